Background: an optimization exercise with open tools, aiming at small area, a short achievable clock period and few clock cycles. Do not read the settings as production practice. At most, simulation tests tie the RTL to the original design; equivalence was not proved. The runs stand in the order in which they began. Some may have run side by side, so a run need not build on the results above it, and the first need not be the original design. The series may have gaps, and a smaller design here may also do less where the tests do not look. Function not checked in runs 6 and 7: the RTL went through the layout flow alone.

===== flow/config.mk =====
export PLATFORM = sky130hd
export DESIGN_NAME = ascon_CORE
export DESIGN_NICKNAME = ascon_CORE
export VERILOG_FILES = /design/flow/design.v
export SDC_FILE = /design/flow/constraint.sdc
export NUM_CORES = 4
export LEC_CHECK = 0
export CAP_MARGIN = 30
export CORE_MARGIN = 2
export CORE_UTILIZATION = 25
export PLACE_DENSITY = 0.35
export SLEW_MARGIN = 30

===== flow/run.sh =====
#!/bin/bash
# synth_recipe.tcl (not shown) runs the flow's synth.tcl, then flattens the netlist and writes it again
# the make line also repeats each setting of config.mk as NAME=value (left out here)
make -C /OpenROAD-flow-scripts/flow DESIGN_CONFIG=/design/flow/config.mk WORK_HOME=/design/flow/orfs CLKGATE_MAP_FILE= SYNTH_SCRIPT=/design/flow/synth_recipe.tcl finish

===== flow/design.v =====
`timescale 1ns/1ps
module ASCON_ROUND_COMB (
    input  wire [319:0] state_in,
    input  wire [3:0]   ridx,
    output wire [319:0] state_out
);
    wire [63:0] x0 = state_in[319:256];
    wire [63:0] x1 = state_in[255:192];
    wire [63:0] x2 = state_in[191:128] ^ {56'h0, ~ridx, ridx};
    wire [63:0] x3 = state_in[127: 64];
    wire [63:0] x4 = state_in[ 63:  0];
    wire [63:0] v0 = x0 ^ x4;
    wire [63:0] v2 = x2 ^ x1;
    wire [63:0] v4 = x4 ^ x3;
    wire [63:0] u0 = v0 ^ (~x1 & v2);
    wire [63:0] u1 = x1 ^ (~v2 & x3);
    wire [63:0] u2 = v2 ^ (~x3 & v4);
    wire [63:0] u3 = x3 ^ (~v4 & v0);
    wire [63:0] u4 = v4 ^ (~v0 & x1);
    wire [63:0] s0 = u0 ^ u4;
    wire [63:0] s1 = u1 ^ u0;
    wire [63:0] s2 = ~u2;
    wire [63:0] s3 = u3 ^ u2;
    wire [63:0] s4 = u4;
    assign state_out = {
        s0 ^ {s0[18:0], s0[63:19]} ^ {s0[27:0], s0[63:28]},
        s1 ^ {s1[60:0], s1[63:61]} ^ {s1[38:0], s1[63:39]},
        s2 ^ {s2[ 0:0], s2[63: 1]} ^ {s2[ 5:0], s2[63: 6]},
        s3 ^ {s3[ 9:0], s3[63:10]} ^ {s3[16:0], s3[63:17]},
        s4 ^ {s4[ 6:0], s4[63: 7]} ^ {s4[40:0], s4[63:41]}
    };
endmodule
`timescale 1ns/1ps
module ascon_CORE (
    input  wire         clk,
    input  wire         rst_n,
    input  wire         start,
    input  wire [1:0]   mode,
    input  wire         enc_dec,
    input  wire [127:0] key_in,
    input  wire [127:0] nonce_in,
    input  wire [127:0] ad_in,
    input  wire         ad_valid,
    input  wire         ad_last,
    input  wire [127:0] data_in,
    input  wire         data_valid,
    input  wire         data_last,
    input  wire [6:0]   data_len,
    input  wire [127:0] tag_received,
    output wire [127:0] data_out,
    output wire         data_out_valid,
    output wire         data_ready,
    output wire         ad_ready,
    output wire [127:0] tag_out,
    output wire         tag_valid,
    output wire         tag_match,
    output wire         done,
    output wire         busy
);
    localparam integer NR = 3;    
    localparam [1:0] S_IDLE = 2'd0, S_RUN = 2'd1, S_DONE = 2'd2;
    localparam [1:0] P_INIT = 2'd0, P_B = 2'd1, P_FIN = 2'd2;
    function [63:0] bswap64;
        input [63:0] x;
        begin
            bswap64 = { x[ 7: 0], x[15: 8], x[23:16], x[31:24],
                        x[39:32], x[47:40], x[55:48], x[63:56] };
        end
    endfunction
    reg  [1:0]   fsm;
    reg  [1:0]   run;        
    reg  [3:0]   rnd;        
    reg          a128;       
    reg          dec;        
    reg          exp_ad;     
    reg          exp_dt;     
    reg          first_dt;   
    reg          bval;       
    reg          bad;        
    reg          blast;      
    reg  [4:0]   blen;       
    reg          dov;        
    reg  [127:0] blk;
    reg  [63:0]  x0, x1, x2, x3, x4;
    reg          tmatch;
    wire [319:0] chain [0:NR];
    assign chain[0] = {x0, x1, x2, x3, x4};
    genvar g;
    generate
        for (g = 0; g < NR; g = g + 1) begin : rounds
            ASCON_ROUND_COMB u_round (
                .state_in (chain[g]),
                .ridx     (rnd + g[3:0]),
                .state_out(chain[g+1])
            );
        end
    endgenerate
    wire last_chunk = ({1'b0, rnd} + NR) >= 5'd12;
    wire short      = ({1'b0, rnd} + NR) >  5'd12;
    wire [319:0] pout = short ? chain[2] : chain[NR];
    wire [63:0] r0 = pout[319:256];
    wire [63:0] r1 = pout[255:192];
    wire [63:0] r2 = pout[191:128];
    wire [63:0] r3 = pout[127: 64];
    wire [63:0] r4 = pout[ 63:  0];
    wire running  = (fsm == S_RUN);
    wire idle     = (fsm == S_IDLE);
    wire fin_end  = running && last_chunk && (run == P_FIN);
    wire absorb   = running && last_chunk && (run != P_FIN) && bval;
    wire stall    = running && last_chunk && (run != P_FIN) && !bval;
    wire ab_dt    = absorb && !bad;
    wire post_ini = absorb && (run == P_INIT);
    wire pre_fin  = ab_dt && blast;
    wire dom_sep  = ab_dt && first_dt;
    wire take_ad  = running && exp_ad && !bval && ad_valid;
    wire take_dt  = running && exp_dt && !bval && data_valid;
    wire [63:0] khi = bswap64(key_in[127:64]);
    wire [63:0] klo = bswap64(key_in[ 63: 0]);
    wire [127:0] rrate = {r0, r1};
    reg  [127:0] nrate;      
    reg  [127:0] tout;       
    integer i;
    reg [7:0] xb, bb, ub;
    reg       act, lt, eq;
    always @(*) begin
        nrate = rrate;
        tout  = 128'h0;
        for (i = 0; i < 16; i = i + 1) begin
            xb  = rrate[64 - 64*(i/8) + 8*(i%8) +: 8];
            bb  = blk[127 - 8*i -: 8];
            act = (i < 8) || a128;
            lt  = (i < blen);
            eq  = (i == blen);
            ub  = xb ^ (lt || (dec && !bad) ? bb : 8'h00);
            if (absorb && act) begin
                if (bad || !dec) begin
                    nrate[64 - 64*(i/8) + 8*(i%8) +: 8] = ub ^ {7'h0, eq};
                    tout[127 - 8*i -: 8] = ub ^ {7'h0, eq};
                end else begin
                    nrate[64 - 64*(i/8) + 8*(i%8) +: 8] = lt ? bb : (ub ^ {7'h0, eq});
                    tout[127 - 8*i -: 8] = ub;
                end
            end
        end
    end
    reg [63:0] n0, n1, n2, n3, n4;
    always @(*) begin
        if (idle) begin
            n0 = {18'h0, mode[0], ~mode[0], 44'h000_808c0001};
            n1 = khi;
            n2 = klo;
            n3 = bswap64(nonce_in[127:64]);
            n4 = bswap64(nonce_in[ 63: 0]);
        end else begin
            n0 = nrate[127:64];
            n1 = nrate[ 63: 0];
            n2 = r2 ^ (pre_fin ? khi : 64'h0);
            n3 = r3 ^ (post_ini || fin_end ? khi : 64'h0) ^ (pre_fin ? klo : 64'h0);
            n4 = r4 ^ (post_ini || fin_end ? klo : 64'h0) ^ {dom_sep, 63'h0};
        end
    end
    wire st_en = idle || (running && !stall);
    always @(posedge clk) begin
        if (st_en) begin
            x0 <= n0; x1 <= n1; x2 <= n2; x3 <= n3; x4 <= n4;
        end
    end
    wire [127:0] tag_pre = {bswap64(r3), bswap64(r4)};
    always @(posedge clk) begin
        if (fin_end)
            tmatch <= (tag_pre == blk);
    end
    always @(posedge clk) begin
        if (ab_dt)
            blk <= tout;
        else if (!bval) begin
            if (exp_ad)      blk <= ad_in;
            else if (exp_dt) blk <= data_in;
            else             blk <= tag_received ^ key_in;
        end
        if (!bval) begin
            blen  <= data_len[4:0];
            blast <= exp_ad ? ad_last : data_last;
            bad   <= exp_ad;
        end
    end
    always @(posedge clk or negedge rst_n) begin
        if (!rst_n) begin
            fsm      <= S_IDLE;
            run      <= P_INIT;
            rnd      <= 4'd0;
            a128     <= 1'b0;
            dec      <= 1'b0;
            exp_ad   <= 1'b0;
            exp_dt   <= 1'b0;
            first_dt <= 1'b0;
            bval     <= 1'b0;
            dov      <= 1'b0;
        end else begin
            dov <= ab_dt;
            case (fsm)
                S_IDLE: begin
                    bval <= 1'b0;
                    if (start) begin
                        fsm      <= S_RUN;
                        run      <= P_INIT;
                        rnd      <= 4'd0;
                        a128     <= mode[0];
                        dec      <= enc_dec;
                        exp_ad   <= ad_valid;
                        exp_dt   <= !ad_valid;
                        first_dt <= 1'b1;
                    end
                end
                S_RUN: begin
                    if (take_ad) begin
                        bval <= 1'b1;
                        if (ad_last) begin
                            exp_ad <= 1'b0;
                            exp_dt <= 1'b1;
                        end
                    end else if (take_dt) begin
                        bval <= 1'b1;
                        if (data_last)
                            exp_dt <= 1'b0;
                    end else if (absorb)
                        bval <= 1'b0;
                    if (!last_chunk)
                        rnd <= rnd + NR;
                    else if (fin_end)
                        fsm <= S_DONE;
                    else if (absorb) begin
                        if (ab_dt)
                            first_dt <= 1'b0;
                        if (pre_fin) begin
                            run <= P_FIN;
                            rnd <= 4'd0;
                        end else begin
                            run <= P_B;
                            rnd <= a128 ? 4'd4 : 4'd6;
                        end
                    end
                end
                default: begin
                    fsm <= S_IDLE;
                end
            endcase
        end
    end
    assign data_out       = blk;
    assign data_out_valid = dov;
    assign data_ready     = idle || (running && exp_dt && !bval);
    assign ad_ready       = running && exp_ad && !bval;
    assign tag_out        = {bswap64(x3), bswap64(x4)};
    assign tag_valid      = (fsm == S_DONE);
    assign tag_match      = tmatch;
    assign done           = (fsm == S_DONE);
    assign busy           = running;
endmodule

===== flow/constraint.sdc =====
create_clock -name core_clock -period 40.0 [get_ports {clk}]
set_input_delay 8.0000 -clock core_clock [delete_from_list [all_inputs] [get_ports {clk}]]
set_output_delay 8.0000 -clock core_clock [all_outputs]
set_load 0.01 [all_outputs]

==> metrics.yaml, run 1 <==
outcome:
  status: "complete, no violations"
floorplan:
  fp.dieW_um: 584
  io-pin-count: 920
  start_util_pct: 25.1
  rows: 213
  core_area_sq_um: 336000
  die_h_um: 584
  dieArea_sq_um: 341000
synthesis:
  syn_nets: 10615
  synth_top_area_share_pct: 22.8
  synth_ff_type: "edfxtp_1"
  yosysMostFrequentCell: "xnor2_1"
  yosys.area.top_type: "xnor2_1"
  synth_common_cells: "2192 x xnor2_1, 1091 x nand2_1, 900 x nor2_1"
  yosysWarnings: 1
  ys_types: 80
  yosys-top-cells-area: "xnor2_1 23%, edfxtp_1 16%, xnor3_1 12%"
  netlist_instances: 9628
  syn_area_sq_um: 84200
  synth_area_per_cell_sq_um: 8.74
  ys_seq_elements: 471
  synthArstFlopShare_pct: 3.18
  ys_seq_area_share_pct: 16.7
  synth_edf_count: 456
setup_path:
  cpMaxStageDelayCell: "nor4_2"
  critical_path_class: "flip-flop to flip-flop"
  cp.required_ns: 40.69
  crit_chain: "xnor2_1, ha_1, xnor2_1, xnor2_1, xnor2_1, ha_1, xnor2_2, xnor2_1, xnor2_1, xnor2_1, ha_1, xnor2_1, xnor2_1, xnor2_1, xnor2_4, a22o_1, nor3_1, o221ai_1, nor4_1, o2111ai_1, nor4_2, buf_4"
  path_common_cell: "xnor2_1"
  slowest_delay_ns: 0.90
  start_kind: "flip-flop"
  cp.arrival_ns: 11.96
  cp-end-kind: "flip-flop"
  worstPathMaxFanout: 11
clock_tree:
  ctsResizeCount: 0
  cts_setup_buffers: 0
  clk_latency_ns: 0.85
  cts_sinks: 471
  hold_buffers: 0
  clockBufferDepth: 4
  clk_root_buffer_cell: "clkbuf_16"
  numCtsBuffers: 73
  h-tree-depth: 3
  cts_tree: "built"
  cts.clk_slew.worst_paths_ns: 0.06
placed_design:
  place_congestion: 1.09
  dp_hpwl_mm: 698
  pre_cts_slack_ns: 29.25
  io_buffers: 916
final_layout:
  layout-drive-gt1-share_pct: 12.9
  syn_to_final_growth_pct: 29.2
  num-nets-final: 11793
route:
  met2_wirelength_mm: 318
  wl_met1_mm: 321
  routed_wirelength_mm: 786
  dr_wl_met3_mm: 76.1
  vias: 86282
  dr.pass1.iters: 6
  drc: 0
  highest_layer: "met5"
  drt-vias-per-instance: 5.61
  detail-route-antenna-nets: 0
  drt_iter0_drc: 13960
  wire_per_inst_um: 51.1
sta:
  setup_slack_ns: 28.73
  fin_crit_sh_pct: 28.2
  min_period_ns: 11.27
  fmax_mhz: 88.7
  skew_ns: 0.0825
  hold_viol: 0
  totalNegativeSetupSlack_ns: 0
  relSlewSlack_pct: 9.94
  finalSetupViolCount: 0
  tightest_slew_ns: 1.34
  holdWs_ns: 0.521
  slew_viol_final: 0
  rsz0062_at_grt: "false"
flow_run:
  cap_violations: 0
grt:
  grt-ovfl-total: 0
  track_usage_pct: 44.7
  grt_pass1_vias: 76776
  antenna_found_initial: 149
  grt_pass1_wl_mm: 948
  grt_max_degree: 142
worst_hold_path:
  min_path_type: "flip-flop to flip-flop"
## area by class of cell
class	instances	area (sq um)
fill	34984	227000
multi-input combinational	8313	70700
inverter	355	1330
antenna	129	323
timing repair buffer	1592	14400
tap	4407	5510
clock inverter	41	474
sequential	471	14100
clock buffer	84	1900
## kinds of logic after synthesis
| logic type | Yosys count | share of synthesized area, % |
|---|---|---|
| multiplexers | 305 | 3.66 |
| XOR/XNOR | 3661 | 47.2 |
| AND/OR/NAND/NOR | 2317 | 11.2 |
| AO/OA/AOI/OAI | 1623 | 11.0 |
| flip-flops | 471 | 16.7 |
| buffers and inverters | 844 | 4.35 |
| adder cells (fa/ha/maj) | 407 | 5.83 |
## per-layer routing
| metal | up-vias | GRT usage, % |
|---|---|---|
| met2 | 6264 | 63.6 |
| li1 | 34791 | - |
| met4 | 46 | 32.9 |
| met3 | 1304 | 12.1 |
| met5 | - | 0 |
| met1 | 43877 | 57.5 |
## metrics by stage
step           area, sq um  std cells  utilization (%)
2_1_floorplan        84200       9628                -
3_3_place_gp        104000      15124             30.9
3_5_place_dp        106000      15133             31.4
4_1_cts             108000      15258             32.1
5_1_grt             108000      15265             32.3
6_report            109000      15392             32.4
## critical path, delay by kind of cell, from the launching register on
kind | cells | cell delay [ns]
buffers and inverters | 1 | 0.24
XOR/XNOR | 12 | 5.88
AO/OA/AOI/OAI | 3 | 0.80
flip-flops | 1 | 0.73
adder cells (fa/ha/maj) | 3 | 1.09
AND/OR/NAND/NOR | 3 | 2.32
## sequential cells by signal, summed over array words and instances, names as in the netlist, 4 cells and up
| register | count |
|---|---|
| blk | 128 |
| x2 | 64 |
| blen | 5 |
| x3 | 64 |
| rnd | 4 |
| x4 | 64 |
| x1 | 64 |
| x0 | 64 |
## worst paths after layout
check | from | cells after the start | slack (ns) | endpoint
max in group asynchronous | rst_n | 1 | 31.81 | exp_ad
min in group asynchronous | rst_n | 1 | 7.63 | rnd[2]
max reg2reg | rnd[3] | 22 | 28.73 | tmatch
min reg2reg | rnd[1] | 2 | 0.52 | rnd[1]
min | rnd[1] | 2 | 0.52 | rnd[1]
max | rnd[3] | 22 | 28.73 | tmatch
## cells in the final DEF (no fill, tap or decap), types with 129 or more instances in the layout
cell type and instances:
xnor2_1 1897, nand2_1 1090, clkdlybuf4s50_1 915, nor2_1 889, xor2_1 812, a21oi_1 699
buf_4 661, edfxtp_1 456, xnor3_1 450, inv_1 350, ha_1 330, o21ai_0 326
xnor2_2 317, mux2i_1 267, o22ai_1 137, diode_2 129
Testbench counts, summed over its fixed seeds: cycles 7,964.
Power of run 1 is left out: the tool's default activity adds up to more than one toggle a clock period on the data nets, which glitch-free logic cannot reach.
==> inputs of run 2 (changes only) <==
--- a/flow/design.v
+++ b/flow/design.v
@@ -60,3 +60,3 @@
     localparam integer NR = 3;    
-    localparam [1:0] S_IDLE = 2'd0, S_RUN = 2'd1, S_DONE = 2'd2;
+    localparam [1:0] S_IDLE = 2'd0, S_RUN = 2'd1, S_CMP = 2'd2, S_DONE = 2'd3;
     localparam [1:0] P_INIT = 2'd0, P_B = 2'd1, P_FIN = 2'd2;
@@ -72,2 +72,5 @@
     reg  [3:0]   rnd;        
+    reg  [3:0]   ridx [0:NR-1];  
+    reg          lchunk;     
+    reg          shrt;       
     reg          a128;       
@@ -82,2 +85,3 @@
     reg          dov;        
+    reg          busy_r, done_r, adr_r, dtr_r;
     reg  [127:0] blk;
@@ -92,3 +96,3 @@
                 .state_in (chain[g]),
-                .ridx     (rnd + g[3:0]),
+                .ridx     (ridx[g]),
                 .state_out(chain[g+1])
@@ -97,5 +101,3 @@
     endgenerate
-    wire last_chunk = ({1'b0, rnd} + NR) >= 5'd12;
-    wire short      = ({1'b0, rnd} + NR) >  5'd12;
-    wire [319:0] pout = short ? chain[2] : chain[NR];
+    wire [319:0] pout = shrt ? chain[2] : chain[NR];
     wire [63:0] r0 = pout[319:256];
@@ -107,5 +109,5 @@
     wire idle     = (fsm == S_IDLE);
-    wire fin_end  = running && last_chunk && (run == P_FIN);
-    wire absorb   = running && last_chunk && (run != P_FIN) && bval;
-    wire stall    = running && last_chunk && (run != P_FIN) && !bval;
+    wire fin_end  = running && lchunk && (run == P_FIN);
+    wire absorb   = running && lchunk && (run != P_FIN) && bval;
+    wire stall    = running && lchunk && (run != P_FIN) && !bval;
     wire ab_dt    = absorb && !bad;
@@ -167,6 +169,5 @@
     end
-    wire [127:0] tag_pre = {bswap64(r3), bswap64(r4)};
     always @(posedge clk) begin
-        if (fin_end)
-            tmatch <= (tag_pre == blk);
+        if (fsm == S_CMP)
+            tmatch <= ({bswap64(x3), bswap64(x4)} == blk);
     end
@@ -178,3 +179,3 @@
             else if (exp_dt) blk <= data_in;
-            else             blk <= tag_received ^ key_in;
+            else             blk <= tag_received;
         end
@@ -186,2 +187,63 @@
     end
+    reg [1:0] fsm_n, run_n;
+    reg [3:0] rnd_n;
+    reg       exp_ad_n, exp_dt_n, bval_n, first_dt_n, a128_n, dec_n;
+    always @(*) begin
+        fsm_n      = fsm;
+        run_n      = run;
+        rnd_n      = rnd;
+        exp_ad_n   = exp_ad;
+        exp_dt_n   = exp_dt;
+        bval_n     = bval;
+        first_dt_n = first_dt;
+        a128_n     = a128;
+        dec_n      = dec;
+        case (fsm)
+            S_IDLE: begin
+                bval_n = 1'b0;
+                if (start) begin
+                    fsm_n      = S_RUN;
+                    run_n      = P_INIT;
+                    rnd_n      = 4'd0;
+                    a128_n     = mode[0];
+                    dec_n      = enc_dec;
+                    exp_ad_n   = ad_valid;
+                    exp_dt_n   = !ad_valid;
+                    first_dt_n = 1'b1;
+                end
+            end
+            S_RUN: begin
+                if (take_ad) begin
+                    bval_n = 1'b1;
+                    if (ad_last) begin
+                        exp_ad_n = 1'b0;
+                        exp_dt_n = 1'b1;
+                    end
+                end else if (take_dt) begin
+                    bval_n = 1'b1;
+                    if (data_last)
+                        exp_dt_n = 1'b0;
+                end else if (absorb)
+                    bval_n = 1'b0;
+                if (!lchunk)
+                    rnd_n = rnd + NR;
+                else if (fin_end)
+                    fsm_n = dec ? S_CMP : S_DONE;
+                else if (absorb) begin
+                    if (ab_dt)
+                        first_dt_n = 1'b0;
+                    if (pre_fin) begin
+                        run_n = P_FIN;
+                        rnd_n = 4'd0;
+                    end else begin
+                        run_n = P_B;
+                        rnd_n = a128 ? 4'd4 : 4'd6;
+                    end
+                end
+            end
+            S_CMP:   fsm_n = S_DONE;
+            default: fsm_n = S_IDLE;
+        endcase
+    end
+    integer k;
     always @(posedge clk or negedge rst_n) begin
@@ -191,2 +253,6 @@
             rnd      <= 4'd0;
+            for (k = 0; k < NR; k = k + 1)
+                ridx[k] <= k;
+            lchunk   <= 1'b0;
+            shrt     <= 1'b0;
             a128     <= 1'b0;
@@ -198,51 +264,25 @@
             dov      <= 1'b0;
+            busy_r   <= 1'b0;
+            done_r   <= 1'b0;
+            adr_r    <= 1'b0;
+            dtr_r    <= 1'b1;
         end else begin
-            dov <= ab_dt;
-            case (fsm)
-                S_IDLE: begin
-                    bval <= 1'b0;
-                    if (start) begin
-                        fsm      <= S_RUN;
-                        run      <= P_INIT;
-                        rnd      <= 4'd0;
-                        a128     <= mode[0];
-                        dec      <= enc_dec;
-                        exp_ad   <= ad_valid;
-                        exp_dt   <= !ad_valid;
-                        first_dt <= 1'b1;
-                    end
-                end
-                S_RUN: begin
-                    if (take_ad) begin
-                        bval <= 1'b1;
-                        if (ad_last) begin
-                            exp_ad <= 1'b0;
-                            exp_dt <= 1'b1;
-                        end
-                    end else if (take_dt) begin
-                        bval <= 1'b1;
-                        if (data_last)
-                            exp_dt <= 1'b0;
-                    end else if (absorb)
-                        bval <= 1'b0;
-                    if (!last_chunk)
-                        rnd <= rnd + NR;
-                    else if (fin_end)
-                        fsm <= S_DONE;
-                    else if (absorb) begin
-                        if (ab_dt)
-                            first_dt <= 1'b0;
-                        if (pre_fin) begin
-                            run <= P_FIN;
-                            rnd <= 4'd0;
-                        end else begin
-                            run <= P_B;
-                            rnd <= a128 ? 4'd4 : 4'd6;
-                        end
-                    end
-                end
-                default: begin
-                    fsm <= S_IDLE;
-                end
-            endcase
+            fsm      <= fsm_n;
+            run      <= run_n;
+            rnd      <= rnd_n;
+            for (k = 0; k < NR; k = k + 1)
+                ridx[k] <= rnd_n + k;
+            lchunk   <= ({1'b0, rnd_n} + NR) >= 5'd12;
+            shrt     <= ({1'b0, rnd_n} + NR) >  5'd12;
+            a128     <= a128_n;
+            dec      <= dec_n;
+            exp_ad   <= exp_ad_n;
+            exp_dt   <= exp_dt_n;
+            first_dt <= first_dt_n;
+            bval     <= bval_n;
+            dov      <= ab_dt;
+            busy_r   <= (fsm_n == S_RUN) || (fsm_n == S_CMP);
+            done_r   <= (fsm_n == S_DONE);
+            adr_r    <= (fsm_n == S_RUN) && exp_ad_n && !bval_n;
+            dtr_r    <= (fsm_n == S_IDLE) || ((fsm_n == S_RUN) && exp_dt_n && !bval_n);
         end
@@ -251,9 +291,9 @@
     assign data_out_valid = dov;
-    assign data_ready     = idle || (running && exp_dt && !bval);
-    assign ad_ready       = running && exp_ad && !bval;
+    assign data_ready     = dtr_r;
+    assign ad_ready       = adr_r;
     assign tag_out        = {bswap64(x3), bswap64(x4)};
-    assign tag_valid      = (fsm == S_DONE);
+    assign tag_valid      = done_r;
     assign tag_match      = tmatch;
-    assign done           = (fsm == S_DONE);
-    assign busy           = running;
+    assign done           = done_r;
+    assign busy           = busy_r;
 endmodule
--- a/flow/config.mk
+++ b/flow/config.mk
@@ -7,6 +7,7 @@
 export LEC_CHECK = 0
-export CAP_MARGIN = 30
+export ABC_CLOCK_PERIOD_IN_PS = 8000
+export CAP_MARGIN = 10
 export CORE_MARGIN = 2
-export CORE_UTILIZATION = 25
-export PLACE_DENSITY = 0.35
-export SLEW_MARGIN = 30
+export CORE_UTILIZATION = 50
+export PLACE_DENSITY = 0.6
+export SLEW_MARGIN = 10
==> run 2 against run 1 <==
Effect of this change:
- the flow now stops in 5_1_grt
- area after synthesis shrank 0.68%
- synthesized cell count down 6.4%
==> metrics.yaml, run 2 <==
synthesis:
  ys_types: 91  # +14%
  synthMuxAreaShare_pct: 5.48  # +1.8 points
  synth-simple-area-share_pct: 10.1  # -1.1 points
  ys_seq_area_share_pct: 17.2  # +0.51 points
  synth_ff_type: "edfxtp_1"
  synth_common_cells: "1985 x xnor2_1, 1141 x nand2_1, 747 x xor2_1"
  synthArstFlopShare_pct: 5.79  # +2.6 points
  yosysMostFrequentCell: "xnor2_1"
  synth_edf_count: 456  # unchanged
  yosys.area.top_type: "xnor2_1"
  synth_area_per_cell_sq_um: 9.27  # +6.1%
  yosysWarnings: 3  # +2
  synth_top_family_by_area: "XOR/XNOR gates"
  synth-xor-area-share_pct: 47.1  # -0.16 points
  synthAdderAreaFrac_pct: 7.37  # +1.5 points
  syn_area_sq_um: 83600  # -0.68%
  ys_seq_elements: 484  # +2.8%
  netlist_instances: 9013  # -6.4%
  synth_top_area_share_pct: 20.8  # -2.0 points
  synth_compound_area_share_pct: 8.50  # -2.5 points
  syn_nets: 10062  # -5.2%
  yosys-top-cells-area: "xnor2_1 21%, edfxtp_1 16%, xnor3_1 13%"
grt:
  grt_pass1_wl_mm: 927
  grt_pass1_vias: 88601
  grt_max_degree: 195
  track_usage_pct: 79.6
  grt-ovfl-total: 1283
clock_tree:
  h-tree-depth: 2  # -1
  numCtsBuffers: 58  # -21%
  clk_root_buffer_cell: "clkbuf_16"
  ctsResizeCount: 0  # unchanged
  cts_sinks: 484  # +2.8%
  clockBufferDepth: 3  # -1
  cts_setup_buffers: 0  # unchanged
  hold_buffers: 0  # unchanged
floorplan:
  fp.dieW_um: 413  # -29%
  io-pin-count: 920  # unchanged
  start_util_pct: 50.2  # +25 points
  rows: 150  # -30%
  die_h_um: 413  # -29%
outcome:
  status: "did not finish"
  haltStage: "5_1_grt"
  firstError: "[ERROR GRT-0116] Global routing finished with congestion. Check the congestion regions in the DRC Viewer."
placed_design:
  io_buffers: 916  # unchanged
  dp_hpwl_mm: 532  # -24%
  place_congestion: 1.53  # +40%
  dp.cells: 12045  # -20%
[run 2: cell count changes after synthesis, moves of 50 or more]
cell      before   now
a21oi_1      741   442
clkbuf_1     318   259
ha_1         330   392
mux2i_1      280   364
nand2_1     1091  1141
nor2_1       900   599
o21ai_1       11    65
o22ai_1      137    87
xnor2_1     2192  1985
xnor2_2       69   138
xor2_1       880   747
[run 2: per-stage QoR]
step	instance area [sq um]	worst slack, ns
after floorplan	83600	21.34
after global placement	96400	28.73
after detailed placement	96400	28.52
after CTS	98400	29.25
[run 2: cells by family after synthesis]
family / count (synthesis)
AO/OA/AOI/OAI: 1244
XOR/XNOR: 3455
adder cells (fa/ha/maj): 516
buffers and inverters: 810
flip-flops: 484
multiplexers: 442
AND/OR/NAND/NOR: 2062
[run 2: layer usage]
layer / GRT overflow / global-route usage [%]
met1: 4 / 81.7
met2: 776 / 91.9
met3: 25 / 69.3
met4: 471 / 73.7
met5: 7 / 37.9
[run 2: worst max-delay path by stage]
| stage | depth (start not counted) | startpoint | to | slack, ns |
|---|---|---|---|---|
| after floorplan | 2 | fsm[0] | x0[0] | 21.34 |
| after global placement | 9 | start | lchunk | 28.73 |
| after detailed placement | 9 | start | lchunk | 28.52 |
| after CTS | 9 | start | lchunk | 29.25 |
Testbench counts for the RTL of run 2, summed over its fixed seeds: cycles 8,157.
==> inputs of run 3 (changes only) <==
--- a/flow/config.mk
+++ b/flow/config.mk
@@ -7,3 +7,2 @@
 export LEC_CHECK = 0
-export ABC_CLOCK_PERIOD_IN_PS = 8000
 export CAP_MARGIN = 10
==> run 3 against run 2 <==
Effect of this change:
- the run again fails in 5_1_grt
- synthesized cell count unchanged
- area after synthesis unchanged
==> metrics.yaml, run 3 <==
outcome:
  firstError: "[ERROR GRT-0116] Global routing finished with congestion. Check the congestion regions in the DRC Viewer."
  status: "did not finish"
  haltStage: "5_1_grt"
placed_design:
  dp.cells: 12045  # unchanged
  dp_hpwl_mm: 532  # unchanged
  io_buffers: 916  # unchanged
  place_congestion: 1.53  # unchanged
  pre_cts_slack_ns: 28.52  # unchanged
grt:
  grt_max_degree: 195
  grt_pass1_wl_mm: 927
  track_usage_pct: 79.6
  grt_pass1_vias: 88601
  grt-ovfl-total: 1283
synthesis:
  synth_top_family_by_area: "XOR/XNOR gates"
  syn_nets: 10062  # unchanged
  ys_seq_elements: 484  # unchanged
  synth_ff_type: "edfxtp_1"
  synth_compound_area_share_pct: 8.50  # unchanged
  netlist_instances: 9013  # unchanged
  ys_seq_area_share_pct: 17.2  # unchanged
  yosys.area.top_type: "xnor2_1"
  synthArstFlopShare_pct: 5.79  # unchanged
  ys_types: 91  # unchanged
  synthMuxAreaShare_pct: 5.48  # unchanged
  synth-simple-area-share_pct: 10.1  # unchanged
  synth_common_cells: "1985 x xnor2_1, 1141 x nand2_1, 747 x xor2_1"
  synth-xor-area-share_pct: 47.1  # unchanged
  synthAdderAreaFrac_pct: 7.37  # unchanged
  synth_top_area_share_pct: 20.8  # unchanged
  yosysMostFrequentCell: "xnor2_1"
  synth_edf_count: 456  # unchanged
  syn_area_sq_um: 83600  # unchanged
  synth_area_per_cell_sq_um: 9.27  # unchanged
  yosysWarnings: 3  # unchanged
  yosys-top-cells-area: "xnor2_1 21%, edfxtp_1 16%, xnor3_1 13%"
floorplan:
  io-pin-count: 920  # unchanged
  fp.dieW_um: 413  # unchanged
  start_util_pct: 50.2  # unchanged
  die_h_um: 413  # unchanged
  rows: 150  # unchanged
clock_tree:
  h-tree-depth: 2  # unchanged
  clockBufferDepth: 3  # unchanged
  cts_sinks: 484  # unchanged
  clk_root_buffer_cell: "clkbuf_16"
  cts_setup_buffers: 0  # unchanged
  ctsResizeCount: 0  # unchanged
  hold_buffers: 0  # unchanged
  numCtsBuffers: 58  # unchanged
[run 3: cell counts after synthesis]
No cell type changed its count.
[run 3: worst max path at each step]
stage	from	end	slack, ns
after floorplan	fsm[0]	x0[0]	21.34
after detailed placement	start	lchunk	28.52
after CTS	start	lchunk	29.25
after global placement	start	lchunk	28.73
[run 3: per-stage QoR]
step / hold slack [ns] / cell area, sq um
floorplan: 0.423 / 83600
global placement: 0.496 / 96400
detailed placement: 0.534 / 96400
CTS: 0.553 / 98400
[run 3: per-layer routing]
metal	GRT overflow	track usage, %
met5	7	37.9
met4	471	73.7
met3	25	69.3
met2	776	91.9
met1	4	81.7
[run 3: cells by family after synthesis]
family                     after synthesis
xor gates and xnor gates              3455
and+or+nand+nor                       2062
AOI/OAI and AO/OA                     1244
buffers and inverters                  810
adders and majority gates              516
DFF                                    484
muxes                                  442
==> inputs of run 4 (changes only) <==
==> flow/flow/run.sh (new file) <==
#!/bin/bash
# Standard layout (standard.sh), with two changes to how it is made:
#  - repair_timing works towards a setup slack margin of SETUP_MARGIN ns, so
#    that it sizes the logic for a short achieved period (the clock period and
#    all constraints stay the design's);
#  - every port still gets its own buffer, but a plain sky130 buffer instead
#    of the clkdlybuf4s50 delay cell buffer_ports picks by default.
# Each step's full output goes to a log file in this folder.
set -euo pipefail
SETUP_MARGIN=30
bash standard.sh synth > flow_synth.log 2>&1
bash standard.sh "SETUP_SLACK_MARGIN=${SETUP_MARGIN}" \
    "BUFFER_PORTS_ARGS=-buffer_cell sky130_fd_sc_hd__buf_2" finish > flow_layout.log 2>&1
cp -r orfs/logs flow_orfs_logs 2>/dev/null || true
==> flow/standard.sh (new file) <==
#!/bin/bash
# synth_recipe.tcl (not shown) runs the flow's synth.tcl, then flattens the netlist and writes it again
# the make line also repeats each setting of config.mk as NAME=value (left out here)
make -C /OpenROAD-flow-scripts/flow DESIGN_CONFIG=/design/flow/config.mk WORK_HOME=/design/flow/orfs CLKGATE_MAP_FILE= SYNTH_SCRIPT=/design/flow/synth_recipe.tcl "${@:-finish}"
--- a/flow/config.mk
+++ b/flow/config.mk
@@ -9,4 +9,4 @@
 export CORE_MARGIN = 2
-export CORE_UTILIZATION = 50
-export PLACE_DENSITY = 0.6
+export CORE_UTILIZATION = 33
+export PLACE_DENSITY = 0.45
 export SLEW_MARGIN = 10
removed: flow/run.sh
==> run 4 against run 3 <==
Effect of this change:
- the layout now fails its checks (max-capacitance violations, max-slew violations)
- synthesized cell count did not move
- area after synthesis stayed put
==> metrics.yaml, run 4 <==
sta:
  hold_viol: 0
  skew_ns: 0.0723
  fin_crit_sh_pct: 26.2
  rsz0062_at_grt: "false"
  slew_viol_final: 8
  fmax_mhz: 95.4
  relSlewSlack_pct: -5.04
  tightest_slew_ns: 1.57
  totalNegativeSetupSlack_ns: 0
  min_period_ns: 10.48
  holdWs_ns: 0.561
  finalSetupViolCount: 0
setup_path:
  path_common_cell: "xnor2_1"
  slowest_delay_ns: 1.10
  critical_path_class: "flip-flop to flip-flop"
  cpMaxStageDelayCell: "xor2_1"
  worstPathMaxFanout: 5
  start_kind: "flip-flop"
  cp.required_ns: 40.47
  cp.arrival_ns: 10.95
  crit_chain: "ha_1, xor2_1, xor2_1, xnor3_1, inv_1, ha_1, xnor2_1, xnor2_1, xnor2_1, inv_1, ha_1, xor2_1, xnor2_1, xor3_1, o21ai_1, a21oi_1, nand3b_1, a21oi_1"
  cp-end-kind: "flip-flop"
synthesis:
  syn_area_sq_um: 83600  # unchanged
  yosysMostFrequentCell: "xnor2_1"
  synth_ff_type: "edfxtp_1"
  ys_types: 91  # unchanged
  synth_common_cells: "1985 x xnor2_1, 1141 x nand2_1, 747 x xor2_1"
  ys_seq_elements: 484  # unchanged
  yosys.area.top_type: "xnor2_1"
  syn_nets: 10062  # unchanged
  yosysWarnings: 3  # unchanged
  synth_edf_count: 456  # unchanged
  synth_top_area_share_pct: 20.8  # unchanged
  yosys-top-cells-area: "xnor2_1 21%, edfxtp_1 16%, xnor3_1 13%"
  synthArstFlopShare_pct: 5.79  # unchanged
  netlist_instances: 9013  # unchanged
  ys_seq_area_share_pct: 17.2  # unchanged
  synth_area_per_cell_sq_um: 9.27  # unchanged
final_layout:
  largest_reg_flops: 128
  multiInputGateArea_sq_um: 67100
  layout-drive-gt1-share_pct: 20.2
  regMostFlops: "blk"
  finish.utilization_pct: 39.3
  syn_to_final_growth_pct: 18.2
  seq_area_sq_um: 14400
  nFillCells: 25341
  stdcell_area_sq_um: 98800
  final_common_cell: "xnor2_1"
  num-nets-final: 11149
  layout_common_cells: "1834 x xnor2_1, 1140 x nand2_1, 916 x buf_2"
clock_tree:
  hold_buffers: 0  # unchanged
  clk_root_buffer_cell: "clkbuf_16"
  clk_latency_ns: 0.80
  h-tree-depth: 3  # +1
  clockBufferDepth: 3  # unchanged
  cts_tree: "built"
  cts.clk_slew.worst_paths_ns: 0.06
  numCtsBuffers: 67  # +16%
  cts_sinks: 484  # unchanged
outcome:
  violatedChecks: "max-capacitance violations, max-slew violations"
  status: "finished with violations"
route:
  drt_iter0_drc: 17802
  drc: 0
  vias: 87311
  wire_per_inst_um: 55.1
  dr.pass1.iters: 8
  drt-vias-per-instance: 6.39
  routed_wirelength_mm: 753
  detail-route-antenna-nets: 0
placed_design:
  place_congestion: 1.21  # -20%
  place_area_sq_um: 95300  # -1.2%
  io_buffers: 916  # unchanged
  dp_hpwl_mm: 653  # +23%
worst_hold_path:
  min_path_type: "flip-flop to flip-flop"
flow_run:
  cap_violations: 5
grt:
  grt_pass1_vias: 75752
  track_usage_pct: 56.6
  grt_pass1_wl_mm: 912
  grt_max_degree: 141
  antenna_found_initial: 170
  grt-ovfl-total: 0
floorplan:
  rows: 184  # +23%
  dieArea_sq_um: 257000
  io-pin-count: 920  # unchanged
  die_h_um: 507  # +23%
  fp.dieW_um: 507  # +23%
  core_area_sq_um: 252000
  start_util_pct: 33.2  # -17 points
[run 4: through the flow]
| stage | setup slack, ns | cells |
|---|---|---|
| CTS | 30.00 | 13484 |
| global route | 30.03 | 13574 |
| floorplan | 30.27 | 9013 |
| detailed placement | 29.50 | 13328 |
| global placement | 29.74 | 13327 |
| finish | 29.52 | 13665 |
[run 4: worst paths after layout]
| path | start | to | slack, ns | cells after the start |
|---|---|---|---|---|
| max in group asynchronous | rst_n | shrt | 31.86 | 1 |
| min | a128 | a128 | 0.56 | 1 |
| min reg2reg | a128 | a128 | 0.56 | 1 |
| max reg2reg | x4[23] | x0[36] | 29.52 | 18 |
| max | x4[23] | x0[36] | 29.52 | 18 |
| min in group asynchronous | rst_n | dov | 7.35 | 1 |
[run 4: critical path: cells and delay by family, from the launching register on]
kind                     cells  cell delay [ns]
AO/OA/AOI/OAI                3             1.48
buffers and inverters        2             0.22
XOR/XNOR                     9             6.39
adder cells (fa/ha/maj)      3             0.78
flip-flops                   1             1.06
AND/OR/NAND/NOR              1             0.19
[run 4: cell families (layout without fill, tap and decap cells)]
kind of cell | Yosys count | count (layout) | synth area share, %
AOI/OAI and AO/OA | 1244 | 1244 | 8.50
adders and majority gates | 516 | 516 | 7.37
and+or+nand+nor | 2062 | 2062 | 10.1
muxes | 442 | 442 | 5.48
DFF | 484 | 484 | 17.2
xor gates and xnor gates | 3455 | 3455 | 47.1
buffers and inverters | 810 | 1951 | 4.23
other | 0 | 163 | 0
[run 4: timing repair]
action / 4_1_cts / 5_1_grt
buffers inserted: 33 / 8
resized for setup: 0 / 3
endpoints found under the setup margin: 15 / 9
[run 4: layer usage]
| metal | track usage [%] | vias to the layer above | part of all wire (%) |
|---|---|---|---|
| met2 | 73.9 | 9283 | 37 |
| li1 | - | 32653 | - |
| met5 | 3.28 | - | 0.14 |
| met1 | 60.7 | 42683 | 33 |
| met4 | 58.6 | 42 | 13 |
| met3 | 33.1 | 2650 | 16 |
[run 4: layout make-up]
type,count,share of cell area (%)
well taps,3348,4.24
clock inverters,46,0.579
inverters,382,1.46
clock buffers,77,1.80
diodes,163,0.413
multi-input cells,7719,67.9
flip-flops and latches,484,14.6
repair buffers,1446,8.97
Power of run 4 is left out for the same reason.
==> inputs of run 5 (changes only) <==
--- a/flow/design.v
+++ b/flow/design.v
@@ -60,3 +60,3 @@
     localparam integer NR = 3;    
-    localparam [1:0] S_IDLE = 2'd0, S_RUN = 2'd1, S_CMP = 2'd2, S_DONE = 2'd3;
+    localparam [1:0] S_IDLE = 2'd0, S_RUN = 2'd1, S_DONE = 2'd2;
     localparam [1:0] P_INIT = 2'd0, P_B = 2'd1, P_FIN = 2'd2;
@@ -159,4 +159,4 @@
             n2 = r2 ^ (pre_fin ? khi : 64'h0);
-            n3 = r3 ^ (post_ini || fin_end ? khi : 64'h0) ^ (pre_fin ? klo : 64'h0);
-            n4 = r4 ^ (post_ini || fin_end ? klo : 64'h0) ^ {dom_sep, 63'h0};
+            n3 = r3 ^ (post_ini ? khi : 64'h0) ^ (pre_fin ? klo : 64'h0);
+            n4 = r4 ^ (post_ini ? klo : 64'h0) ^ {dom_sep, 63'h0};
         end
@@ -169,5 +169,6 @@
     end
+    wire [127:0] tag_pre = {bswap64(r3), bswap64(r4)};
     always @(posedge clk) begin
-        if (fsm == S_CMP)
-            tmatch <= ({bswap64(x3), bswap64(x4)} == blk);
+        if (fin_end)
+            tmatch <= (tag_pre == blk);
     end
@@ -176,2 +177,4 @@
             blk <= tout;
+        else if (fin_end)
+            blk <= tag_pre ^ key_in;
         else if (!bval) begin
@@ -179,3 +182,3 @@
             else if (exp_dt) blk <= data_in;
-            else             blk <= tag_received;
+            else             blk <= tag_received ^ key_in;
         end
@@ -230,3 +233,3 @@
                 else if (fin_end)
-                    fsm_n = dec ? S_CMP : S_DONE;
+                    fsm_n = S_DONE;
                 else if (absorb) begin
@@ -243,3 +246,2 @@
             end
-            S_CMP:   fsm_n = S_DONE;
             default: fsm_n = S_IDLE;
@@ -283,3 +285,3 @@
             dov      <= ab_dt;
-            busy_r   <= (fsm_n == S_RUN) || (fsm_n == S_CMP);
+            busy_r   <= (fsm_n == S_RUN);
             done_r   <= (fsm_n == S_DONE);
@@ -293,3 +295,3 @@
     assign ad_ready       = adr_r;
-    assign tag_out        = {bswap64(x3), bswap64(x4)};
+    assign tag_out        = blk;
     assign tag_valid      = done_r;
--- a/flow/config.mk
+++ b/flow/config.mk
@@ -7,6 +7,6 @@
 export LEC_CHECK = 0
-export CAP_MARGIN = 10
+export CAP_MARGIN = 25
 export CORE_MARGIN = 2
-export CORE_UTILIZATION = 33
-export PLACE_DENSITY = 0.45
-export SLEW_MARGIN = 10
+export CORE_UTILIZATION = 28
+export PLACE_DENSITY = 0.4
+export SLEW_MARGIN = 25
==> run 5 against run 4 <==
Effect of this change:
- non-clock buffer count is 126 higher
- register-to-register slack worse by 0.09 ns
- highest routed layer unchanged
- critical path type unchanged
- cell area is 7.6% higher
- global-route usage is 8.8 points lower
- hold slack worse by 0.071 ns
- the layout still fails its checks (max-capacitance violations, max-slew violations)
- final cell count is 13% higher
- count of clock-buffer cells in the layout is 9 higher
- flip-flop and latch count stayed put
==> metrics.yaml, run 5 <==
outcome:
  status: "finished with violations"
  violatedChecks: "max-capacitance violations, max-slew violations"
clock_tree:
  cts_sinks: 484  # unchanged
  numCtsBuffers: 74  # +10%
  clk_root_buffer_cell: "clkbuf_16"
  cts.clk_slew.worst_paths_ns: 0.07  # about the same
  clockBufferDepth: 4  # +1
  clk_latency_ns: 0.82  # +0.02 ns
  h-tree-depth: 3  # unchanged
  cts_tree: "built"
final_layout:
  finish.utilization_pct: 34.0  # -5.2 points
  syn_to_final_growth_pct: 20.6
  final_common_cell: "xnor2_1"
  regMostFlops: "blk"
  layout_common_cells: "2003 x xnor2_1, 1229 x nand2_1, 916 x buf_2"
  largest_reg_flops: 128  # unchanged
  layout-drive-gt1-share_pct: 21.3  # +1.1 points
  num-nets-final: 12029  # +7.9%
grt:
  track_usage_pct: 47.7  # -8.8 points
  grt_max_degree: 146  # +3.5%
  grt-ovfl-total: 0  # unchanged
  antenna_found_initial: 153  # -10%
  grt_pass1_vias: 78986  # +4.3%
  grt_pass1_wl_mm: 948  # +4.0%
synthesis:
  synthArstFlopShare_pct: 5.79  # unchanged
  ys_seq_elements: 484  # unchanged
  yosysWarnings: 3  # unchanged
  yosys-top-cells-area: "xnor2_1 22%, edfxtp_1 16%, xnor3_1 11%"
  synth_ff_type: "edfxtp_1"
  netlist_instances: 9908  # +9.9%
  synth_area_per_cell_sq_um: 8.89  # -4.1%
  yosysMostFrequentCell: "xnor2_1"
  ys_seq_area_share_pct: 16.3  # -0.89 points
  synth_top_area_share_pct: 21.9  # +1.1 points
  syn_area_sq_um: 88100  # +5.4%
  syn_nets: 10895  # +8.3%
  ys_types: 95  # +4.4%
  synth_common_cells: "2206 x xnor2_1, 1231 x nand2_1, 861 x xor2_1"
  yosys.area.top_type: "xnor2_1"
  synth_edf_count: 456  # unchanged
sta:
  fmax_mhz: 94.6  # -0.88%
  finalSetupViolCount: 0  # unchanged
  fin_crit_sh_pct: 26.4  # +0.23 points
  relSlewSlack_pct: -5.89  # -0.85 points
  min_period_ns: 10.58  # +0.0927 ns
  holdWs_ns: 0.489  # -0.0714 ns
  rsz0062_at_grt: "true"
  tightest_slew_ns: 1.58  # +0.00984 ns
  totalNegativeSetupSlack_ns: 0  # unchanged
  skew_ns: 0.0733  # +0.00106 ns
  slew_viol_final: 12  # +4
  hold_viol: 0  # unchanged
floorplan:
  io-pin-count: 920  # unchanged
  core_area_sq_um: 312000  # +24%
  die_h_um: 565  # +11%
  fp.dieW_um: 565  # +11%
  start_util_pct: 28.2  # -5.0 points
  dieArea_sq_um: 319000  # +24%
  rows: 205  # +11%
setup_path:
  worstPathMaxFanout: 7  # +2
  start_kind: "flip-flop"
  cp.required_ns: 40.58  # +0.11 ns
  cp.arrival_ns: 11.16  # +0.21 ns
  regToRegSetupSlack_ns: 29.42  # -0.09 ns
  cp-end-kind: "flip-flop"
  critical_path_class: "flip-flop to flip-flop"
  ff2ff_path_depth: 21  # +3
  r2r_start: "ridx[0][2]"
  r2r_end: "tmatch"
route:
  wire_per_inst_um: 51.0  # -7.5%
  drt_iter0_drc: 14184  # -20%
  drc: 0  # unchanged
  dr.pass1.iters: 7  # -1
  routed_wirelength_mm: 786  # +4.5%
  drt-vias-per-instance: 5.80  # -9.2%
  vias: 89478  # +2.5%
  detail-route-antenna-nets: 0  # unchanged
worst_hold_path:
  min_path_cells: 2  # +1
  hold_path.startpoint: "first_dt"
  min_path_type: "flip-flop to flip-flop"
  worstHoldEndpoint: "first_dt"
flow_run:
  cap_violations: 1  # -4
placed_design:
  place_congestion: 1.08  # -11%
  dp_hpwl_mm: 693  # +6.1%
  io_buffers: 916  # unchanged
==> run 5: stage by stage <==
stage                     cells  setup slack (ns)  instance area, sq um
after global routing      15289             29.80                106000
after floorplan            9908             30.25                 88100
after global placement    15081             29.15                102000
after CTS                 15227             29.79                105000
final                     15428             29.42                106000
after detailed placement  15087             29.34                103000
==> run 5: kinds of logic (layout without fill, tap and decap cells) <==
logic type | count (synthesis) | count (layout) | synth area share [%]
buffers and inverters | 900 | 2088 | 4.39
AOI/OAI and AO/OA | 1649 | 1649 | 10.9
adders and majority gates | 405 | 405 | 5.55
other | 0 | 192 | 0
DFF | 484 | 484 | 16.3
muxes | 358 | 358 | 4.15
and+or+nand+nor | 2321 | 2321 | 10.9
xor gates and xnor gates | 3791 | 3791 | 47.8
==> run 5: worst max-delay path: stages, from the launching register on <==
cell and delay [ns]:
dfrtp_1 0.93, xor2_1 0.30, ha_1 0.31, xnor2_1 0.45
xor2_1 0.85, xnor3_1 0.69, inv_1 0.13, ha_1 0.25
xnor2_1 0.63, xor2_1 0.80, xor2_1 0.22, xnor2_2 0.18
buf_4 0.26, xnor2_4 0.56, xor2_1 0.18, xnor2_1 0.60
mux2i_1 0.52, xnor2_1 0.89, nand4_1 0.46, nor4_1 0.42
nand3_1 0.26, nor4_2 0.40
==> run 5: worst max path at each step <==
stage                from  cells past startpoint     end
5_1_grt            x4[30]                     22  tmatch
4_1_cts        ridx[0][1]                     21  tmatch
3_5_place_dp        start                     10  lchunk
6_report       ridx[0][2]                     21  tmatch
2_1_floorplan       start                      8  lchunk
3_3_place_gp        start                     10  lchunk
==> run 5: routing by layer <==
metal | GRT usage [%] | up-vias | routed length, um
met5 | 1.58 | - | 602
met1 | 58.2 | 45271 | 303000
met4 | 37.9 | 64 | 75700
li1 | - | 35793 | -
met3 | 17.6 | 1541 | 90700
met2 | 67.1 | 6809 | 317000
==> run 5: area by class of cell <==
cell class	count	area [sq um]
inverter	386	1460
multi-input combinational	8524	72800
fill	32590	206000
clock inverter	44	389
antenna	192	480
sequential	484	14400
tap	4140	5180
clock buffer	86	1910
timing repair buffer	1572	9630
==> run 5: what timing repair did <==
item                                    4_1_cts  5_1_grt
endpoints found under the setup margin       13        2
endpoints found under the hold margin         0        0
cloned                                        0        0
buffers inserted                             10        0
resized for setup                             5        3
hold buffers                                  0        0
Testbench counts for the RTL of run 5, summed over its fixed seeds: cycles 7,964.
Power of run 5 is left out for the same reason.
==> inputs of run 6 (changes only) <==
--- a/flow/design.v
+++ b/flow/design.v
@@ -59,3 +59,3 @@
 );
-    localparam integer NR = 3;    
+    localparam integer NR = 4;    
     localparam [1:0] S_IDLE = 2'd0, S_RUN = 2'd1, S_DONE = 2'd2;
--- a/flow/flow/run.sh
+++ b/flow/flow/run.sh
@@ -9,3 +9,3 @@
 set -euo pipefail
-SETUP_MARGIN=30
+SETUP_MARGIN=29
 bash standard.sh synth > flow_synth.log 2>&1
--- a/flow/config.mk
+++ b/flow/config.mk
@@ -7,3 +7,3 @@
 export LEC_CHECK = 0
-export CAP_MARGIN = 25
+export CAP_MARGIN = 35
 export CORE_MARGIN = 2
@@ -11,2 +11,2 @@
 export PLACE_DENSITY = 0.4
-export SLEW_MARGIN = 25
+export SLEW_MARGIN = 35
==> run 6 against run 5 <==
Effect of this change:
- now clean on timing, DRC and antenna
- clock skew increased by 0.038 ns
- register-to-register slack got worse by 1.5 ns
- flip-flop and latch count increased by 3
- critical path type unchanged
- critical endpoint unchanged
==> metrics.yaml, run 6 <==
outcome:
  status: "complete, no violations"
final_layout:
  num-nets-final: 14006  # +16%
  syn_to_final_growth_pct: 25.5
  nFillCells: 37518  # +15%
  regMostFlops: "blk"
  fin_cells: 18139  # +18%
  layout_common_cells: "2173 x xnor2_1, 1247 x nand2_1, 970 x xor2_1"
  final_common_cell: "xnor2_1"
  stdcell_area_sq_um: 131000  # +23%
  seq_area_sq_um: 14500  # +0.54%
  finish.utilization_pct: 35.3  # +1.3 points
  layout-drive-gt1-share_pct: 24.8  # +3.4 points
  largest_reg_flops: 128  # unchanged
  multiInputGateArea_sq_um: 93000  # +28%
clock_tree:
  cts_sinks: 487  # +0.62%
  hold_buffers: 0  # unchanged
  cts_tree: "built"
  h-tree-depth: 3  # unchanged
  clockBufferDepth: 4  # unchanged
  cts.clk_slew.worst_paths_ns: 0.06  # about the same
  numCtsBuffers: 76  # +2.7%
  clk_latency_ns: 0.88  # +0.06 ns
  clk_root_buffer_cell: "clkbuf_16"
grt:
  grt_max_degree: 153  # +4.8%
  grt_pass1_wl_mm: 1290  # +36%
  grt-ovfl-total: 0  # unchanged
  track_usage_pct: 55.7  # +8.0 points
  grt_pass1_vias: 100067  # +27%
  antenna_found_initial: 220  # +44%
sta:
  rsz0062_at_grt: "true"
  totalNegativeSetupSlack_ns: 0  # unchanged
  finalSetupViolCount: 0  # unchanged
  slew_viol_final: 0  # -12
  tightest_slew_ns: 1.21  # -0.369 ns
  min_period_ns: 12.05  # +1.48 ns
  skew_ns: 0.111  # +0.0377 ns
  fmax_mhz: 83.0  # -12%
  fin_crit_sh_pct: 30.1  # +3.7 points
  hold_viol: 0  # unchanged
  relSlewSlack_pct: 19.4  # +25 points
synthesis:
  synth_ff_type: "edfxtp_1"
  syn_nets: 12658  # +16%
  synth_common_cells: "2687 x xnor2_1, 1248 x nand2_1, 1094 x xor2_1"
  yosys.area.top_type: "xnor2_1"
  yosys-top-cells-area: "xnor2_1 23%, xnor3_1 14%, edfxtp_1 13%"
  netlist_instances: 11505  # +16%
  yosysMostFrequentCell: "xnor2_1"
  ys_seq_area_share_pct: 13.9  # -2.4 points
  yosysWarnings: 3  # unchanged
  syn_area_sq_um: 104000  # +18%
  synth_top_area_share_pct: 22.6  # +0.70 points
  synthArstFlopShare_pct: 6.37  # +0.58 points
  ys_seq_elements: 487  # +0.62%
  ys_types: 96  # +1.1%
  synth_edf_count: 456  # unchanged
  synth_area_per_cell_sq_um: 9.04  # +1.7%
setup_path:
  worstPathMaxFanout: 5  # -2
  ff2ff_path_depth: 32  # +52%
  r2r_end: "tmatch"
  cpMaxStageDelayCell: "xnor2_2"
  critPathTopFamily: "XOR/XNOR gates"
  critical_path_class: "flip-flop to flip-flop"
  slowest_delay_ns: 0.68  # -0.25 ns
  path_common_cell: "xnor2_1"
  cp.arrival_ns: 12.61  # +1.45 ns
  start_kind: "flip-flop"
  r2r_start: "ridx[2][0]"
  crit_cells: 32  # +52%
  regToRegSetupSlack_ns: 27.95  # -1.48 ns
  cp-end-kind: "flip-flop"
  cp.required_ns: 40.56  # -0.02 ns
  path_buf_inv: 7  # +5
route:
  wire_per_inst_um: 59.7  # +17%
  drc: 0  # unchanged
  drt_iter0_drc: 22069  # +56%
  dr.pass1.iters: 13  # +6
  routed_wirelength_mm: 1080  # +38%
  drt-vias-per-instance: 6.24  # +7.6%
  vias: 113187  # +26%
  detail-route-antenna-nets: 0  # unchanged
placed_design:
  dp.cells: 17699  # +17%
  place_area_sq_um: 125000  # +22%
  io_buffers: 916  # unchanged
  place_congestion: 1.22  # +12%
  dp_hpwl_mm: 947  # +37%
worst_hold_path:
  min_path_cells: 2  # unchanged
  min_path_type: "flip-flop to flip-flop"
  hold_path.startpoint: "first_dt"
  worstHoldEndpoint: "first_dt"
floorplan:
  fp.dieW_um: 613  # +8.6%
  die_h_um: 613  # +8.6%
  rows: 223  # +8.8%
  io-pin-count: 920  # unchanged
  core_area_sq_um: 369000  # +18%
  dieArea_sq_um: 376000  # +18%
  start_util_pct: 28.2  # -0.047 points
flow_run:
  cap_violations: 0  # -1
run 6: cell types whose count changed after synthesis, sizes merged, moves of 33 or more:
cell,before,now
maj3,75,179
inv,386,576
xor2,891,1127
mux2i,330,260
xnor2,2383,2951
nor2b,72,105
a21oi,531,617
nor2,706,811
o211ai,180,145
ha,330,496
xnor3,444,639
run 6: how the worst max path moves through the flow:
stage / start / end / slack (ns)
global route: rnd[2] / tmatch / 28.67
detailed placement: rnd[3] / tmatch / 27.43
finish: ridx[2][0] / tmatch / 27.95
floorplan: start / ridx[3][3] / 30.74
global placement: ridx[2][0] / x1[46] / 26.33
CTS: rnd[3] / tmatch / 28.93
run 6: repair_timing:
action / 4_1_cts / 5_1_grt
setup buffers: 11 / 5
pin swaps: 8 / 3
gates resized for setup: 125 / 34
endpoints found under the hold margin: 0 / 0
endpoints found under the setup margin: 47 / 8
run 6: metrics by stage:
| stage | hold WS (ns) | setup slack, ns |
|---|---|---|
| after global placement | 0.463 | 26.33 |
| after detailed placement | 0.473 | 27.43 |
| after floorplan | 0.423 | 30.74 |
| after global routing | 0.501 | 28.67 |
| after CTS | 0.484 | 28.93 |
| final | 0.493 | 27.95 |
run 6: cell type report:
cell class / instances / area share (%)
Antenna cell: 282 / 0.541
Clock buffer: 97 / 1.58
Multi-Input combinational cell: 9916 / 71.3
Clock inverter: 35 / 0.250
Timing Repair Buffer: 1792 / 8.82
Sequential cell: 487 / 11.1
Inverter: 580 / 1.69
Tap cell: 4950 / 4.75
run 6: worst reg2reg max path: cells and delay by family (launching register included):
| kind | cells | cell delay (ns) |
|---|---|---|
| and+or+nand+nor | 2 | 0.95 |
| xor gates and xnor gates | 16 | 5.61 |
| AOI/OAI and AO/OA | 3 | 1.47 |
| buffers and inverters | 7 | 1.88 |
| DFF | 1 | 0.58 |
| adders and majority gates | 4 | 1.33 |
run 6: kinds of logic after synthesis:
family / Yosys count / synth area share (%)
xor+xnor: 4770 / 51.6
simple gates: 2446 / 9.68
compound gates: 1713 / 9.51
buf+inv: 1102 / 4.47
fa+ha+maj: 675 / 7.72
flops: 487 / 13.9
mux: 312 / 3.08
run 6: routing by layer:
metal,global-route usage [%],wire (um)
met5,10.4,3130
met4,58.0,148000
met3,32.5,167000
met2,72.6,399000
met1,59.2,367000
Power of run 6 is left out for the same reason.
==> inputs of run 7 (changes only) <==
--- a/flow/flow/run.sh
+++ b/flow/flow/run.sh
@@ -9,3 +9,3 @@
 set -euo pipefail
-SETUP_MARGIN=29
+SETUP_MARGIN=30
 bash standard.sh synth > flow_synth.log 2>&1
==> run 7 against run 6 <==
Effect of this change:
- setup slack gained 1.2 ns
- die area is the same
- sequential share of layout area shrank 0.42 points
- register-to-register slack gained 1.2 ns
- via count grew 0.88%
- highest routed layer unchanged
- final cell count grew 1.2%
- routed wire length grew 0.41%
- now fails the layout checks on antenna violations
- critical path type unchanged
- core utilization grew 1.4 points
- maximum frequency grew 11%
- synthesized cell count is the same
- first-iteration DRC count grew 0.37%
- cell area grew 4.0%
==> metrics.yaml, run 7 <==
final_layout:
  finish.utilization_pct: 36.7  # +1.4 points
  syn_to_final_growth_pct: 30.5
  largest_reg_flops: 128  # unchanged
  layout_common_cells: "2053 x xnor2_1, 1247 x nand2_1, 943 x buf_4"
  final_common_cell: "xnor2_1"
  num-nets-final: 14172  # +1.2%
  regMostFlops: "blk"
  layout-drive-gt1-share_pct: 27.5  # +2.7 points
sta:
  finalSetupViolCount: 0  # unchanged
  slew_viol_final: 0  # unchanged
  fmax_mhz: 92.1  # +11%
  min_period_ns: 10.85  # -1.20 ns
  skew_ns: 0.119  # +0.00814 ns
  rsz0062_at_grt: "true"
  totalNegativeSetupSlack_ns: 0  # unchanged
  fin_crit_sh_pct: 27.1  # -3.0 points
  tightest_slew_ns: 1.27  # +0.0603 ns
  hold_viol: 0  # unchanged
  relSlewSlack_pct: 15.1  # -4.3 points
clock_tree:
  cts_tree: "built"
  hold_buffers: 0  # unchanged
  h-tree-depth: 3  # unchanged
  cts_sinks: 487  # unchanged
  numCtsBuffers: 76  # unchanged
  clk_latency_ns: 0.89  # about the same
  clk_root_buffer_cell: "clkbuf_16"
  clockBufferDepth: 4  # unchanged
  cts.clk_slew.worst_paths_ns: 0.06  # about the same
setup_path:
  critical_path_class: "flip-flop to flip-flop"
  cp.required_ns: 40.61  # +0.05 ns
  cp.arrival_ns: 11.46  # -1.15 ns
  start_kind: "flip-flop"
  cp-end-kind: "flip-flop"
  worstPathMaxFanout: 6  # +1
floorplan:
  dieArea_sq_um: 376000  # unchanged
  fp.dieW_um: 613  # unchanged
  rows: 223  # unchanged
  die_h_um: 613  # unchanged
  start_util_pct: 28.2  # unchanged
  core_area_sq_um: 369000  # unchanged
  io-pin-count: 920  # unchanged
synthesis:
  synth_top_area_share_pct: 22.6  # unchanged
  synth_top_family_by_area: "XOR/XNOR gates"
  ys_seq_area_share_pct: 13.9  # unchanged
  synthAdderAreaFrac_pct: 7.72  # unchanged
  yosysMostFrequentCell: "xnor2_1"
  ys_types: 96  # unchanged
  synth_common_cells: "2687 x xnor2_1, 1248 x nand2_1, 1094 x xor2_1"
  synth_edf_count: 456  # unchanged
  synth-simple-area-share_pct: 9.68  # unchanged
  synth_compound_area_share_pct: 9.51  # unchanged
  netlist_instances: 11505  # unchanged
  synth_area_per_cell_sq_um: 9.04  # unchanged
  yosys-top-cells-area: "xnor2_1 23%, xnor3_1 14%, edfxtp_1 13%"
  synth-xor-area-share_pct: 51.6  # unchanged
  synthMuxAreaShare_pct: 3.08  # unchanged
  yosys.area.top_type: "xnor2_1"
  synthArstFlopShare_pct: 6.37  # unchanged
  ys_seq_elements: 487  # unchanged
  yosysWarnings: 3  # unchanged
  syn_area_sq_um: 104000  # unchanged
  syn_nets: 12658  # unchanged
  synth_ff_type: "edfxtp_1"
route:
  vias: 114182  # +0.88%
  detail-route-antenna-nets: 1  # +1
  drc: 0  # unchanged
  drt-vias-per-instance: 6.22  # -0.30%
  drt_iter0_drc: 22151  # +0.37%
  dr.pass1.iters: 13  # unchanged
  routed_wirelength_mm: 1090  # +0.41%
  wire_per_inst_um: 59.3  # -0.76%
grt:
  grt_max_degree: 153  # unchanged
  grt-ovfl-total: 0  # unchanged
  grt_pass1_wl_mm: 1290  # +0.23%
  grt_pass1_vias: 100896  # +0.83%
  track_usage_pct: 55.8  # +0.13 points
  antenna_found_initial: 213  # -3.2%
placed_design:
  place_congestion: 1.22  # unchanged
  dp_hpwl_mm: 947  # unchanged
  io_buffers: 916  # unchanged
flow_run:
  cap_violations: 0  # unchanged
outcome:
  violatedChecks: "antenna violations"
  status: "finished with violations"
worst_hold_path:
  min_path_type: "flip-flop to flip-flop"
run 7: cell counts after synthesis:
Identical to the previous run, type by type.
run 7: path summary, 6_finish.rpt:
kind / start / to / slack, ns / cells past startpoint
setup / recovery: rnd[2] / tmatch / 29.15 / 25
hold / removal: first_dt / first_dt / 0.50 / 2
setup reg to reg: rnd[2] / tmatch / 29.15 / 25
hold reg to reg: first_dt / first_dt / 0.50 / 2
max in group asynchronous: rst_n / ridx[2][0] / 32.30 / 1
min in group asynchronous: rst_n / done_r / 7.12 / 1
run 7: layer usage:
metal  up-vias  GRT usage, %  routed length (um)
li1      41689             -                   -
met1     56992          58.7              366000
met2     11816          72.7              402000
met3      3614          32.9              169000
met4        71          59.0              147000
met5         -          12.8                3290
run 7: kinds of logic after synthesis:
group | after synthesis
fa+ha+maj | 675
xor+xnor | 4770
compound gates | 1713
mux | 312
simple gates | 2446
flops | 487
buf+inv | 1102
run 7: final cells by class:
| cell class | instances | area [sq um] |
|---|---|---|
| repair buffers | 1958 | 13500 |
| well taps | 4950 | 6190 |
| clock inverters | 35 | 327 |
| diodes | 330 | 826 |
| flip-flops and latches | 487 | 14500 |
| inverters | 580 | 2250 |
| multi-input cells | 9916 | 96000 |
| fillers | 37114 | 234000 |
| clock buffers | 97 | 2060 |
run 7: metrics by stage:
stage / cells / hold WS, ns / area (sq um) / worst slack (ns)
after floorplan: 11505 / 0.423 / 104000 / 30.74
after global placement: 17685 / 0.463 / 121000 / 26.33
after detailed placement: 17699 / 0.473 / 125000 / 27.43
after CTS: 17928 / 0.484 / 132000 / 29.75
after global routing: 18207 / 0.501 / 135000 / 29.68
final: 18353 / 0.496 / 136000 / 29.15
run 7: what timing repair did:
item | 4_1_cts | 5_1_grt
setup buffers | 97 | 86
endpoints found under the setup margin | 400 | 91
pin swaps | 49 | 58
gates resized for setup | 407 | 163
run 7: worst max-delay path: stages (launching register included):
cell and delay [ns]:
dfrtp_2 0.54, xor2_1 0.37, ha_1 0.30, xor2_1 0.37
xnor2_4 0.27, xnor3_1 0.87, xor2_1 0.32, xnor3_1 0.55
xor2_1 0.30, xnor2_4 0.58, inv_1 0.24, ha_1 0.30
xnor3_2 0.55, xnor2_1 0.46, xnor2_2 0.20, buf_12 0.16
mux2i_1 0.38, xor2_4 0.46, xnor2_1 0.19, xnor2_2 0.41
o32ai_1 0.26, a311o_1 0.45, nor3_4 0.46, nand4_1 0.53
or4_1 0.74, nor4_4 0.31
Power of run 7 is left out for the same reason.
==> inputs of run 8 (changes only) <==
--- a/flow/design.v
+++ b/flow/design.v
@@ -60,3 +60,3 @@
     localparam integer NR = 4;    
-    localparam [1:0] S_IDLE = 2'd0, S_RUN = 2'd1, S_DONE = 2'd2;
+    localparam [1:0] S_IDLE = 2'd0, S_RUN = 2'd1, S_CMP = 2'd2, S_DONE = 2'd3;
     localparam [1:0] P_INIT = 2'd0, P_B = 2'd1, P_FIN = 2'd2;
@@ -159,4 +159,4 @@
             n2 = r2 ^ (pre_fin ? khi : 64'h0);
-            n3 = r3 ^ (post_ini ? khi : 64'h0) ^ (pre_fin ? klo : 64'h0);
-            n4 = r4 ^ (post_ini ? klo : 64'h0) ^ {dom_sep, 63'h0};
+            n3 = r3 ^ (post_ini || fin_end ? khi : 64'h0) ^ (pre_fin ? klo : 64'h0);
+            n4 = r4 ^ (post_ini || fin_end ? klo : 64'h0) ^ {dom_sep, 63'h0};
         end
@@ -169,6 +169,5 @@
     end
-    wire [127:0] tag_pre = {bswap64(r3), bswap64(r4)};
     always @(posedge clk) begin
-        if (fin_end)
-            tmatch <= (tag_pre == blk);
+        if (fsm == S_CMP)
+            tmatch <= ({bswap64(x3), bswap64(x4)} == blk);
     end
@@ -177,4 +176,2 @@
             blk <= tout;
-        else if (fin_end)
-            blk <= tag_pre ^ key_in;
         else if (!bval) begin
@@ -182,3 +179,3 @@
             else if (exp_dt) blk <= data_in;
-            else             blk <= tag_received ^ key_in;
+            else             blk <= tag_received;
         end
@@ -233,3 +230,3 @@
                 else if (fin_end)
-                    fsm_n = S_DONE;
+                    fsm_n = dec ? S_CMP : S_DONE;
                 else if (absorb) begin
@@ -246,2 +243,3 @@
             end
+            S_CMP:   fsm_n = S_DONE;
             default: fsm_n = S_IDLE;
@@ -285,3 +283,3 @@
             dov      <= ab_dt;
-            busy_r   <= (fsm_n == S_RUN);
+            busy_r   <= (fsm_n == S_RUN) || (fsm_n == S_CMP);
             done_r   <= (fsm_n == S_DONE);
@@ -295,3 +293,3 @@
     assign ad_ready       = adr_r;
-    assign tag_out        = blk;
+    assign tag_out        = {bswap64(x3), bswap64(x4)};
     assign tag_valid      = done_r;
--- a/flow/flow/run.sh
+++ b/flow/flow/run.sh
@@ -9,3 +9,3 @@
 set -euo pipefail
-SETUP_MARGIN=30
+SETUP_MARGIN=31
 bash standard.sh synth > flow_synth.log 2>&1
--- a/flow/config.mk
+++ b/flow/config.mk
@@ -7,3 +7,3 @@
 export LEC_CHECK = 0
-export CAP_MARGIN = 35
+export CAP_MARGIN = 25
 export CORE_MARGIN = 2
@@ -11,2 +11,2 @@
 export PLACE_DENSITY = 0.4
-export SLEW_MARGIN = 35
+export SLEW_MARGIN = 25
==> run 8 against run 7 <==
Effect of this change:
- the run now finishes clean
- die area decreased by 3.6%
- synthesized cell count decreased by 8.6%
- critical path type is now flip-flop to output port
- routed wire length decreased by 9.2%
==> metrics.yaml, run 8 <==
flow_run:
  cap_violations: 0  # unchanged
floorplan:
  start_util_pct: 28.2  # about the same
  fp.dieW_um: 603  # -1.8%
  io-pin-count: 920  # unchanged
  rows: 219  # -1.8%
  die_h_um: 603  # -1.8%
  core_area_sq_um: 356000  # -3.6%
  dieArea_sq_um: 363000  # -3.6%
synthesis:
  syn_area_sq_um: 100000  # -3.6%
  yosys-top-cells-area: "xnor2_1 21%, xnor3_1 15%, edfxtp_1 14%"
  ys_types: 93  # -3.1%
  yosys.area.top_type: "xnor2_1"
  synth_ff_type: "edfxtp_1"
  yosysMostFrequentCell: "xnor2_1"
  synthArstFlopShare_pct: 6.37  # unchanged
  ys_seq_elements: 487  # unchanged
  synth_top_area_share_pct: 21.4  # -1.3 points
  syn_nets: 11692  # -7.6%
  netlist_instances: 10518  # -8.6%
  ys_seq_area_share_pct: 14.4  # +0.52 points
  synth_area_per_cell_sq_um: 9.54  # +5.5%
  yosysWarnings: 3  # unchanged
  synth_edf_count: 456  # unchanged
  synth_common_cells: "2445 x xnor2_1, 1227 x nand2_1, 972 x xor2_1"
grt:
  grt-ovfl-total: 0  # unchanged
  grt_max_degree: 126  # -18%
  antenna_found_initial: 170  # -20%
  grt_pass1_wl_mm: 1170  # -9.3%
  grt_pass1_vias: 91830  # -9.0%
  track_usage_pct: 52.4  # -3.4 points
sta:
  fin_crit_sh_pct: 24.1  # -3.1 points
  skew_ns: 0.0539  # -0.0653 ns
  hold_viol: 0  # unchanged
  relSlewSlack_pct: 11.7  # -3.4 points
  slew_viol_final: 0  # unchanged
  finalSetupViolCount: 0  # unchanged
  min_period_ns: 9.62  # -1.23 ns
  rsz0062_at_grt: "true"
  totalNegativeSetupSlack_ns: 0  # unchanged
  fmax_mhz: 104  # +13%
  tightest_slew_ns: 1.29  # +0.0190 ns
route:
  drc: 0  # unchanged
  drt-vias-per-instance: 5.99  # -3.7%
  drt_iter0_drc: 19376  # -13%
  wire_per_inst_um: 57.0  # -3.9%
  routed_wirelength_mm: 988  # -9.2%
  dr.pass1.iters: 9  # -4
  vias: 103907  # -9.0%
  detail-route-antenna-nets: 0  # -1
final_layout:
  largest_reg_flops: 128  # unchanged
  regMostFlops: "blk"
  syn_to_final_growth_pct: 35.7
  final_common_cell: "xnor2_1"
  seq_area_sq_um: 14500  # about the same
  layout-drive-gt1-share_pct: 31.6  # +4.0 points
  layout_common_cells: "1805 x xnor2_1, 1226 x nand2_1, 1148 x buf_4"
  multiInputGateArea_sq_um: 93400  # -2.7%
  nFillCells: 35379  # -4.7%
  num-nets-final: 13600  # -4.0%
worst_hold_path:
  hold_path.startpoint: "first_dt"
  min_path_cells: 2  # unchanged
  min_path_type: "flip-flop to flip-flop"
  worstHoldEndpoint: "first_dt"
placed_design:
  dp_hpwl_mm: 870  # -8.1%
  place_congestion: 1.18  # -3.0%
  io_buffers: 916  # unchanged
outcome:
  status: "complete, no violations"
setup_path:
  regToRegSetupSlack_ns: 30.57  # +1.42 ns
  cp.arrival_ns: 1.62  # -9.84 ns
  ff2ff_path_depth: 29  # +16%
  worstPathMaxFanout: 3  # -3
  cp-end-kind: "output port"
  cp.required_ns: 32.00  # -8.61 ns
  start_kind: "flip-flop"
  critical_path_class: "flip-flop to output port"
  r2r_end: "x0[34]"
  r2r_start: "x4[15]"
clock_tree:
  cts.clk_slew.worst_paths_ns: 0.07  # about the same
  numCtsBuffers: 55  # -28%
  hold_buffers: 0  # unchanged
  clockBufferDepth: 3  # -1
  cts_sinks: 487  # unchanged
  clk_root_buffer_cell: "clkbuf_16"
  clk_latency_ns: 0.75  # -0.14 ns
  h-tree-depth: 2  # -1
  cts_tree: "built"
[run 8: changes by cell type after synthesis, moves of 37 or more]
cell	delta
inv_1	-59
a21oi_1	-198
xnor2_2	+57
a31oi_1	-57
o21ai_0	-165
xnor3_1	+37
mux2i_1	+138
nor2_1	-231
clkbuf_1	-88
o21ai_1	+96
o211ai_1	-133
xor2_1	-122
xnor2_1	-242
nand3_1	-59
[run 8: worst max path at each step]
stage | startpoint | to | slack, ns | cells after the start
floorplan | start | ridx[3][3] | 30.94 | 8
global placement | x4[39] | x4[35] | 27.50 | 22
detailed placement | rnd[2] | x4[44] | 27.85 | 24
CTS | x4[24] | tag_out[32] | 30.40 | 3
global route | x4[24] | tag_out[32] | 30.38 | 3
finish | x4[24] | tag_out[32] | 30.38 | 3
[run 8: repair_timing]
action | 4_1_cts | 5_1_grt
resized for setup | 1218 | 290
setup endpoints to repair | 711 | 588
buffers inserted | 550 | 151
pin swaps | 81 | 87
[run 8: per-layer routing]
layer | global-route usage [%] | vias to the layer above | share of wire [%]
met5 | 1.61 | - | 0.20
met4 | 43.1 | 68 | 10
met3 | 29.0 | 2141 | 16
met2 | 66.8 | 9707 | 36
met1 | 62.9 | 52982 | 37
li1 | - | 39009 | -
[run 8: stage by stage]
stage          setup WS (ns)  hold WS (ns)  util, %  instance area (sq um)  instances
6_report               30.38         0.508     38.2                 136000      17337
5_1_grt                30.38         0.522     38.1                 136000      17250
4_1_cts                30.40         0.496     37.1                 132000      17073
3_5_place_dp           27.85         0.478     32.8                 117000      16419
3_3_place_gp           27.50         0.469     32.5                 116000      16413
2_1_floorplan          30.94         0.423        -                 100000      10518
[run 8: cell type report]
| type | instances | area share, % |
|---|---|---|
| multi-input cells | 9094 | 68.7 |
| clock buffers | 62 | 1.10 |
| well taps | 4751 | 4.37 |
| repair buffers | 2275 | 13.3 |
| flip-flops and latches | 487 | 10.6 |
| inverters | 513 | 1.43 |
| diodes | 113 | 0.208 |
| clock inverters | 42 | 0.272 |
[run 8: critical path: stages (launching register included)]
cell and delay [ns]:
edfxtp_1 0.42, buf_12 0.17, buf_12 0.15, buf_6 0.13
[run 8: logic make-up (layout without fill, tap and decap cells)]
logic type / count (synthesis) / after routing / share of synthesized area, %
simple gates: 2174 / 2174 / 9.06
mux: 469 / 469 / 4.79
compound gates: 1239 / 1239 / 7.13
xor+xnor: 4501 / 4501 / 52.2
buf+inv: 937 / 2892 / 4.00
fa+ha+maj: 711 / 711 / 8.40
other cells: 0 / 113 / 0
flops: 487 / 487 / 14.4
Testbench counts for the RTL of run 8, summed over its fixed seeds: cycles 6,733.
Power of run 8 is left out for the same reason.
==> inputs of run 9 (changes only) <==
--- a/flow/design.v
+++ b/flow/design.v
@@ -169,5 +169,7 @@
     end
+    wire         cmp     = (fsm == S_CMP);
+    wire [127:0] tag_st  = {bswap64(x3), bswap64(x4)};
     always @(posedge clk) begin
-        if (fsm == S_CMP)
-            tmatch <= ({bswap64(x3), bswap64(x4)} == blk);
+        if (cmp)
+            tmatch <= (tag_st == blk);
     end
@@ -176,2 +178,6 @@
             blk <= tout;
+        else if (fin_end && !dec)
+            blk <= {bswap64(r3), bswap64(r4)} ^ key_in;
+        else if (cmp)
+            blk <= tag_st;
         else if (!bval) begin
@@ -293,3 +299,3 @@
     assign ad_ready       = adr_r;
-    assign tag_out        = {bswap64(x3), bswap64(x4)};
+    assign tag_out        = blk;
     assign tag_valid      = done_r;
--- a/flow/flow/run.sh
+++ b/flow/flow/run.sh
@@ -9,3 +9,3 @@
 set -euo pipefail
-SETUP_MARGIN=31
+SETUP_MARGIN=30
 bash standard.sh synth > flow_synth.log 2>&1
--- a/flow/config.mk
+++ b/flow/config.mk
@@ -7,3 +7,3 @@
 export LEC_CHECK = 0
-export CAP_MARGIN = 25
+export CAP_MARGIN = 35
 export CORE_MARGIN = 2
@@ -11,2 +11,2 @@
 export PLACE_DENSITY = 0.4
-export SLEW_MARGIN = 25
+export SLEW_MARGIN = 35
==> run 9 against run 8 <==
Effect of this change:
- critical endpoint is now blk[107]
- setup slack worse by 0.86 ns
- final cell count up 0.55%
- critical path depth up 22
- highest routed layer unchanged
- critical path type is now flip-flop to flip-flop
- routed wire length up 2.4%
- global-route usage down 0.69 points
==> metrics.yaml, run 9 <==
synthesis:
  ys_seq_elements: 487  # unchanged
  netlist_instances: 11078  # +5.3%
  syn_nets: 12253  # +4.8%
  synth_ff_type: "edfxtp_1"
  ys_types: 92  # -1.1%
  synthArstFlopShare_pct: 6.37  # unchanged
  yosys-top-cells-area: "xnor2_1 19%, xnor3_1 16%, edfxtp_1 13%"
  yosysWarnings: 3  # unchanged
  syn_area_sq_um: 104000  # +4.0%
  synth_area_per_cell_sq_um: 9.41  # -1.3%
  synth_top_area_share_pct: 19.2  # -2.1 points
  yosysMostFrequentCell: "xnor2_1"
  synth_edf_count: 456  # unchanged
  yosys.area.top_type: "xnor2_1"
  ys_seq_area_share_pct: 13.9  # -0.55 points
  synth_common_cells: "2291 x xnor2_1, 1365 x nand2_1, 1071 x xor2_1"
clock_tree:
  cts.clk_slew.worst_paths_ns: 0.06  # about the same
  h-tree-depth: 3  # +1
  clk_root_buffer_cell: "clkbuf_16"
  clk_latency_ns: 0.78  # +0.03 ns
  clockBufferDepth: 3  # unchanged
  cts_tree: "built"
  cts_sinks: 487  # unchanged
  hold_buffers: 0  # unchanged
  numCtsBuffers: 69  # +25%
sta:
  finalSetupViolCount: 0  # unchanged
  fin_crit_sh_pct: 26.2  # +2.2 points
  rsz0062_at_grt: "true"
  fmax_mhz: 95.4  # -8.2%
  hold_viol: 0  # unchanged
  relSlewSlack_pct: 17.1  # +5.5 points
  tightest_slew_ns: 1.24  # -0.0515 ns
  skew_ns: 0.0911  # +0.0372 ns
  min_period_ns: 10.48  # +0.860 ns
  totalNegativeSetupSlack_ns: 0  # unchanged
  slew_viol_final: 0  # unchanged
outcome:
  status: "complete, no violations"
route:
  drc: 0  # unchanged
  vias: 105304  # +1.3%
  routed_wirelength_mm: 1010  # +2.4%
  detail-route-antenna-nets: 0  # unchanged
  wire_per_inst_um: 58.0  # +1.8%
  drt-vias-per-instance: 6.04  # +0.79%
  drt_iter0_drc: 18878  # -2.6%
  dr.pass1.iters: 8  # -1
grt:
  grt_pass1_vias: 92826  # +1.1%
  grt_max_degree: 111  # -12%
  grt_pass1_wl_mm: 1210  # +3.3%
  antenna_found_initial: 242  # +42%
  grt-ovfl-total: 0  # unchanged
  track_usage_pct: 51.7  # -0.69 points
floorplan:
  start_util_pct: 28.1  # -0.077 points
  die_h_um: 614  # +1.9%
  rows: 224  # +2.3%
  dieArea_sq_um: 377000  # +3.9%
  core_area_sq_um: 371000  # +4.2%
  io-pin-count: 920  # unchanged
  fp.dieW_um: 614  # +1.9%
final_layout:
  regMostFlops: "blk"
  layout-drive-gt1-share_pct: 24.0  # -7.5 points
  multiInputGateArea_sq_um: 92700  # -0.84%
  seq_area_sq_um: 14500  # about the same
  syn_to_final_growth_pct: 23.2
  num-nets-final: 13444  # -1.1%
  final_common_cell: "xnor2_1"
  layout_common_cells: "1843 x xnor2_1, 1363 x nand2_1, 988 x xor2_1"
  largest_reg_flops: 128  # unchanged
  nFillCells: 38017  # +7.5%
setup_path:
  cp.arrival_ns: 10.90  # +9.28 ns
  regToRegSetupSlack_ns: 29.52  # -1.05 ns
  start_kind: "flip-flop"
  r2r_start: "ridx[2][0]"
  r2r_end: "blk[107]"
  cp.required_ns: 40.41  # +8.41 ns
  critical_path_class: "flip-flop to flip-flop"
  cp-end-kind: "flip-flop"
  ff2ff_path_depth: 25  # -14%
  worstPathMaxFanout: 5  # +2
placed_design:
  place_congestion: 1.27  # +7.9%
  dp_hpwl_mm: 893  # +2.6%
  io_buffers: 916  # unchanged
worst_hold_path:
  min_path_cells: 2  # unchanged
  worstHoldEndpoint: "first_dt"
  min_path_type: "flip-flop to flip-flop"
  hold_path.startpoint: "first_dt"
flow_run:
  cap_violations: 0  # unchanged
-- run 9: repair_timing --
item                       CTS  global route
hold endpoints to repair     0             0
setup buffers                5            10
resized for setup           92            61
pin swaps                    1             8
setup endpoints to repair  301           113
-- run 9: kinds of logic (layout without fill, tap and decap cells) --
group / count (synthesis) / count (layout) / synth area share, %
adder cells (fa/ha/maj): 724 / 724 / 8.22
flip-flops: 487 / 487 / 13.9
buffers and inverters: 1097 / 2341 / 4.42
other: 0 / 139 / 0
AO/OA/AOI/OAI: 1420 / 1420 / 8.01
multiplexers: 507 / 507 / 5.04
AND/OR/NAND/NOR: 2341 / 2341 / 9.29
XOR/XNOR: 4502 / 4502 / 51.1
-- run 9: metal layers --
| metal | up-vias | wire (um) | track usage [%] | share of wire (%) |
|---|---|---|---|---|
| met4 | 46 | 99800 | 42.0 | 9.9 |
| li1 | 39580 | - | - | - |
| met3 | 2226 | 150000 | 28.2 | 15 |
| met1 | 54103 | 383000 | 61.9 | 38 |
| met5 | - | 1130 | 1.06 | 0.11 |
| met2 | 9349 | 377000 | 66.9 | 37 |
-- run 9: cell type report --
type                            instances  area share [%]
Antenna cell                          139           0.271
Sequential cell                       487            11.3
Timing Repair Buffer                 1616            7.93
Tap cell                             4972            4.84
Clock inverter                         37           0.327
Inverter                              601            1.77
Multi-Input combinational cell       9494            72.1
Clock buffer                           87            1.44
-- run 9: worst max-delay path by stage --
stage / from / to / slack [ns] / cells after the start
finish: ridx[2][0] / blk[107] / 29.52 / 25
detailed placement: ridx[2][0] / x3[36] / 28.86 / 23
global placement: x3[27] / blk[80] / 27.76 / 26
floorplan: start / ridx[3][3] / 30.68 / 8
CTS: ridx[2][0] / x3[36] / 30.00 / 27
global route: ridx[2][0] / x4[36] / 29.91 / 22
-- run 9: critical path, cell delays in order, from the launching register on --
cell      delay [ns]
dfrtp_1         0.68
xnor2_1         0.22
ha_1            0.27
xnor2_1         0.14
xnor2_2         0.56
xnor3_1         0.69
ha_1            0.41
xnor2_2         0.73
xnor2_2         0.49
xnor2_1         0.71
inv_1           0.11
ha_1            0.28
xnor2_4         0.30
xnor2_2         0.81
xor2_1          0.28
inv_1           0.11
ha_1            0.28
xnor2_4         0.67
xor2_2          0.63
xor2_1          0.37
xnor2_1         0.11
o21ai_0         0.56
buf_4           0.29
xor2_1          0.09
o211ai_1        0.16
o21ai_0         0.16
-- run 9: through the flow --
stage | util (%) | cells | hold WS, ns | area, sq um | worst slack, ns
global placement | 32.4 | 17135 | 0.473 | 120000 | 27.76
detailed placement | 33.4 | 17148 | 0.476 | 124000 | 28.86
CTS | 34.2 | 17277 | 0.493 | 127000 | 30.00
finish | 34.6 | 17433 | 0.500 | 128000 | 29.52
global route | 34.5 | 17331 | 0.510 | 128000 | 29.91
floorplan | - | 11078 | 0.423 | 104000 | 30.68
Testbench counts for the RTL of run 9, summed over its fixed seeds: cycles 6,733.
Power of run 9 is left out for the same reason.
==> inputs of run 10 (changes only) <==
--- a/flow/design.v
+++ b/flow/design.v
@@ -59,3 +59,3 @@
 );
-    localparam integer NR = 4;    
+    localparam integer NR = 3;    
     localparam [1:0] S_IDLE = 2'd0, S_RUN = 2'd1, S_CMP = 2'd2, S_DONE = 2'd3;
--- a/flow/flow/run.sh
+++ b/flow/flow/run.sh
@@ -9,3 +9,3 @@
 set -euo pipefail
-SETUP_MARGIN=30
+SETUP_MARGIN=31
 bash standard.sh synth > flow_synth.log 2>&1
==> run 10 against run 9 <==
Effect of this change:
- final cell count decreased by 12%
- sequential share of layout area increased by 1.9 points
- global-route usage decreased by 3.5 points
- via count decreased by 16%
- first-iteration DRC count decreased by 25%
- synthesized cell count decreased by 12%
- hold slack got worse by 0.0025 ns
- setup slack improved by 0.92 ns
- area after synthesis decreased by 17%
- critical path depth decreased by 24
- critical endpoint is now tag_out[126]
- largest cell class unchanged
==> metrics.yaml, run 10 <==
outcome:
  status: "complete, no violations"
floorplan:
  core_area_sq_um: 306000  # -18%
  rows: 203  # -9.4%
  die_h_um: 559  # -8.9%
  fp.dieW_um: 559  # -8.9%
  io-pin-count: 920  # unchanged
  dieArea_sq_um: 313000  # -17%
  start_util_pct: 28.2  # +0.12 points
final_layout:
  syn_to_final_growth_pct: 26.2
  final_common_cell: "xnor2_1"
  largest_reg_flops: 128  # unchanged
  layout-drive-gt1-share_pct: 23.6  # -0.39 points
  num-nets-final: 12104  # -10%
  layout_common_cells: "1645 x xnor2_1, 1337 x nand2_1, 987 x xor2_1"
  regMostFlops: "blk"
setup_path:
  regToRegSetupSlack_ns: 30.46  # +0.94 ns
  r2r_start: "x3[2]"
  start_kind: "flip-flop"
  path_buf_inv: 1  # -2
  slowest_delay_ns: 0.58  # -0.23 ns
  ff2ff_path_depth: 18  # -28%
  cp.arrival_ns: 1.56  # -9.34 ns
  crit_chain: "buf_2"
  critical_path_class: "flip-flop to output port"
  r2r_end: "x0[31]"
  cp-end-kind: "output port"
  worstPathMaxFanout: 3  # -2
  critPathTopFamily: "flip-flops"
  cp.required_ns: 32.00  # -8.41 ns
  cpMaxStageDelayCell: "edfxtp_1"
placed_design:
  io_buffers: 916  # unchanged
  dp_hpwl_mm: 687  # -23%
  place_congestion: 1.12  # -13%
synthesis:
  yosysMostFrequentCell: "xnor2_1"
  synthArstFlopShare_pct: 5.79  # -0.58 points
  ys_seq_elements: 484  # -0.62%
  yosysWarnings: 3  # unchanged
  ys_types: 90  # -2.2%
  yosys-top-cells-area: "xnor2_1 20%, edfxtp_1 16%, xor2_1 11%"
  syn_area_sq_um: 86400  # -17%
  synth_edf_count: 456  # unchanged
  ys_seq_area_share_pct: 16.7  # +2.8 points
  yosys.area.top_type: "xnor2_1"
  synth_top_area_share_pct: 20.1  # +0.89 points
  synth_ff_type: "edfxtp_1"
  syn_nets: 10825  # -12%
  netlist_instances: 9776  # -12%
  synth_area_per_cell_sq_um: 8.84  # -6.1%
  synth_common_cells: "1986 x xnor2_1, 1338 x nand2_1, 1088 x xor2_1"
flow_run:
  cap_violations: 0  # unchanged
clock_tree:
  clockBufferDepth: 3  # unchanged
  clk_root_buffer_cell: "clkbuf_16"
  h-tree-depth: 3  # unchanged
  cts_sinks: 484  # -0.62%
  numCtsBuffers: 72  # +4.3%
  cts.clk_slew.worst_paths_ns: 0.06  # about the same
  clk_latency_ns: 0.76  # -0.02 ns
  cts_tree: "built"
grt:
  grt_pass1_vias: 80118  # -14%
  grt-ovfl-total: 0  # unchanged
  grt_pass1_wl_mm: 951  # -22%
  met2_usage_pct: 67.2  # +0.28 points
  grt_use_met1_pct: 57.7  # -4.2 points
  grt_busiest_layer: "met2"
  grt_max_degree: 136  # +23%
  groute.layer.met3.usage_pct: 16.2  # -12 points
  track_usage_pct: 48.2  # -3.5 points
  antenna_found_initial: 135  # -44%
route:
  drt-vias-per-instance: 5.79  # -4.1%
  vias: 88577  # -16%
  detail-route-antenna-nets: 0  # unchanged
  wire_per_inst_um: 51.3  # -12%
  drc: 0  # unchanged
  routed_wirelength_mm: 784  # -23%
  dr.pass1.iters: 6  # -2
  drt_iter0_drc: 14185  # -25%
sta:
  hold_viol: 0  # unchanged
  skew_ns: 0.0635  # -0.0276 ns
  rsz0062_at_grt: "true"
  tightest_slew_ns: 1.14  # -0.0946 ns
  finalSetupViolCount: 0  # unchanged
  fin_crit_sh_pct: 23.9  # -2.3 points
  fmax_mhz: 105  # +9.7%
  slew_viol_final: 0  # unchanged
  relSlewSlack_pct: 23.5  # +6.3 points
  min_period_ns: 9.56  # -0.924 ns
  totalNegativeSetupSlack_ns: 0  # unchanged
worst_hold_path:
  min_path_cells: 2  # unchanged
  worstHoldEndpoint: "first_dt"
  min_path_type: "flip-flop to flip-flop"
  hold_path.startpoint: "first_dt"
-- run 10: changes by cell type in the layout (fill, tap and decap cells not counted), moves of 51 or more --
cell,before,now
buf_6,5,179
xnor2_1,1843,1645
a21oi_1,278,365
diode_2,139,76
inv_1,583,434
xnor2_2,547,388
buf_2,915,784
xnor3_1,726,391
ha_1,518,389
nor2_1,582,526
maj3_1,185,114
mux2_2,74,23
xnor2_4,195,100
-- run 10: worst max-delay path by stage --
stage | from | endpoint | slack, ns | cells past startpoint
CTS | blk[111] | data_out[111] | 30.45 | 2
floorplan | start | lchunk | 30.75 | 8
global placement | x3[27] | blk[65] | 29.98 | 22
detailed placement | start | lchunk | 29.97 | 10
finish | blk[126] | tag_out[126] | 30.44 | 1
global route | blk[111] | data_out[111] | 30.43 | 2
-- run 10: area by class of cell --
type	instances	area, sq um
well taps	4100	5130
diodes	76	190
inverters	449	1700
multi-input cells	8351	73300
fillers	31692	197000
clock inverters	37	445
flip-flops and latches	484	14400
repair buffers	1697	11900
clock buffers	95	1970
-- run 10: cell families after synthesis --
| logic type | Yosys count | synth area share [%] |
|---|---|---|
| fa+ha+maj | 514 | 7.10 |
| flops | 484 | 16.7 |
| buf+inv | 941 | 4.65 |
| simple gates | 2205 | 10.4 |
| xor+xnor | 3683 | 46.0 |
| compound gates | 1560 | 10.5 |
| mux | 389 | 4.59 |
-- run 10: timing repair --
item / in CTS / in global routing
resized for setup: 241 / 36
pin swaps: 2 / 4
endpoints found under the setup margin: 283 / 291
buffers inserted: 211 / 14
hold buffers: 0 / 0
-- run 10: tightest hold or removal path, delay by kind of cell, from the launching register on --
family	cells	cell delay (ns)
simple gates	2	0.12
flops	1	0.34
-- run 10: through the flow --
step	setup WS [ns]	hold slack [ns]	cells	utilization, %	area (sq um)
6_report	30.44	0.498	15289	35.6	109000
5_1_grt	30.43	0.507	15232	35.6	109000
4_1_cts	30.45	0.501	15191	35.3	108000
3_5_place_dp	29.97	0.486	14848	33.6	103000
3_3_place_gp	29.98	0.475	14839	32.7	100000
2_1_floorplan	30.75	0.423	9776	-	86500
-- run 10: layer usage --
metal	part of all wire, %	wire length [um]
met1	38	296000
met2	40	311000
met3	11	85600
met4	12	90400
met5	0.093	727
Testbench counts for the RTL of run 10, summed over its fixed seeds: cycles 8,157.
Power of run 10 is left out for the same reason.
==> inputs of run 11 (changes only) <==
--- a/flow/design.v
+++ b/flow/design.v
@@ -59,3 +59,3 @@
 );
-    localparam integer NR = 3;    
+    localparam integer NR = 4;    
     localparam [1:0] S_IDLE = 2'd0, S_RUN = 2'd1, S_CMP = 2'd2, S_DONE = 2'd3;
@@ -169,7 +169,5 @@
     end
-    wire         cmp     = (fsm == S_CMP);
-    wire [127:0] tag_st  = {bswap64(x3), bswap64(x4)};
     always @(posedge clk) begin
-        if (cmp)
-            tmatch <= (tag_st == blk);
+        if (fsm == S_CMP)
+            tmatch <= ({bswap64(x3), bswap64(x4)} == blk);
     end
@@ -178,6 +176,2 @@
             blk <= tout;
-        else if (fin_end && !dec)
-            blk <= {bswap64(r3), bswap64(r4)} ^ key_in;
-        else if (cmp)
-            blk <= tag_st;
         else if (!bval) begin
@@ -299,3 +293,3 @@
     assign ad_ready       = adr_r;
-    assign tag_out        = blk;
+    assign tag_out        = {bswap64(x3), bswap64(x4)};
     assign tag_valid      = done_r;
--- a/flow/flow/run.sh
+++ b/flow/flow/run.sh
@@ -9,3 +9,3 @@
 set -euo pipefail
-SETUP_MARGIN=31
+SETUP_MARGIN=31.5
 bash standard.sh synth > flow_synth.log 2>&1
--- a/flow/config.mk
+++ b/flow/config.mk
@@ -7,3 +7,3 @@
 export LEC_CHECK = 0
-export CAP_MARGIN = 35
+export CAP_MARGIN = 25
 export CORE_MARGIN = 2
@@ -11,2 +11,2 @@
 export PLACE_DENSITY = 0.4
-export SLEW_MARGIN = 35
+export SLEW_MARGIN = 25
==> run 11 against run 10 <==
Effect of this change:
- cell area increased by 37%
- non-clock buffer count increased by 984
- area after synthesis increased by 16%
- hold slack improved by 0.0043 ns
- setup slack got worse by 0.16 ns
- flip-flop and latch count increased by 3
- die area increased by 16%
- via count increased by 20%
- maximum frequency decreased by 1.6%
- count of clock-buffer cells in the layout decreased by 3
- final cell count increased by 16%
- synthesized cell count increased by 7.6%
==> metrics.yaml, run 11 <==
outcome:
  status: "complete, no violations"
setup_path:
  r2r_end: "x1[49]"
  ff2ff_path_depth: 23  # +5
  r2r_start: "x1[60]"
  cp.arrival_ns: 1.72  # +0.16 ns
  crit_chain: "buf_8, buf_6"
  critical_path_class: "flip-flop to output port"
  regToRegSetupSlack_ns: 31.10  # +0.64 ns
  cp.required_ns: 32.00  # about the same
  start_kind: "flip-flop"
  cp-end-kind: "output port"
  slowest_delay_ns: 0.50  # -0.08 ns
  worstPathMaxFanout: 2  # -1
  critPathTopFamily: "flip-flops"
  path_buf_inv: 2  # +1
  cpMaxStageDelayCell: "edfxtp_1"
final_layout:
  layout_common_cells: "1538 x xnor2_1, 1374 x buf_4, 1067 x nand2_1"
  syn_to_final_growth_pct: 48.7
  largest_reg_flops: 128  # unchanged
  layout-drive-gt1-share_pct: 39.4  # +16 points
  num-nets-final: 14027  # +16%
  final_common_cell: "xnor2_1"
  regMostFlops: "blk"
  nFillCells: 34201  # +7.9%
sta:
  finalSetupViolCount: 0  # unchanged
  totalNegativeSetupSlack_ns: 0  # unchanged
  fmax_mhz: 103  # -1.6%
  fin_crit_sh_pct: 24.3  # +0.40 points
  hold_viol: 0  # unchanged
  tightest_slew_ns: 1.30  # +0.158 ns
  rsz0062_at_grt: "true"
  relSlewSlack_pct: 12.7  # -11 points
  min_period_ns: 9.72  # +0.158 ns
  skew_ns: 0.164  # +0.100 ns
  slew_viol_final: 0  # unchanged
synthesis:
  synth_common_cells: "2445 x xnor2_1, 1227 x nand2_1, 972 x xor2_1"
  synthArstFlopShare_pct: 6.37  # +0.58 points
  syn_area_sq_um: 100000  # +16%
  yosysMostFrequentCell: "xnor2_1"
  yosys.area.top_type: "xnor2_1"
  synth_ff_type: "edfxtp_1"
  yosysWarnings: 3  # unchanged
  ys_types: 93  # +3.3%
  synth_edf_count: 456  # unchanged
  ys_seq_area_share_pct: 14.4  # -2.2 points
  syn_nets: 11692  # +8.0%
  synth_top_area_share_pct: 21.4  # +1.2 points
  yosys-top-cells-area: "xnor2_1 21%, xnor3_1 15%, edfxtp_1 14%"
  synth_area_per_cell_sq_um: 9.54  # +7.9%
  ys_seq_elements: 487  # +0.62%
  netlist_instances: 10518  # +7.6%
placed_design:
  dp_hpwl_mm: 867  # +26%
  place_congestion: 1.19  # +6.3%
  io_buffers: 916  # unchanged
route:
  wl_met1_mm: 360  # +22%
  vias: 106074  # +20%
  dr.pass1.iters: 9  # +3
  drc: 0  # unchanged
  detail-route-antenna-nets: 0  # unchanged
  dr_wl_met3_mm: 153  # +79%
  met2_wirelength_mm: 368  # +18%
  routed_wirelength_mm: 993  # +27%
  highest_layer: "met5"
  wire_per_inst_um: 55.8  # +8.9%
  drt-vias-per-instance: 5.96  # +2.9%
  drt_iter0_drc: 18545  # +31%
floorplan:
  dieArea_sq_um: 363000  # +16%
  die_h_um: 603  # +7.7%
  io-pin-count: 920  # unchanged
  rows: 219  # +7.9%
  start_util_pct: 28.2  # -0.046 points
  core_area_sq_um: 356000  # +16%
  fp.dieW_um: 603  # +7.7%
grt:
  grt_pass1_vias: 93414  # +17%
  grt_pass1_wl_mm: 1180  # +24%
  grt-ovfl-total: 0  # unchanged
  antenna_found_initial: 179  # +33%
  grt_max_degree: 140  # +2.9%
  track_usage_pct: 52.7  # +4.5 points
clock_tree:
  clk_root_buffer_cell: "clkbuf_16"
  h-tree-depth: 3  # unchanged
  cts.clk_slew.worst_paths_ns: 0.06  # about the same
  clockBufferDepth: 4  # +1
  cts_tree: "built"
  cts_sinks: 487  # +0.62%
  numCtsBuffers: 76  # +5.6%
  clk_latency_ns: 0.94  # +0.18 ns
worst_hold_path:
  min_path_type: "flip-flop to flip-flop"
  hold_path.startpoint: "first_dt"
  worstHoldEndpoint: "first_dt"
  min_path_cells: 2  # unchanged
flow_run:
  cap_violations: 0  # unchanged
==> run 11: cell types whose count changed after synthesis, moves of 125 or more <==
cell | before | now
o211ai_1 | 178 | 12
xnor2_1 | 1986 | 2445
ha_1 | 392 | 517
xnor3_1 | 394 | 664
xnor2_2 | 141 | 314
o21ai_0 | 538 | 362
==> run 11: logic make-up after synthesis <==
logic type | Yosys count | synth area share (%)
flops | 487 | 14.4
compound gates | 1239 | 7.13
fa+ha+maj | 711 | 8.40
buf+inv | 937 | 4.00
xor+xnor | 4501 | 52.2
mux | 469 | 4.79
simple gates | 2174 | 9.06
==> run 11: layer usage <==
layer	global-route usage [%]	vias up
li1	-	39853
met1	62.5	54026
met2	68.8	9766
met3	26.8	2351
met4	46.1	78
met5	1.14	-
==> run 11: how the worst max path moves through the flow <==
stage | start | to | slack, ns | cells past startpoint
2_1_floorplan | start | ridx[3][3] | 30.95 | 8
3_3_place_gp | x1[48] | x3[22] | 27.59 | 25
3_5_place_dp | x3[28] | x0[8] | 28.07 | 25
4_1_cts | x3[27] | tag_out[99] | 30.26 | 2
5_1_grt | x4[27] | tag_out[35] | 30.29 | 2
6_report | x3[63] | tag_out[71] | 30.28 | 2
==> run 11: final cells by class <==
cell class              instances  area, sq um  area share [%]
diodes                        135          338           0.227
well taps                    4751         5940            3.99
repair buffers               2681        23200            15.6
multi-input cells            9094       101000            67.5
flip-flops and latches        487        14500            9.72
clock buffers                  92         2010            1.35
inverters                     513         1940            1.30
clock inverters                42          528           0.354
==> run 11: tightest hold or removal path: cells and delay by family (launching register included) <==
family	cells	cell delay, ns
AND/OR/NAND/NOR	2	0.11
flip-flops	1	0.35
==> run 11: stage by stage <==
step / area, sq um / setup slack, ns / hold WS (ns) / util [%] / std cells
after floorplan: 103000 / 30.95 / 0.423 / - / 10518
after global placement: 117000 / 27.59 / 0.470 / 33.0 / 16399
after detailed placement: 119000 / 28.07 / 0.480 / 33.3 / 16408
after CTS: 141000 / 30.26 / 0.495 / 39.7 / 17331
after global routing: 149000 / 30.29 / 0.529 / 41.8 / 17714
final: 149000 / 30.28 / 0.502 / 41.9 / 17795
==> run 11: timing repair <==
action	4_1_cts	5_1_grt
gates resized for setup	1762	641
pin swaps	287	291
setup endpoints to repair	719	601
cloned	0	0
hold buffers	0	0
buffers inserted	789	325
Testbench counts for the RTL of run 11, summed over its fixed seeds: cycles 6,733.
Power of run 11 is left out for the same reason.
==> inputs of run 12 (changes only) <==
--- a/flow/design.v
+++ b/flow/design.v
@@ -59,3 +59,3 @@
 );
-    localparam integer NR = 4;    
+    localparam integer NR = 3;    
     localparam [1:0] S_IDLE = 2'd0, S_RUN = 2'd1, S_CMP = 2'd2, S_DONE = 2'd3;
@@ -169,5 +169,7 @@
     end
+    wire         cmp     = (fsm == S_CMP);
+    wire [127:0] tag_st  = {bswap64(x3), bswap64(x4)};
     always @(posedge clk) begin
-        if (fsm == S_CMP)
-            tmatch <= ({bswap64(x3), bswap64(x4)} == blk);
+        if (cmp)
+            tmatch <= (tag_st == blk);
     end
@@ -176,2 +178,6 @@
             blk <= tout;
+        else if (fin_end && !dec)
+            blk <= {bswap64(r3), bswap64(r4)} ^ key_in;
+        else if (cmp)
+            blk <= tag_st;
         else if (!bval) begin
@@ -293,3 +299,3 @@
     assign ad_ready       = adr_r;
-    assign tag_out        = {bswap64(x3), bswap64(x4)};
+    assign tag_out        = blk;
     assign tag_valid      = done_r;
--- a/flow/config.mk
+++ b/flow/config.mk
@@ -7,3 +7,3 @@
 export LEC_CHECK = 0
-export CAP_MARGIN = 25
+export CAP_MARGIN = 30
 export CORE_MARGIN = 2
@@ -11,2 +11,2 @@
 export PLACE_DENSITY = 0.4
-export SLEW_MARGIN = 25
+export SLEW_MARGIN = 30
==> run 12 against run 11 <==
Effect of this change:
- cell area fell by 26%
- synthesized cell count fell by 7.1%
- non-clock buffer count fell by 970
- flip-flop and latch count fell by 3
- final cell count fell by 14%
- setup slack improved by 0.042 ns
- die area fell by 14%
- register-to-register slack got worse by 0.12 ns
- global-route usage fell by 4.9 points
- critical path type unchanged
==> metrics.yaml, run 12 <==
placed_design:
  io_buffers: 916  # unchanged
  pre_cts_slack_ns: 29.97  # +1.90 ns
  dp_hpwl_mm: 679  # -22%
  dp.cells: 14859  # -9.4%
  place_congestion: 1.16  # -2.3%
  place_area_sq_um: 103000  # -13%
final_layout:
  final_common_cell: "xnor2_1"
  seq_area_sq_um: 14400  # -0.56%
  layout-drive-gt1-share_pct: 25.7  # -14 points
  stdcell_area_sq_um: 110000  # -26%
  largest_reg_flops: 128  # unchanged
  syn_to_final_growth_pct: 27.9
  regMostFlops: "blk"
  fin_cells: 15288  # -14%
  nFillCells: 31607  # -7.6%
  num-nets-final: 12124  # -14%
  multiInputGateArea_sq_um: 74500  # -26%
  layout_common_cells: "1625 x xnor2_1, 1154 x nand2_1, 989 x xor2_1"
clock_tree:
  h-tree-depth: 3  # unchanged
  numCtsBuffers: 78  # +2.6%
  cts_tree: "built"
  cts_sinks: 484  # -0.62%
  cts.clk_slew.worst_paths_ns: 0.07  # about the same
  clk_root_buffer_cell: "clkbuf_16"
  clockBufferDepth: 4  # unchanged
  clk_latency_ns: 0.87  # -0.07 ns
setup_path:
  crit_start: "blk[71]"
  crit_chain: "buf_2"
  start_kind: "flip-flop"
  path_buf_inv: 1  # -1
  r2r_start: "x3[3]"
  cp-end-kind: "output port"
  cp.arrival_ns: 1.68  # -0.04 ns
  slowest_delay_ns: 0.59  # +0.09 ns
  worstPathMaxFanout: 3  # +1
  cpMaxStageDelayCell: "edfxtp_1"
  r2r_end: "x0[36]"
  critPathTopFamily: "flip-flops"
  regToRegSetupSlack_ns: 30.98  # -0.12 ns
  critical_path_class: "flip-flop to output port"
  cp.required_ns: 32.00  # about the same
  ff2ff_path_depth: 17  # -26%
worst_hold_path:
  worstHoldEndpoint: "first_dt"
  min_path_cells: 2  # unchanged
  min_path_type: "flip-flop to flip-flop"
  hold_path.startpoint: "first_dt"
floorplan:
  core_area_sq_um: 306000  # -14%
  dieArea_sq_um: 313000  # -14%
  die_h_um: 559  # -7.1%
  start_util_pct: 28.2  # +0.046 points
  io-pin-count: 920  # unchanged
  fp.dieW_um: 559  # -7.1%
  rows: 203  # -7.3%
route:
  vias: 88315  # -17%
  wire_per_inst_um: 50.8  # -9.1%
  drt_iter0_drc: 13397  # -28%
  drt-vias-per-instance: 5.78  # -3.1%
  dr.pass1.iters: 6  # -3
  drc: 0  # unchanged
  routed_wirelength_mm: 776  # -22%
  detail-route-antenna-nets: 0  # unchanged
synthesis:
  yosysMostFrequentCell: "xnor2_1"
  synth_common_cells: "1986 x xnor2_1, 1338 x nand2_1, 1088 x xor2_1"
  syn_area_sq_um: 86400  # -14%
  yosys-top-cells-area: "xnor2_1 20%, edfxtp_1 16%, xor2_1 11%"
  yosysWarnings: 3  # unchanged
  synth_ff_type: "edfxtp_1"
  ys_types: 90  # -3.2%
  synth_top_area_share_pct: 20.1  # -1.2 points
  ys_seq_area_share_pct: 16.7  # +2.2 points
  ys_seq_elements: 484  # -0.62%
  synthArstFlopShare_pct: 5.79  # -0.58 points
  synth_edf_count: 456  # unchanged
  synth_area_per_cell_sq_um: 8.84  # -7.3%
  syn_nets: 10825  # -7.4%
  netlist_instances: 9776  # -7.1%
  yosys.area.top_type: "xnor2_1"
sta:
  finalSetupViolCount: 0  # unchanged
  fmax_mhz: 103  # +0.43%
  skew_ns: 0.109  # -0.0545 ns
  tightest_slew_ns: 1.26  # -0.0448 ns
  totalNegativeSetupSlack_ns: 0  # unchanged
  setup_slack_ns: 30.32  # +0.0420 ns
  relSlewSlack_pct: 15.7  # +3.0 points
  rsz0062_at_grt: "true"
  hold_viol: 0  # unchanged
  slew_viol_final: 0  # unchanged
  min_period_ns: 9.68  # -0.0420 ns
  fin_crit_sh_pct: 24.2  # -0.11 points
grt:
  grt_use_met1_pct: 57.2  # -5.3 points
  grt_busiest_layer: "met2"
  grt_max_degree: 134  # -4.3%
  groute.layer.met3.usage_pct: 15.5  # -11 points
  grt-ovfl-total: 0  # unchanged
  antenna_found_initial: 107  # -40%
  met2_usage_pct: 67.0  # -1.7 points
  grt_pass1_vias: 80236  # -14%
  track_usage_pct: 47.8  # -4.9 points
  grt_pass1_wl_mm: 944  # -20%
flow_run:
  cap_violations: 0  # unchanged
outcome:
  status: "complete, no violations"
==> run 12: cell count changes after synthesis, sizes merged, moves of 72 or more <==
cell	delta
nand2	+111
maj3	-72
clkbuf	+77
xnor3	-270
ha	-125
o21ai	+185
xor2	+106
o211ai	+166
xnor2	-632
==> run 12: what timing repair did <==
item | in CTS | in global routing
pin swaps | 11 | 27
resized for setup | 327 | 116
hold buffers | 0 | 0
endpoints found under the setup margin | 437 | 335
cloned | 0 | 0
hold endpoints to repair | 0 | 0
buffers inserted | 212 | 23
==> run 12: area by class of cell <==
cell class,count,area share [%]
Multi-Input combinational cell,8351,67.5
Sequential cell,484,13.0
Timing Repair Buffer,1711,11.0
Tap cell,4100,4.64
Clock buffer,99,1.93
Inverter,449,1.53
Clock inverter,32,0.301
Antenna cell,62,0.140
==> run 12: metal layers <==
metal / vias to the layer above / share of wire (%)
met5: - / 0.067
met4: 26 / 11
met3: 1526 / 11
met2: 6681 / 40
met1: 44726 / 38
li1: 35356 / -
==> run 12: how the worst max path moves through the flow <==
stage | to | cells after the start
final | tag_out[71] | 1
after CTS | data_out[46] | 2
after global routing | data_out[46] | 2
after global placement | lchunk | 10
after floorplan | lchunk | 8
after detailed placement | lchunk | 10
==> run 12: cells by family after synthesis <==
| group | synth area share (%) |
|---|---|
| AO/OA/AOI/OAI | 10.5 |
| XOR/XNOR | 46.0 |
| adder cells (fa/ha/maj) | 7.10 |
| buffers and inverters | 4.65 |
| flip-flops | 16.7 |
| multiplexers | 4.59 |
| AND/OR/NAND/NOR | 10.4 |
==> run 12: stage by stage <==
step	util (%)	hold slack (ns)
2_1_floorplan	-	0.423
3_3_place_gp	33.3	0.472
3_5_place_dp	33.7	0.473
4_1_cts	35.7	0.486
5_1_grt	36.0	0.504
6_report	36.1	0.491
Testbench counts for the RTL of run 12, summed over its fixed seeds: cycles 8,157.
Power of run 12 is left out for the same reason.
==> inputs of run 13 (changes only) <==
--- a/flow/flow/run.sh
+++ b/flow/flow/run.sh
@@ -9,3 +9,3 @@
 set -euo pipefail
-SETUP_MARGIN=31.5
+SETUP_MARGIN=31
 bash standard.sh synth > flow_synth.log 2>&1
--- a/flow/config.mk
+++ b/flow/config.mk
@@ -7,3 +7,3 @@
 export LEC_CHECK = 0
-export CAP_MARGIN = 30
+export CAP_MARGIN = 25
 export CORE_MARGIN = 2
@@ -11,2 +11,2 @@
 export PLACE_DENSITY = 0.4
-export SLEW_MARGIN = 30
+export SLEW_MARGIN = 25
==> run 13 against run 12 <==
Effect of this change:
- still clean on timing, DRC and antenna
- non-clock buffer count is 1 lower
- global-route usage grew 0.43 points
- flip-flop and latch count did not move
- synthesized cell count is the same
- first-iteration DRC count rose by 7.4%
- setup slack improved by 0.13 ns
- count of clock-buffer cells in the layout shrank 3
- maximum frequency is 1.3% higher
- clock skew is 0.034 ns lower
- critical endpoint is now data_out[111]
==> metrics.yaml, run 13 <==
sta:
  finalSetupViolCount: 0  # unchanged
  min_period_ns: 9.55  # -0.127 ns
  holdWs_ns: 0.486  # -0.00530 ns
  totalNegativeSetupSlack_ns: 0  # unchanged
  slew_viol_final: 0  # unchanged
  tightest_slew_ns: 1.33  # +0.0757 ns
  fin_crit_sh_pct: 23.9  # -0.32 points
  hold_viol: 0  # unchanged
  fmax_mhz: 105  # +1.3%
  rsz0062_at_grt: "true"
  skew_ns: 0.0747  # -0.0344 ns
  setup_slack_ns: 30.45  # +0.127 ns
  relSlewSlack_pct: 10.6  # -5.1 points
flow_run:
  cap_violations: 0  # unchanged
floorplan:
  die_h_um: 559  # unchanged
  io-pin-count: 920  # unchanged
  fp.dieW_um: 559  # unchanged
  core_area_sq_um: 306000  # unchanged
  start_util_pct: 28.2  # unchanged
  dieArea_sq_um: 313000  # unchanged
  rows: 203  # unchanged
synthesis:
  yosys-top-cells-area: "xnor2_1 20%, edfxtp_1 16%, xor2_1 11%"
  syn_area_sq_um: 86400  # unchanged
  synth_ff_type: "edfxtp_1"
  synth_common_cells: "1986 x xnor2_1, 1338 x nand2_1, 1088 x xor2_1"
  ys_seq_elements: 484  # unchanged
  yosysWarnings: 3  # unchanged
  synthArstFlopShare_pct: 5.79  # unchanged
  ys_types: 90  # unchanged
  syn_nets: 10825  # unchanged
  synth_edf_count: 456  # unchanged
  synth_area_per_cell_sq_um: 8.84  # unchanged
  netlist_instances: 9776  # unchanged
  synth_top_area_share_pct: 20.1  # unchanged
  ys_seq_area_share_pct: 16.7  # unchanged
  yosys.area.top_type: "xnor2_1"
  yosysMostFrequentCell: "xnor2_1"
final_layout:
  regMostFlops: "blk"
  final_common_cell: "xnor2_1"
  layout_common_cells: "1729 x xnor2_1, 1337 x nand2_1, 1002 x xor2_1"
  syn_to_final_growth_pct: 24.5
  num-nets-final: 12116  # -0.066%
  seq_area_sq_um: 14400  # about the same
  multiInputGateArea_sq_um: 71700  # -3.8%
  nFillCells: 31873  # +0.84%
  largest_reg_flops: 128  # unchanged
  layout-drive-gt1-share_pct: 22.5  # -3.1 points
clock_tree:
  cts_sinks: 484  # unchanged
  clk_latency_ns: 0.76  # -0.11 ns
  clockBufferDepth: 3  # -1
  hold_buffers: 0  # unchanged
  cts.clk_slew.worst_paths_ns: 0.06  # about the same
  h-tree-depth: 3  # unchanged
  numCtsBuffers: 71  # -9.0%
  clk_root_buffer_cell: "clkbuf_16"
  cts_tree: "built"
setup_path:
  crit_start: "blk[111]"
  r2r_end: "blk[127]"
  worstPathMaxFanout: 3  # unchanged
  critical_path_class: "flip-flop to output port"
  regToRegSetupSlack_ns: 30.48  # -0.50 ns
  cp-end-kind: "output port"
  endpoint: "data_out[111]"
  cp.required_ns: 32.00  # about the same
  r2r_start: "x3[1]"
  cp.arrival_ns: 1.55  # -0.13 ns
  ff2ff_path_depth: 20  # +3
  slowest_delay_ns: 0.47  # -0.12 ns
  start_kind: "flip-flop"
  crit_chain: "buf_12, buf_6"
  cpMaxStageDelayCell: "edfxtp_1"
route:
  detail-route-antenna-nets: 0  # unchanged
  drc: 0  # unchanged
  drt-vias-per-instance: 5.78  # about the same
  routed_wirelength_mm: 784  # +0.99%
  vias: 88497  # +0.21%
  drt_iter0_drc: 14392  # +7.4%
  wire_per_inst_um: 51.2  # +0.80%
  dr.pass1.iters: 8  # +2
placed_design:
  place_congestion: 1.12  # -3.7%
  dp_hpwl_mm: 686  # +1.1%
  pre_cts_slack_ns: 29.96  # -0.0154 ns
  io_buffers: 916  # unchanged
grt:
  grt-ovfl-total: 0  # unchanged
  track_usage_pct: 48.2  # +0.43 points
  grt_max_degree: 136  # +1.5%
  grt_pass1_vias: 79965  # -0.34%
  antenna_found_initial: 126  # +18%
  grt_pass1_wl_mm: 950  # +0.67%
worst_hold_path:
  min_path_type: "flip-flop to flip-flop"
outcome:
  status: "complete, no violations"
## run 13: layout make-up
type                       count  area share [%]
antenna                       92           0.214
clock buffer                  96            1.80
clock inverter                34           0.486
inverter                     449            1.58
multi-input combinational   8351            66.6
sequential                   484            13.4
tap                         4100            4.77
timing repair buffer        1710            11.1
## run 13: how the worst min path moves through the flow
stage,from,depth (start not counted),endpoint
2_1_floorplan,exp_ad,0,bad
3_5_place_dp,first_dt,2,first_dt
4_1_cts,first_dt,2,first_dt
5_1_grt,first_dt,2,first_dt
3_3_place_gp,first_dt,2,first_dt
6_report,first_dt,2,first_dt
## run 13: cells by family after synthesis
logic type	share of synthesized area [%]
buffers and inverters	4.65
AOI/OAI and AO/OA	10.5
DFF	16.7
adders and majority gates	7.10
xor gates and xnor gates	46.0
muxes	4.59
and+or+nand+nor	10.4
## run 13: repair_timing
action | in CTS | in global routing
pin swaps | 8 | 10
buffers inserted | 218 | 26
resized for setup | 281 | 58
endpoints found under the setup margin | 336 | 323
## run 13: metrics by stage
step / area (sq um) / utilization (%) / instances
3_3_place_gp: 100000 / 32.7 / 14839
2_1_floorplan: 86500 / - / 9776
4_1_cts: 107000 / 34.8 / 15195
6_report: 108000 / 35.1 / 15316
5_1_grt: 107000 / 35.1 / 15247
3_5_place_dp: 101000 / 32.9 / 14847
## run 13: routing by layer
layer,part of all wire [%],track usage (%),up-vias
li1,-,-,35365
met1,38,57.5,44859
met2,39,66.6,6638
met3,11,16.3,1593
met4,12,46.8,42
met5,0.068,0,-
## run 13: critical path, delay by kind of cell, from the launching register on
kind	cells	cell delay (ns)
buffers and inverters	2	0.31
DFF	1	0.47
Power of run 13 is left out for the same reason.
==> inputs of run 14 (changes only) <==
--- a/flow/design.v
+++ b/flow/design.v
@@ -60,3 +60,3 @@
     localparam integer NR = 3;    
-    localparam [1:0] S_IDLE = 2'd0, S_RUN = 2'd1, S_CMP = 2'd2, S_DONE = 2'd3;
+    localparam [1:0] S_IDLE = 2'd0, S_RUN = 2'd1, S_DONE = 2'd2;
     localparam [1:0] P_INIT = 2'd0, P_B = 2'd1, P_FIN = 2'd2;
@@ -159,4 +159,4 @@
             n2 = r2 ^ (pre_fin ? khi : 64'h0);
-            n3 = r3 ^ (post_ini || fin_end ? khi : 64'h0) ^ (pre_fin ? klo : 64'h0);
-            n4 = r4 ^ (post_ini || fin_end ? klo : 64'h0) ^ {dom_sep, 63'h0};
+            n3 = r3 ^ (post_ini ? khi : 64'h0) ^ (pre_fin ? klo : 64'h0);
+            n4 = r4 ^ (post_ini ? klo : 64'h0) ^ {dom_sep, 63'h0};
         end
@@ -169,7 +169,6 @@
     end
-    wire         cmp     = (fsm == S_CMP);
-    wire [127:0] tag_st  = {bswap64(x3), bswap64(x4)};
+    wire [127:0] tag_pre = {bswap64(r3), bswap64(r4)};
     always @(posedge clk) begin
-        if (cmp)
-            tmatch <= (tag_st == blk);
+        if (fin_end)
+            tmatch <= (tag_pre == blk);
     end
@@ -178,6 +177,4 @@
             blk <= tout;
-        else if (fin_end && !dec)
-            blk <= {bswap64(r3), bswap64(r4)} ^ key_in;
-        else if (cmp)
-            blk <= tag_st;
+        else if (fin_end)
+            blk <= tag_pre ^ key_in;
         else if (!bval) begin
@@ -185,3 +182,3 @@
             else if (exp_dt) blk <= data_in;
-            else             blk <= tag_received;
+            else             blk <= tag_received ^ key_in;
         end
@@ -236,3 +233,3 @@
                 else if (fin_end)
-                    fsm_n = dec ? S_CMP : S_DONE;
+                    fsm_n = S_DONE;
                 else if (absorb) begin
@@ -249,3 +246,2 @@
             end
-            S_CMP:   fsm_n = S_DONE;
             default: fsm_n = S_IDLE;
@@ -289,3 +285,3 @@
             dov      <= ab_dt;
-            busy_r   <= (fsm_n == S_RUN) || (fsm_n == S_CMP);
+            busy_r   <= (fsm_n == S_RUN);
             done_r   <= (fsm_n == S_DONE);
--- a/flow/config.mk
+++ b/flow/config.mk
@@ -7,3 +7,3 @@
 export LEC_CHECK = 0
-export CAP_MARGIN = 25
+export CAP_MARGIN = 35
 export CORE_MARGIN = 2
@@ -11,2 +11,2 @@
 export PLACE_DENSITY = 0.4
-export SLEW_MARGIN = 25
+export SLEW_MARGIN = 35
==> run 14 against run 13 <==
Effect of this change:
- synthesized cell count is 1.4% higher
- largest cell class unchanged
- area after synthesis up 2.0%
- highest routed layer unchanged
- via count increased by 2.6%
- flip-flop and latch count did not move
- cell area is 3.4% higher
- setup slack got worse by 0.11 ns
- hold slack better by 0.022 ns
- routed wire length increased by 0.46%
==> metrics.yaml, run 14 <==
sta:
  min_period_ns: 9.66  # +0.112 ns
  slew_viol_final: 0  # unchanged
  hold_viol: 0  # unchanged
  relSlewSlack_pct: 15.4  # +4.8 points
  totalNegativeSetupSlack_ns: 0  # unchanged
  tightest_slew_ns: 1.26  # -0.0707 ns
  fmax_mhz: 104  # -1.2%
  finalSetupViolCount: 0  # unchanged
  rsz0062_at_grt: "true"
  skew_ns: 0.109  # +0.0343 ns
  fin_crit_sh_pct: 24.2  # +0.28 points
synthesis:
  synth_common_cells: "2206 x xnor2_1, 1231 x nand2_1, 861 x xor2_1"
  yosys-top-cells-area: "xnor2_1 22%, edfxtp_1 16%, xnor3_1 11%"
  yosys.area.top_type: "xnor2_1"
  yosysWarnings: 3  # unchanged
  synth_area_per_cell_sq_um: 8.89  # +0.64%
  syn_area_sq_um: 88100  # +2.0%
  ys_types: 95  # +5.6%
  netlist_instances: 9908  # +1.4%
  yosysMostFrequentCell: "xnor2_1"
  synth_ff_type: "edfxtp_1"
  ys_seq_elements: 484  # unchanged
  syn_nets: 10895  # +0.65%
  synth_edf_count: 456  # unchanged
  ys_seq_area_share_pct: 16.3  # -0.33 points
  synth_top_area_share_pct: 21.9  # +1.8 points
  synthArstFlopShare_pct: 5.79  # unchanged
grt:
  grt_pass1_wl_mm: 948  # -0.17%
  grt-ovfl-total: 0  # unchanged
  track_usage_pct: 47.7  # -0.46 points
  grt_max_degree: 128  # -5.9%
  antenna_found_initial: 159  # +26%
  grt_pass1_vias: 79676  # -0.36%
final_layout:
  stdcell_area_sq_um: 111000  # +3.4%
  layout_common_cells: "1902 x xnor2_1, 1229 x nand2_1, 810 x buf_2"
  regMostFlops: "blk"
  nFillCells: 32089  # +0.68%
  final_common_cell: "xnor2_1"
  largest_reg_flops: 128  # unchanged
  fin_cells: 15639  # +2.1%
  num-nets-final: 12214  # +0.81%
  layout-drive-gt1-share_pct: 24.5  # +1.9 points
  syn_to_final_growth_pct: 26.3
  finish.utilization_pct: 35.6  # +0.50 points
setup_path:
  crit_chain: "buf_2"
  critical_path_class: "flip-flop to output port"
  slowest_delay_ns: 0.59  # +0.12 ns
  worstPathMaxFanout: 3  # unchanged
  path_buf_inv: 1  # -1
  cp-end-kind: "output port"
  cpMaxStageDelayCell: "edfxtp_1"
  cp.required_ns: 32.00  # about the same
  cp.arrival_ns: 1.66  # +0.11 ns
  critPathTopFamily: "flip-flops"
  start_kind: "flip-flop"
clock_tree:
  cts.clk_slew.worst_paths_ns: 0.07  # about the same
  cts_sinks: 484  # unchanged
  h-tree-depth: 3  # unchanged
  cts_tree: "built"
  clk_latency_ns: 0.86  # +0.10 ns
  clk_root_buffer_cell: "clkbuf_16"
  clockBufferDepth: 4  # +1
  numCtsBuffers: 71  # unchanged
  hold_buffers: 0  # unchanged
placed_design:
  place_area_sq_um: 105000  # +3.9%
  io_buffers: 916  # unchanged
  dp_hpwl_mm: 687  # +0.12%
  dp.cells: 15090  # +1.6%
  place_congestion: 1.11  # -0.84%
worst_hold_path:
  min_path_type: "flip-flop to flip-flop"
route:
  drt-vias-per-instance: 5.81  # +0.48%
  routed_wirelength_mm: 787  # +0.46%
  drt_iter0_drc: 15137  # +5.2%
  detail-route-antenna-nets: 0  # unchanged
  dr.pass1.iters: 8  # unchanged
  vias: 90801  # +2.6%
  drc: 0  # unchanged
  wire_per_inst_um: 50.3  # -1.6%
floorplan:
  die_h_um: 565  # +0.99%
  rows: 205  # +0.99%
  start_util_pct: 28.2  # about the same
  fp.dieW_um: 565  # +0.99%
  core_area_sq_um: 312000  # +2.0%
  io-pin-count: 920  # unchanged
  dieArea_sq_um: 319000  # +2.0%
outcome:
  status: "complete, no violations"
flow_run:
  cap_violations: 0  # unchanged
run 14: changes by cell type in the layout (fill, tap and decap cells not counted), moves of 66 or more:
cell     delta
diode_2   +129
nor2_1    +157
nand2_1   -108
o21ai_0    -74
xor2_1    -219
xnor2_1   +173
mux2i_1    -66
a21oi_1   +108
run 14: repair_timing:
item | CTS | global route
endpoints found under the hold margin | 0 | 0
cloned | 0 | 0
endpoints found under the setup margin | 283 | 284
buffers inserted | 174 | 27
gates resized for setup | 241 | 41
pin swaps | 3 | 4
run 14: cells by family (layout without fill, tap and decap cells):
kind of cell / count (synthesis) / after routing / synth area share [%]
buffers and inverters: 900 / 2270 / 4.39
muxes: 358 / 358 / 4.15
adders and majority gates: 405 / 405 / 5.55
xor gates and xnor gates: 3791 / 3791 / 47.8
DFF: 484 / 484 / 16.3
AOI/OAI and AO/OA: 1649 / 1649 / 10.9
other: 0 / 221 / 0
and+or+nand+nor: 2321 / 2321 / 10.9
run 14: final timing paths:
check	startpoint	to	slack (ns)	depth (start not counted)
setup reg to reg	ridx[0][3]	tmatch	30.72	20
min in group asynchronous	rst_n	dov	7.20	1
setup / recovery	blk[33]	data_out[33]	30.34	1
hold / removal	first_dt	first_dt	0.51	2
max in group asynchronous	rst_n	shrt	32.36	1
hold reg to reg	first_dt	first_dt	0.51	2
run 14: stage by stage:
| stage | worst slack [ns] | hold slack [ns] |
|---|---|---|
| after detailed placement | 29.76 | 0.487 |
| after global routing | 30.40 | 0.535 |
| after global placement | 29.51 | 0.469 |
| after CTS | 30.38 | 0.502 |
| final | 30.34 | 0.508 |
| after floorplan | 30.73 | 0.423 |
run 14: final cells by class:
| cell class | instances | area (sq um) | area share, % |
|---|---|---|---|
| Sequential cell | 484 | 14400 | 12.9 |
| Clock inverter | 40 | 438 | 0.394 |
| Timing Repair Buffer | 1760 | 12200 | 11.0 |
| Clock buffer | 84 | 1860 | 1.67 |
| Tap cell | 4140 | 5180 | 4.65 |
| Antenna cell | 221 | 553 | 0.497 |
| Multi-Input combinational cell | 8524 | 75200 | 67.6 |
| Inverter | 386 | 1460 | 1.31 |
run 14: routing by layer:
| layer | up-vias | part of all wire [%] | global-route usage [%] |
|---|---|---|---|
| met5 | - | 0.044 | 0.908 |
| met4 | 48 | 9.7 | 38.4 |
| met3 | 1569 | 11 | 17.3 |
| met2 | 7096 | 40 | 66.3 |
| met1 | 45875 | 39 | 58.9 |
| li1 | 36213 | - | - |
Testbench counts for the RTL of run 14, summed over its fixed seeds: cycles 7,964.
Power of run 14 is left out for the same reason.

==> port drivers added, routing unchanged <==
The flow's constraints put no driver on any port. The routed layouts listed below were extracted and timed again, unchanged, in two steps. Step 1 assumes that a clkbuf_16 drives the clock port and a buf_2 every other input. Step 2 times the ports against the registers' clock, not the clock port: input delays grow and output delays shrink by t, the midpoint of the rising clock arrivals with the driver on. Slacks: ideal ports / drivers / drivers and shift; pairs: ideal ports / drivers.
run	t (ns)	slack for setup (ns)	cell pins on the clock port's net
run 1	0.927	28.732 / 28.732 / 28.732	1
run 4	0.865	29.517 / 29.517 / 29.517	1
run 5	0.899	29.424 / 29.424 / 29.195	1
run 6	0.956	27.948 / 27.948 / 27.948	1
run 7	0.958	29.147 / 29.147 / 29.147	1
run 8	0.823	30.376 / 30.278 / 30.013	1
run 9	0.871	29.516 / 29.516 / 29.406	1
run 10	0.842	30.440 / 30.331 / 30.248	1
run 11	0.981	30.281 / 30.160 / 30.422	1
run 12	0.934	30.323 / 30.203 / 30.311	1
run 13	0.843	30.450 / 30.334 / 30.085	1
run 14	0.928	30.338 / 30.213 / 29.980	1
For run 13, which loses most, drivers alone change the setup slack by -0.116 ns; drivers and shift together by -0.365 ns.
